This is an optimization exercise on Yosys and OpenROAD, whose aim is small area, not a production implementation. At most, simulation tests tie the RTL to the original design; equivalence was not proved. Runs are listed by start time; runs that overlapped did not see each other's results, and the first one shown may already differ from the original design. The series may have gaps, and a smaller design here may also do less where the tests do not look. For run 3, only the layout was checked, not whether the RTL still works. Power figures rest on the tool's default switching activity, not on a simulated workload.

==> flow/design.v <==
module SPI_Slave
	#(parameter	DataWidth	= 8,
				BuferSize	= 32)
	(input logic					i_SCK, i_NRESET,
	input logic						i_NCE,
	input logic						i_MOSI,
	output logic					o_MISO,
	input logic[(DataWidth - 1):0]	i_WriteData,
	output logic[(DataWidth - 1):0]	o_ReadData);
	logic[4:0]		S, C;
	logic[2:0]		K;
	logic[7:0]		W;
	logic[7:0]		s_DataBufer[0:31];
	logic			s_MISO;
	logic[7:0]		s_ReadData_Reg;
	logic[4:0]		RdAddr;
	logic[31:0]		RdSel, WrEn;
	logic[7:0]		RdByte, RdMerged, WrByte;
	logic			CS_live;
	assign RdAddr = i_NCE ? C : (S - 5'd1);
	always_comb
	begin
		RdByte = 8'b0;
		for (int i = 0; i < 32; i++)
		begin
			RdSel[i] = (RdAddr == i);
			WrEn[i] = i_NCE ? RdSel[i] : ((K == 3'd0) && (RdAddr == ((i - 1) & 31)));
			RdByte = RdByte | (s_DataBufer[i] & {8{RdSel[i]}});
		end
	end
	assign CS_live = (C == S);
	always_comb
		for (int j = 0; j < 8; j++)
			RdMerged[j] = (CS_live && (j > K)) ? W[j] : RdByte[j];
	assign WrByte = i_NCE ? i_WriteData : {W[7:1], i_MOSI};
	always_ff	@(posedge i_SCK, negedge i_NRESET)
	begin
		if (~i_NRESET)
		begin
			for (int i = 0; i < 32; i++)	s_DataBufer[i] <= 8'b0;
			S <= 5'd0;
			C <= 5'd0;
			K <= 3'd7;
		end
		else
		begin
			for (int i = 0; i < 32; i++)
				if (WrEn[i])	s_DataBufer[i] <= WrByte;
			if (i_NCE)
				C <= C + 5'd1;
			else
			begin
				K <= K - 3'd1;
				if (K == 3'd0)	S <= S + 5'd1;
			end
		end
	end
	always_ff	@(posedge i_SCK)
	begin
		if (i_NCE)
		begin
			if (CS_live)	W <= i_WriteData;
		end
		else
			W[K] <= i_MOSI;
	end
	always_ff	@(posedge i_SCK)
	begin
		if (i_NRESET)
		begin
			if (~i_NCE)
				s_MISO <= RdByte[K];
			else
				s_ReadData_Reg <= RdMerged;
		end
	end
	assign o_MISO = s_MISO;
	assign o_ReadData = s_ReadData_Reg;
endmodule
==> flow/run.sh <==
#!/bin/bash
# synth_recipe.tcl (not shown) runs the flow's synth.tcl, then flattens the netlist and writes it again
# the make line also repeats each setting of config.mk as NAME=value (left out here)
make -C /OpenROAD-flow-scripts/flow DESIGN_CONFIG=/design/flow/config.mk WORK_HOME=/design/flow/orfs CLKGATE_MAP_FILE= SYNTH_SCRIPT=/design/flow/synth_recipe.tcl finish
==> flow/config.mk <==
export PLATFORM = sky130hd
export DESIGN_NAME = SPI_Slave
export DESIGN_NICKNAME = SPI_Slave
export VERILOG_FILES = /design/flow/design.v
export SDC_FILE = /design/flow/constraint.sdc
export NUM_CORES = 4
export LEC_CHECK = 0
export CAP_MARGIN = 20
export CORE_MARGIN = 2
export CORE_UTILIZATION = 40
export SLEW_MARGIN = 20
==> flow/constraint.sdc <==
create_clock -name core_clock -period 6.0 [get_ports {i_SCK}]
set_input_delay 1.2000 -clock core_clock [delete_from_list [all_inputs] [get_ports {i_SCK}]]
set_output_delay 1.2000 -clock core_clock [all_outputs]
set_load 0.01 [all_outputs]
==> results of run 1 <==
cells by family after synthesis:
group / Yosys count
multiplexers: 85
XOR/XNOR: 16
flip-flops: 286
AND/OR/NAND/NOR: 412
buffers and inverters: 110
AO/OA/AOI/OAI: 451
adder cells (fa/ha/maj): 10
per-stage QoR:
step,area (sq um),std cells
2_1_floorplan,13770,1370
3_5_place_dp,14580,1794
5_1_grt,15640,1851
4_1_cts,15620,1848
6_report,15640,1851
3_3_place_gp,14570,1794
registers in the layout (all words and copies together) (netlist names):
| register | flops |
|---|---|
| s_MISO | 1 |
| K | 3 |
| W | 8 |
| s_DataBufer | 256 |
| S | 5 |
| s_ReadData_Reg | 8 |
| C | 5 |
path summary, 6_finish.rpt:
kind                              startpoint            endpoint  slack, ns  cells past startpoint
setup reg to reg                        S[0]              s_MISO       1.37                     12
hold reg to reg            s_DataBufer[7][1]   s_DataBufer[7][1]       0.48                      2
setup / recovery                        S[0]              s_MISO       1.37                     12
min in group asynchronous           i_NRESET  s_DataBufer[27][7]       0.69                      1
hold / removal             s_DataBufer[7][1]   s_DataBufer[7][1]       0.48                      2
max in group asynchronous           i_NRESET  s_DataBufer[13][3]       3.83                      2
cell type report:
| cell class | count | share of cell area [%] |
|---|---|---|
| tap | 448 | 3.583 |
| clock buffer | 47 | 6.175 |
| timing repair buffer | 78 | 4.143 |
| inverter | 11 | 0.2640 |
| clock inverter | 7 | 0.4959 |
| multi-input combinational | 974 | 39.02 |
| sequential | 286 | 46.32 |
critical path, delay by kind of cell, from the launching register on:
family / cells / cell delay, ns
compound gates: 7 / 2.41
fa+ha+maj: 1 / 0.31
simple gates: 1 / 0.09
xor+xnor: 1 / 0.48
flops: 1 / 0.67
buf+inv: 2 / 0.39
power breakdown:
group	total [mW]	leakage [nW]	internal, mW	switching, mW
logic	3.71	2.57	1.29	2.42
clock network	1.96	0.519	1.14	0.816
registers	3.64	3.54	2.86	0.773
cells in the final DEF, fill, tap and decap left out, types with 4 or more instances in the layout:
master | netlist | layout
o22ai_1 | 5 | 5
nor3_1 | 12 | 11
clkbuf_16 | 0 | 31
o31a_1 | 5 | 5
nor4_1 | 6 | 6
clkinv_2 | 0 | 4
dfrtp_1 | 266 | 266
and3_1 | 6 | 6
buf_4 | 4 | 55
nor2b_1 | 8 | 7
nand3_1 | 27 | 27
clkbuf_8 | 0 | 13
o21ai_1 | 10 | 9
ha_1 | 10 | 10
a21o_1 | 6 | 6
a22o_1 | 15 | 15
nand4_1 | 17 | 17
and2_1 | 11 | 9
a32oi_1 | 30 | 30
inv_1 | 11 | 11
edfxtp_1 | 17 | 17
mux2_2 | 70 | 70
xor2_1 | 4 | 4
a222oi_1 | 8 | 8
a221oi_1 | 8 | 8
clkdlybuf4s50_1 | 0 | 18
a22oi_1 | 40 | 40
mux2i_1 | 14 | 14
a32o_1 | 9 | 9
xnor2_1 | 11 | 11
o21ai_0 | 69 | 69
a31oi_1 | 8 | 8
a2111oi_2 | 4 | 4
a21oi_1 | 189 | 186
a41oi_1 | 4 | 4
nand2_1 | 118 | 118
nor2_1 | 174 | 174
per-layer routing:
| metal | part of all wire [%] | track usage (%) | vias up |
|---|---|---|---|
| met5 | 0 | 0 | - |
| met4 | 5.6 | 14.64 | 0 |
| met3 | 8.2 | 5.239 | 143 |
| met2 | 43 | 45.97 | 592 |
| met1 | 43 | 43.92 | 5851 |
| li1 | - | - | 5061 |
==> results.cfg, run 1 <==
[status]
status = complete, no violations

[global_routing]
grt_pass1_vias = 11350
gr-usage-all-layers_pct = 30.87
grt_max_degree = 161
grt_pass1_wl_um = 80170
antenna_found_initial = 0
gr-total-overflow = 0

[routing]
routed-via-count = 11650
routed_via_density = 6.292
wl_per_cell_um = 29.80
drt_first_iter_violations = 1410
drc = 0
routed_wirelength_um = 55160
drt-pass1-iter-count = 6
ant_nets = 0

[yosys]
ys_ff_latch = 286
yosys.area.top_type = dfrtp_1
synthSimpleGateAreaFrac_pct = 13.92
ys_seq_area_share_pct = 52.61
synth_nets = 1392
synth_xor_area_share_pct = 1.072
synthTopCellsByArea = dfrtp_1, a21oi_1, mux2_2, nor2_1, edfxtp_1
yosysWarnings = 2
synth_top_area_share_pct = 48.33
netlist_area_sq_um = 13770
synth.avg_cell_area_sq_um = 10.05
synth_fa_ha_area_share_pct = 0.9085
syn_inst = 1370
synthFlopType = dfrtp_1
synth_common_cells = dfrtp_1, a21oi_1, nor2_1
async_flop_share_pct = 94.06
synthDistinctLibCells = 85
synth_compound_area_share_pct = 21.13
synthMuxAreaShare_pct = 6.841
synthMostInstantiatedCell = dfrtp_1
synth_edf_count = 17
synth_top_family_by_area = compound AO/OA/AOI/OAI gates

[place]
dp_slack_ns = 0.9569
io_buffers = 20
place_hpwl_um = 37820
place.gp.congestion = 0.9796

[clock_tree]
htreeDepth = 1
cts_buffers = 31
worstSkewPairLatency_ns = 0.61
cts_hold_buf = 0
cts_tree = built
cts_setup_buffers = 0
cts.sinks = 286
root_buffer = clkbuf_16
cts.path.max_buffers = 3
cts.clk_slew.worst_paths_ns = 0.07
cts_resized = 0

[setup_path]
cp_common_cell = o21ai_0
critPathCaptureType = flop
worstSetupPathType = reg -> reg
crit_fanout = 12
cpMaxStageDelayCell = a2111oi_1
worstPathArrival_ns = 4.98
cp_slowest_stage_delay_ns = 1.00
critPathRequiredTime_ns = 6.35
crit_path_start_kind = flop
crit_chain = inv_1, ha_1, xor2_2, o21ai_1, buf_4, a222oi_1, a21boi_1, o21ai_0, a2111oi_1, a311oi_1, o21ai_0, nand4_1

[floorplanning]
ios = 21
fp.dieH_um = 189.6
initial_core_util_pct = 40.87
rows = 67
core_area_sq_um = 33700
die-area_sq_um = 35930
die_x_um = 189.6

[timing]
rsz0062_at_grt = false
maxSlewViolCount = 0
final.setup.worst_slack_ns = 1.369
setup_viol = 0
setup_tns_ns = 0
holdWs_ns = 0.4790
fin_crit_ns = 4.631
hold_viol_final = 0
finClkSkew_ns = 0.01648
clock.fmax_mhz = 215.9
max-slew-margin-rel_pct = 19.81
worstMarginPinSlew_ns = 1.195
min_period_over_period_pct = 77.19

[cells_and_area]
diodes = 0
fin_util_pct = 46.42
fillers = 3255
drive_above_1_share_pct = 15.75
syn2layout_area_growth_pct = 13.58
multi_input_comb_area_sq_um = 6103
nets = 1404
seq_area_sq_um = 7246

[job]
drv_cap = 0

[power_and_ir_drop]
power.density_nw_per_um2 = 594.8
peakVddDrop_v = 0.0002709
finalPower_mw = 9.305
p_leak_nw = 6.624

[min_path]
hp-class = reg -> reg
==> inputs of run 2 (changes only) <==
==> flow/config.mk (replaced) <==
export PLATFORM = sky130hd
export DESIGN_NAME = SPI_Slave
export DESIGN_NICKNAME = SPI_Slave
export VERILOG_FILES = /design/flow/design.v
export SDC_FILE = /design/flow/constraint.sdc
export NUM_CORES = 4
export LEC_CHECK = 0
export CAP_MARGIN = 10
export CORE_MARGIN = 2
export CORE_UTILIZATION = 55
export CTS_BUF_LIST = sky130_fd_sc_hd__clkbuf_4 sky130_fd_sc_hd__clkbuf_8
export CTS_CLUSTER_SIZE = 20
export SLEW_MARGIN = 10
==> run 2 against run 1 <==
Compared with the run above: still clean; sequential share of layout area rose by 0.37 points; setup slack got worse by 0.41 ns; worst hold slack better by 0.013 ns; clock power hardly changed; largest cell class unchanged; highest routed layer unchanged.
==> results.cfg, run 2 <==
[timing]
hold_viol_final = 0
setup_viol = 0
holdWs_ns = 0.4917
maxSlewViolCount = 0
fin_crit_ns = 5.039
finClkSkew_ns = 0.01049
rsz0062_at_grt = false
setup_tns_ns = 0
clock.fmax_mhz = 198.5
worstMarginPinSlew_ns = 1.398
max-slew-margin-rel_pct = 6.789
min_period_over_period_pct = 83.98

[yosys]
synth_compound_area_share_pct = 21.13
synth.avg_cell_area_sq_um = 10.05
synthTopCellsByArea = dfrtp_1, a21oi_1, mux2_2, nor2_1, edfxtp_1
synthSimpleGateAreaFrac_pct = 13.92
synth_top_family_by_area = compound AO/OA/AOI/OAI gates
synth_top_area_share_pct = 48.33
synthDistinctLibCells = 85
ys_seq_area_share_pct = 52.61
netlist_area_sq_um = 13770
synthMuxAreaShare_pct = 6.841
synth_xor_area_share_pct = 1.072
ys_ff_latch = 286
synth_fa_ha_area_share_pct = 0.9085
yosys.area.top_type = dfrtp_1
synth_nets = 1392
synth_common_cells = dfrtp_1, a21oi_1, nor2_1
synthFlopType = dfrtp_1
synth_edf_count = 17
syn_inst = 1370
synthMostInstantiatedCell = dfrtp_1
yosysWarnings = 2
async_flop_share_pct = 94.06

[routing]
drc = 0
drt_first_iter_violations = 2043
drt-pass1-iter-count = 8
routed_wirelength_um = 52700
routed-via-count = 12010
ant_nets = 0
wl_per_cell_um = 30.01
routed_via_density = 6.841

[power_and_ir_drop]
p_switching_mw = 4.031
p_leak_nw = 6.661
finalPower_mw = 9.326
switching_share_pct = 43.23
p_seq_share_pct = 39.4
pwr-share-clk_pct = 21.2
power.density_nw_per_um2 = 601.0
comb_power_share_pct = 39.5
internal-power_mw = 5.294
peakVddDrop_v = 0.0002852

[global_routing]
busiest_layer = met1
grt_pass1_wl_um = 78030
gr-total-overflow = 0
gr-usage-all-layers_pct = 40.90
antenna_found_initial = 1
grt_use_met1_pct = 58.29
grt_max_degree = 166
grt_pass1_vias = 11440
use_met2_pct = 58.05
met3_usage_pct = 11.24

[clock_tree]
htreeDepth = 2
cts_buffers = 47
cts_hold_buf = 0
cts_setup_buffers = 0
cts.sinks = 286
cts_resized = 0
cts.clk_slew.worst_paths_ns = 0.06
cts_tree = built
cts.path.max_buffers = 3
root_buffer = clkbuf_8
worstSkewPairLatency_ns = 0.58

[cells_and_area]
fillers = 2017
seq_area_sq_um = 7246
layout_common_cells = dfrtp_1, a21oi_1, nor2_1
regMostFlops = s_DataBufer
drive_above_1_share_pct = 17.39
multi_input_comb_area_sq_um = 6095
nets = 1418
stdcell_area_sq_um = 15520
final_cells = 1756
diodes = 0
reg_top3 = s_DataBufer: 256 flops, W: 8 flops, s_ReadData_Reg: 8 flops
largest_register_ffs = 256
syn2layout_area_growth_pct = 12.67
mostFrequentLayoutCell = dfrtp_1

[floorplanning]
die_x_um = 162.2
initial_core_util_pct = 56.30
ios = 21
core_area_sq_um = 24460
rows = 57
die-area_sq_um = 26320
fp.dieH_um = 162.2

[setup_path]
cp-startpoint = S[0]
crit_path_start_kind = flop
critPathCaptureType = flop
worstPathArrival_ns = 5.35
worstSetupPathType = reg -> reg
reg2reg_from = S[0]
crit_fanout = 12
critPathRequiredTime_ns = 6.31

[min_path]
min-delay-start = s_DataBufer[5][5]
hp-class = reg -> reg

[place]
io_buffers = 20
placed_cells = 1670
placed_area_sq_um = 14410
place_hpwl_um = 35870
place.gp.congestion = 0.9977

[status]
status = complete, no violations

[job]
drv_cap = 0
-- run 2: cell counts after synthesis --
Identical to the previous run, type by type.
-- run 2: metrics by stage --
step	util [%]	worst slack [ns]
2_1_floorplan	-	2.300
3_3_place_gp	58.92	0.8825
3_5_place_dp	58.92	0.7652
4_1_cts	63.40	1.166
5_1_grt	63.43	0.8655
6_report	63.43	0.9612
-- run 2: final cells by class --
type / count / share of cell area (%)
multi-input combinational: 974 / 39.28
inverter: 11 / 0.2661
sequential: 286 / 46.69
clock inverter: 16 / 1.234
timing repair buffer: 76 / 4.080
clock buffer: 69 / 5.838
tap: 324 / 2.612
-- run 2: path summary, 6_finish.rpt --
kind,end,slack (ns),cells past startpoint
max in group asynchronous,s_DataBufer[9][3],3.96,2
min reg2reg,s_DataBufer[5][5],0.49,2
min in group asynchronous,S[0],0.64,1
min,s_DataBufer[5][5],0.49,2
max reg2reg,s_MISO,0.96,12
max,s_MISO,0.96,12
-- run 2: kinds of logic after synthesis --
logic type,count (synthesis)
AND/OR/NAND/NOR,412
adder cells (fa/ha/maj),10
XOR/XNOR,16
buffers and inverters,110
flip-flops,286
AO/OA/AOI/OAI,451
multiplexers,85
-- run 2: per-layer routing --
metal | routed length, um | vias to the layer above | share of wire [%]
met5 | 0 | - | 0
met4 | 3064 | 0 | 5.8
met2 | 22090 | 832 | 42
met3 | 6266 | 193 | 12
li1 | - | 5087 | -
met1 | 21280 | 5901 | 40
-- run 2: worst max-delay path: stages (launching register included) --
cell and delay [ns]:
dfrtp_1 0.70, inv_1 0.20, ha_1 0.32, xor2_2 0.56, o21ai_1 0.55, buf_4 0.37, a22oi_1 0.18, o21ai_0 0.32
a32oi_1 0.31, nand4_1 0.18, or4_1 0.60, a2111oi_2 0.33, nand4_1 0.15
-- run 2: power groups by stage --
stage	logic [mW]	registers (mW)	clock network [mW]
after floorplan	2.37	3.25	0
after global placement	3.46	3.64	0
after detailed placement	3.53	3.64	0
after CTS	3.55	3.62	1.98
after global routing	3.91	3.72	2.07
final	3.68	3.67	1.97
==> inputs of run 3 (changes only) <==
==> flow/design.v (replaced) <==
module SPI_Nand2 (input logic a, b, output logic y);
	assign y = ~(a & b);
endmodule
module SPI_Nand3 (input logic a, b, c, output logic y);
	assign y = ~(a & b & c);
endmodule
module SPI_Nand4 (input logic a, b, c, d, output logic y);
	assign y = ~(a & b & c & d);
endmodule
module SPI_Nor2 (input logic a, b, output logic y);
	assign y = ~(a | b);
endmodule
module SPI_And3 (input logic a, b, c, output logic y);
	assign y = a & b & c;
endmodule
module SPI_Oai21 (input logic a1, a2, b1, output logic y);
	assign y = ~((a1 | a2) & b1);
endmodule
module SPI_Aoi222 (input logic a1, a2, b1, b2, c1, c2, output logic y);
	assign y = ~((a1 & a2) | (b1 & b2) | (c1 & c2));
endmodule
module SPI_BitUpdate
	(input logic	en_n, dn, q,
	output logic	nq);
	logic	t;
	SPI_Nand2 u_hold (.a(q), .b(en_n), .y(t));
	SPI_Oai21 u_load (.a1(en_n), .a2(dn), .b1(t), .y(nq));
endmodule
module SPI_ColumnRead
	(input logic[31:0]	sel,
	input logic[31:0]	d,
	output logic		o);
	logic[11:0]	g;
	logic[2:0]	h;
	genvar i;
	generate
		for (i = 0; i < 10; i++)
		begin : g_aoi
			SPI_Aoi222 u_aoi (.a1(sel[3 * i]), .a2(d[3 * i]), .b1(sel[3 * i + 1]), .b2(d[3 * i + 1]),
				.c1(sel[3 * i + 2]), .c2(d[3 * i + 2]), .y(g[i]));
		end
	endgenerate
	SPI_Nand2 u_n30 (.a(sel[30]), .b(d[30]), .y(g[10]));
	SPI_Nand2 u_n31 (.a(sel[31]), .b(d[31]), .y(g[11]));
	SPI_Nand4 u_h0 (.a(g[0]), .b(g[1]), .c(g[2]), .d(g[3]), .y(h[0]));
	SPI_Nand4 u_h1 (.a(g[4]), .b(g[5]), .c(g[6]), .d(g[7]), .y(h[1]));
	SPI_Nand4 u_h2 (.a(g[8]), .b(g[9]), .c(g[10]), .d(g[11]), .y(h[2]));
	assign o = |h;
endmodule
module SPI_DecoderHigh
	(input logic[4:0]	a, a_n,
	output logic[31:0]	y);
	logic[3:0]	lo_n;
	logic[7:0]	hi_n;
	genvar i;
	generate
		for (i = 0; i < 4; i++)
		begin : g_lo
			SPI_Nand2 u_lo (.a(i[0] ? a[0] : a_n[0]), .b(i[1] ? a[1] : a_n[1]), .y(lo_n[i]));
		end
		for (i = 0; i < 8; i++)
		begin : g_hi
			SPI_Nand3 u_hi (.a(i[0] ? a[2] : a_n[2]), .b(i[1] ? a[3] : a_n[3]), .c(i[2] ? a[4] : a_n[4]), .y(hi_n[i]));
		end
		for (i = 0; i < 32; i++)
		begin : g_y
			SPI_Nor2 u_y (.a(lo_n[i % 4]), .b(hi_n[i / 4]), .y(y[i]));
		end
	endgenerate
endmodule
module SPI_DecoderLow
	(input logic[4:0]	a, a_n,
	input logic			en,
	output logic[31:0]	y_n);
	logic[3:0]	lo;
	logic[7:0]	hi;
	genvar i;
	generate
		for (i = 0; i < 4; i++)
		begin : g_lo
			SPI_And3 u_lo (.a(i[0] ? a[0] : a_n[0]), .b(i[1] ? a[1] : a_n[1]), .c(en), .y(lo[i]));
		end
		for (i = 0; i < 8; i++)
		begin : g_hi
			SPI_And3 u_hi (.a(i[0] ? a[2] : a_n[2]), .b(i[1] ? a[3] : a_n[3]), .c(i[2] ? a[4] : a_n[4]), .y(hi[i]));
		end
		for (i = 0; i < 32; i++)
		begin : g_y
			SPI_Nand2 u_y (.a(lo[i % 4]), .b(hi[i / 4]), .y(y_n[i]));
		end
	endgenerate
endmodule
module SPI_Slave
	#(parameter	DataWidth	= 8,
				BuferSize	= 32)
	(input logic					i_SCK, i_NRESET,
	input logic						i_NCE,
	input logic						i_MOSI,
	output logic					o_MISO,
	input logic[(DataWidth - 1):0]	i_WriteData,
	output logic[(DataWidth - 1):0]	o_ReadData);
	logic[4:0]		P, C;
	logic[2:0]		K;
	logic[7:0]		W;
	logic[7:0]		s_DataBufer[0:31];
	logic[7:0]		s_Next[0:31];
	logic			s_MISO;
	logic[7:0]		s_ReadData_Reg;
	logic[4:0]		S, RdAddr, WrAddr;
	logic			WrGo;
	logic[31:0]		RdSel, WrEn_n;
	logic[7:0]		RdByte, RdMerged, WrByteN;
	logic[31:0]		Column[0:7];
	logic			CS_live;
	assign S = P + 5'd1;
	assign RdAddr = i_NCE ? C : P;
	assign WrAddr = i_NCE ? C : S;
	assign WrGo = i_NCE | (K == 3'd0);
	SPI_DecoderHigh u_rd_dec (.a(RdAddr), .a_n(~RdAddr), .y(RdSel));
	SPI_DecoderLow u_wr_dec (.a(WrAddr), .a_n(~WrAddr), .en(WrGo), .y_n(WrEn_n));
	assign WrByteN = ~(i_NCE ? i_WriteData : {W[7:1], i_MOSI});
	genvar gi, gj;
	generate
		for (gj = 0; gj < 8; gj++)
		begin : g_col
			for (gi = 0; gi < 32; gi++)
			begin : g_bit
				assign Column[gj][gi] = s_DataBufer[gi][gj];
				SPI_BitUpdate u_upd (.en_n(WrEn_n[gi]), .dn(WrByteN[gj]), .q(s_DataBufer[gi][gj]), .nq(s_Next[gi][gj]));
			end
			SPI_ColumnRead u_rd (.sel(RdSel), .d(Column[gj]), .o(RdByte[gj]));
		end
	endgenerate
	assign CS_live = (C == S);
	always_comb
		for (int j = 0; j < 8; j++)
			RdMerged[j] = (CS_live && (j > K)) ? W[j] : RdByte[j];
	always_ff	@(posedge i_SCK, negedge i_NRESET)
	begin
		if (~i_NRESET)
		begin
			for (int i = 0; i < 32; i++)	s_DataBufer[i] <= 8'b0;
			P <= 5'd31;
			C <= 5'd0;
			K <= 3'd7;
		end
		else
		begin
			for (int i = 0; i < 32; i++)	s_DataBufer[i] <= s_Next[i];
			if (i_NCE)
				C <= C + 5'd1;
			else
			begin
				K <= K - 3'd1;
				if (K == 3'd0)	P <= S;
			end
		end
	end
	always_ff	@(posedge i_SCK)
	begin
		if (i_NCE)
		begin
			if (CS_live)	W <= i_WriteData;
		end
		else
			W[K] <= i_MOSI;
	end
	always_ff	@(posedge i_SCK)
	begin
		if (i_NRESET)
		begin
			if (~i_NCE)
				s_MISO <= RdByte[K];
			else
				s_ReadData_Reg <= RdMerged;
		end
	end
	assign o_MISO = s_MISO;
	assign o_ReadData = s_ReadData_Reg;
endmodule
==> flow/config.mk (replaced) <==
export PLATFORM = sky130hd
export DESIGN_NAME = SPI_Slave
export DESIGN_NICKNAME = SPI_Slave
export VERILOG_FILES = /design/flow/design.v
export SDC_FILE = /design/flow/constraint.sdc
export NUM_CORES = 4
export LEC_CHECK = 0
export CAP_MARGIN = 20
export CORE_MARGIN = 2
export CORE_UTILIZATION = 55
export CTS_BUF_LIST = sky130_fd_sc_hd__clkbuf_16
export CTS_CLUSTER_DIAMETER = 100
export CTS_CLUSTER_SIZE = 30
export SLEW_MARGIN = 20
export SYNTH_HIERARCHICAL = 1
==> run 3 against run 2 <==
Compared with the run above: register-to-register slack improved by 1.3 ns; sequential cell count unchanged; routed wire length down 32%; setup slack gained 1.0 ns; die area shrank 12%; sequential power shrank 6.0%; fmax up 25%; non-clock buffer count fell by 44; clock power shrank 48%; global-route usage fell by 10 points; highest routed layer unchanged.
==> results.cfg, run 3 <==
[place]
io_buffers = 20
place_hpwl_um = 23810
place.gp.congestion = 1.009
placed_area_sq_um = 12740

[floorplanning]
die-area_sq_um = 23070
fp.dieH_um = 151.9
core_area_sq_um = 21620
rows = 54
initial_core_util_pct = 55.63
ios = 21
die_x_um = 151.9

[clock_tree]
cts.path.max_buffers = 3
worstSkewPairLatency_ns = 0.51
cts_tree = built
cts.sinks = 286
cts_buffers = 13
htreeDepth = 1
cts_setup_buffers = 0
cts_hold_buf = 0
cts.clk_slew.worst_paths_ns = 0.12
cts_resized = 0
root_buffer = clkbuf_16

[yosys]
yosysWarnings = 12
async_flop_share_pct = 94.06
synth_top_area_share_pct = 54.30
synthTopCellsByArea = dfrtp_1, o21ai_1, nand2_1, a222oi_1, edfxtp_1
ys_ff_latch = 286
synthMostInstantiatedCell = nand2_1
ys_seq_area_share_pct = 60.29
netlist_area_sq_um = 12030
synth_edf_count = 17
synthFlopType = dfrtp_1
syn_inst = 1176
synth_nets = 1196
synth.avg_cell_area_sq_um = 10.23
yosys.area.top_type = dfrtp_1
synthDistinctLibCells = 37
synth_common_cells = nand2_1, dfrtp_1, o21ai_1

[setup_path]
critPathRequiredTime_ns = 6.27
worstSetupPathType = in -> reg
crit_fanout = 18
crit_path_start_kind = input pin
worstPathArrival_ns = 4.30
critPathCaptureType = flop

[routing]
drc = 0
routed_wirelength_um = 35650
routed_via_density = 6.382
routed-via-count = 9567
wl_per_cell_um = 23.79
ant_nets = 0
drt-pass1-iter-count = 9
drt_first_iter_violations = 1363

[cells_and_area]
multi_input_comb_area_sq_um = 4745
fillers = 1854
nets = 1233
diodes = 0
layout_common_cells = nand2_1, dfrtp_1, o21ai_1
stdcell_area_sq_um = 13110
seq_area_sq_um = 7252
reg_top3 = s_DataBufer: 256 flops, W: 8 flops, s_ReadData_Reg: 8 flops
largest_register_ffs = 256
drive_above_1_share_pct = 4.922
syn2layout_area_growth_pct = 8.988
regMostFlops = s_DataBufer
mostFrequentLayoutCell = nand2_1

[timing]
holdWs_ns = 0.5015
setup_tns_ns = 0
rsz0062_at_grt = false
maxSlewViolCount = 0
clock.fmax_mhz = 247.7
worstMarginPinSlew_ns = 0.8930
setup_viol = 0
hold_viol_final = 0
max-slew-margin-rel_pct = 40.47
fin_crit_ns = 4.036
min_period_over_period_pct = 67.27
finClkSkew_ns = 0.03160

[min_path]
hp-class = reg -> reg

[global_routing]
gr-usage-all-layers_pct = 30.91
grt_pass1_vias = 9223
antenna_found_initial = 0
grt_pass1_wl_um = 55850
gr-total-overflow = 0
grt_max_degree = 159

[power_and_ir_drop]
power.density_nw_per_um2 = 502.8
finalPower_mw = 6.591
p_leak_nw = 5.771
peakVddDrop_v = 0.0002957

[status]
status = complete, no violations

[job]
drv_cap = 0
## run 3: cell count changes in the layout (fill, tap and decap cells not counted), sizes merged, moves of 40 or more
cell,before,now
a21oi,189,6
o21ai,80,271
mux2,70,12
a222oi,8,80
nor2,176,40
nand2,118,329
a22oi,40,0
buf,57,14
clkbuf,70,13
## run 3: final cells by class
class	instances	share of cell area [%]
clock inverters	8	0.3627
repair buffers	32	2.310
inverters	23	0.6586
multi-input cells	857	36.19
clock buffers	13	2.482
flip-flops and latches	286	55.32
well taps	280	2.673
## run 3: worst paths after layout
check	end	slack, ns	from	depth (start not counted)
min reg2reg	s_DataBufer[6][3]	0.50	s_DataBufer[6][3]	2
min in group asynchronous	s_DataBufer[28][0]	0.74	i_NRESET	1
max in group asynchronous	s_DataBufer[18][5]	3.97	i_NRESET	2
max reg2reg	s_MISO	2.25	P[0]	11
max	s_MISO	1.96	i_NCE	12
min	s_DataBufer[6][3]	0.50	s_DataBufer[6][3]	2
## run 3: kinds of logic after synthesis
logic type / after synthesis / synth area share [%]
mux: 26 / 2.497
simple gates: 440 / 15.09
buf+inv: 33 / 1.092
fa+ha+maj: 8 / 0.8322
compound gates: 364 / 18.81
xor+xnor: 19 / 1.384
flops: 286 / 60.29
## run 3: per-stage QoR
step / util [%] / worst slack (ns) / instances
2_1_floorplan: - / 2.011 / 1176
3_3_place_gp: 58.91 / 1.614 / 1478
3_5_place_dp: 58.91 / 1.584 / 1478
4_1_cts: 60.63 / 2.111 / 1499
5_1_grt: 60.63 / 1.922 / 1499
6_report: 60.63 / 1.964 / 1499
## run 3: per-module statistics from Yosys, one instance, submodules excluded, excerpt
module | cells inside | cell area, sq um
SPI_And3 | 1 | 6.256
SPI_Aoi222 | 1 | 10.01
SPI_ColumnRead | 1 | 6.256
SPI_Nand2 | 1 | 3.754
SPI_Nand3 | 1 | 5.005
SPI_Nand4 | 1 | 6.256
SPI_Nor2 | 1 | 3.754
SPI_Oai21 | 1 | 5.005
SPI_Slave | 448 | 8354
## run 3: critical path: stages
cell and delay, ns:
buf_2 0.26, nand2_1 0.11, o21ai_0 0.15, inv_1 0.10
nand2_1 0.32, nor2_1 0.25, a222oi_1 0.58, nand4_1 0.23
or3_1 0.46, mux4_2 0.49, nand2_1 0.09, nand2_1 0.06
## run 3: power breakdown
group          internal (mW)  total (mW)  switching [mW]
logic                  0.819        2.11            1.30
registers               2.81        3.45           0.648
clock network          0.411        1.02           0.610
## run 3: layer usage
metal / vias up / share of wire (%) / track usage, %
met3: 90 / 8.5 / 5.305
met4: 0 / 4.1 / 10.41
met5: - / 0 / 0
li1: 4391 / - / -
met1: 4655 / 44 / 45.95
met2: 431 / 44 / 46.70
==> inputs of run 4 (changes only) <==
--- a/flow/design.v
+++ b/flow/design.v
@@ -1,5 +1,11 @@
 module SPI_Nand2 (input logic a, b, output logic y);
 	assign y = ~(a & b);
+endmodule
+module SPI_And2 (input logic a, b, output logic y);
+	assign y = a & b;
+endmodule
+module SPI_OrNot (input logic a, b, output logic y);
+	assign y = a | ~b;
 endmodule
 module SPI_Nand3 (input logic a, b, c, output logic y);
 	assign y = ~(a & b & c);
@@ -49,22 +55,23 @@
 endmodule
 module SPI_DecoderHigh
 	(input logic[4:0]	a, a_n,
+	input logic[31:0]	v,
 	output logic[31:0]	y);
-	logic[3:0]	lo_n;
-	logic[7:0]	hi_n;
+	logic[3:0]	lo;
+	logic[7:0]	hi;
 	genvar i;
 	generate
 		for (i = 0; i < 4; i++)
 		begin : g_lo
-			SPI_Nand2 u_lo (.a(i[0] ? a[0] : a_n[0]), .b(i[1] ? a[1] : a_n[1]), .y(lo_n[i]));
+			SPI_And2 u_lo (.a(i[0] ? a[0] : a_n[0]), .b(i[1] ? a[1] : a_n[1]), .y(lo[i]));
 		end
 		for (i = 0; i < 8; i++)
 		begin : g_hi
-			SPI_Nand3 u_hi (.a(i[0] ? a[2] : a_n[2]), .b(i[1] ? a[3] : a_n[3]), .c(i[2] ? a[4] : a_n[4]), .y(hi_n[i]));
+			SPI_And3 u_hi (.a(i[0] ? a[2] : a_n[2]), .b(i[1] ? a[3] : a_n[3]), .c(i[2] ? a[4] : a_n[4]), .y(hi[i]));
 		end
 		for (i = 0; i < 32; i++)
 		begin : g_y
-			SPI_Nor2 u_y (.a(lo_n[i % 4]), .b(hi_n[i / 4]), .y(y[i]));
+			SPI_And3 u_y (.a(lo[i % 4]), .b(hi[i / 4]), .c(v[i]), .y(y[i]));
 		end
 	endgenerate
 endmodule
@@ -104,6 +111,7 @@
 	logic[7:0]		W;
 	logic[7:0]		s_DataBufer[0:31];
 	logic[7:0]		s_Next[0:31];
+	logic[31:0]		s_Valid, s_ValidNext;
 	logic			s_MISO;
 	logic[7:0]		s_ReadData_Reg;
 	logic[4:0]		S, RdAddr, WrAddr;
@@ -116,11 +124,15 @@
 	assign RdAddr = i_NCE ? C : P;
 	assign WrAddr = i_NCE ? C : S;
 	assign WrGo = i_NCE | (K == 3'd0);
-	SPI_DecoderHigh u_rd_dec (.a(RdAddr), .a_n(~RdAddr), .y(RdSel));
+	SPI_DecoderHigh u_rd_dec (.a(RdAddr), .a_n(~RdAddr), .v(s_Valid), .y(RdSel));
 	SPI_DecoderLow u_wr_dec (.a(WrAddr), .a_n(~WrAddr), .en(WrGo), .y_n(WrEn_n));
 	assign WrByteN = ~(i_NCE ? i_WriteData : {W[7:1], i_MOSI});
 	genvar gi, gj;
 	generate
+		for (gi = 0; gi < 32; gi++)
+		begin : g_valid
+			SPI_OrNot u_valid (.a(s_Valid[gi]), .b(WrEn_n[gi]), .y(s_ValidNext[gi]));
+		end
 		for (gj = 0; gj < 8; gj++)
 		begin : g_col
 			for (gi = 0; gi < 32; gi++)
@@ -139,14 +151,14 @@
 	begin
 		if (~i_NRESET)
 		begin
-			for (int i = 0; i < 32; i++)	s_DataBufer[i] <= 8'b0;
+			s_Valid <= 32'b0;
 			P <= 5'd31;
 			C <= 5'd0;
 			K <= 3'd7;
 		end
 		else
 		begin
-			for (int i = 0; i < 32; i++)	s_DataBufer[i] <= s_Next[i];
+			s_Valid <= s_ValidNext;
 			if (i_NCE)
 				C <= C + 5'd1;
 			else
@@ -156,6 +168,8 @@
 			end
 		end
 	end
+	always_ff	@(posedge i_SCK)
+		for (int i = 0; i < 32; i++)	s_DataBufer[i] <= s_Next[i];
 	always_ff	@(posedge i_SCK)
 	begin
 		if (i_NCE)
==> run 4 against run 3 <==
Compared with the run above: worst hold slack got worse by 0.037 ns; synthesized area decreased by 1.5%; largest cell class unchanged; critical endpoint unchanged; still clean; total power increased by 5.5%; sequential power increased by 11%; routed wire length decreased by 3.5%.
==> results.cfg, run 4 <==
[yosys]
netlist_area_sq_um = 11850
yosysWarnings = 12
syn_inst = 1240
synthTopCellsByArea = dfxtp_1, o21ai_1, nand2_1, dfrtp_1, a222oi_1
synth.avg_cell_area_sq_um = 9.555
ys_seq_area_share_pct = 57.15
synth_nets = 1260
synthFlopType = dfxtp_1
synthDistinctLibCells = 38
synth_top_area_share_pct = 43.26
ys_ff_latch = 318
synthMostInstantiatedCell = nand2_1
yosys.area.top_type = dfxtp_1
async_flop_share_pct = 14.15
synth_common_cells = nand2_1, dfxtp_1, o21ai_1
synth_edf_count = 17

[clock_tree]
cts.sinks = 318
cts_resized = 0
cts_buffers = 14
cts_tree = built
cts.path.max_buffers = 3
htreeDepth = 1
root_buffer = clkbuf_16
cts_setup_buffers = 0
cts.clk_slew.worst_paths_ns = 0.12
cts_hold_buf = 0
worstSkewPairLatency_ns = 0.51

[power_and_ir_drop]
p_switching_mw = 2.517
pwr-share-clk_pct = 16.1
p_seq_share_pct = 54.9
p_leak_nw = 5.258
peakVddDrop_v = 0.0003592
power.density_nw_per_um2 = 537.4
comb_power_share_pct = 29.0
internal-power_mw = 4.434
switching_share_pct = 36.21

[timing]
max-slew-margin-rel_pct = 50.52
min_period_over_period_pct = 73.20
setup_viol = 0
final.setup.worst_slack_ns = 1.608
fin_crit_ns = 4.392
hold_viol_final = 0
maxSlewViolCount = 0
worstMarginPinSlew_ns = 0.7422
rsz0062_at_grt = false
setup_tns_ns = 0
clock.fmax_mhz = 227.7
finClkSkew_ns = 0.01857

[floorplanning]
core_area_sq_um = 21090
die-area_sq_um = 22730
ios = 21
initial_core_util_pct = 56.18
rows = 53
fp.dieH_um = 150.8
die_x_um = 150.8

[setup_path]
worstSetupPathType = in -> reg
crit_fanout = 25
crit_chain = buf_2, nand2_1, o21ai_0, inv_1, and2_1, and3_1, a222oi_1, nand4_1, or3_1, mux4_2, nand2_1, nand2_1
crit_path_start_kind = input pin
critPathCaptureType = flop
critPathRequiredTime_ns = 6.27
cpMaxStageDelayCell = a222oi_1
cp_slowest_stage_delay_ns = 0.74
cp_common_cell = nand2_1
worstPathArrival_ns = 4.66

[place]
dp_slack_ns = 1.184
io_buffers = 20
place_hpwl_um = 23290
place.gp.congestion = 1.023

[routing]
routed_via_density = 6.178
wl_per_cell_um = 22.04
drc = 0
routed_wirelength_um = 34400
routed-via-count = 9644
drt_first_iter_violations = 1153
ant_nets = 0
drt-pass1-iter-count = 6

[cells_and_area]
reg_top3 = s_DataBufer: 256 flops, s_Valid: 32 flops
fin_util_pct = 61.33
drive_above_1_share_pct = 4.673
largest_register_ffs = 256
nets = 1296
layout_common_cells = nand2_1, o21ai_1, dfxtp_1
syn2layout_area_growth_pct = 9.167
regMostFlops = s_DataBufer
mostFrequentLayoutCell = nand2_1

[min_path]
hp-class = reg -> reg

[global_routing]
grt_pass1_vias = 8766
grt_max_degree = 48
gr-total-overflow = 0
grt_pass1_wl_um = 52290
antenna_found_initial = 2
gr-usage-all-layers_pct = 30.25

[job]
drv_cap = 0

[status]
status = complete, no violations
## run 4: final timing paths
kind                                         start                  to  slack, ns  cells past startpoint
worst max-delay path                         i_NCE              s_MISO       1.61                     12
worst min-delay path            s_DataBufer[13][3]  s_DataBufer[13][3]       0.46                      2
worst max register to register                P[4]              s_MISO       2.03                     11
worst min register to register  s_DataBufer[13][3]  s_DataBufer[13][3]       0.46                      2
max in group asynchronous                 i_NRESET         s_Valid[30]       4.74                      2
min in group asynchronous                 i_NRESET         s_Valid[12]       0.80                      2
## run 4: routing by layer
| metal | wire [um] | track usage [%] | vias to the layer above |
|---|---|---|---|
| met4 | 1131 | 10.37 | 0 |
| met2 | 15010 | 45.95 | 379 |
| met1 | 15460 | 43.42 | 4572 |
| met5 | 0 | 0 | - |
| met3 | 2802 | 5.934 | 65 |
| li1 | - | - | 4628 |
## run 4: per-stage QoR
step / cell area [sq um] / power, mW / hold WS, ns / instances
finish: 12930 / 6.951 / 0.4648 / 1561
global placement: 12510 / 5.759 / 0.4433 / 1535
global route: 12930 / 7.367 / 0.4783 / 1559
floorplan: 11850 / 4.994 / 0.4267 / 1240
detailed placement: 12510 / 5.800 / 0.4452 / 1535
CTS: 12930 / 6.916 / 0.4665 / 1559
## run 4: area by class of cell
| type | count | area, sq um |
|---|---|---|
| antenna | 2 | 5.005 |
| clock buffer | 15 | 375.4 |
| clock inverter | 9 | 41.29 |
| fill | 1898 | 8154 |
| inverter | 23 | 86.33 |
| multi-input combinational | 889 | 5045 |
| sequential | 318 | 6771 |
| tap | 275 | 344.1 |
| timing repair buffer | 30 | 265.3 |
## run 4: worst max-delay path: cells and delay by family
kind,cells,cell delay [ns]
mux,1,0.46
compound gates,2,0.89
simple gates,7,1.66
buf+inv,2,0.43
## run 4: logic make-up after synthesis
kind of cell    Yosys count  share of synthesized area (%)
fa+ha+maj                 8                         0.8449
buf+inv                  33                          1.109
compound gates          364                          19.09
flops                   318                          57.15
xor+xnor                 19                          1.405
simple gates            472                          17.86
mux                      26                          2.535
## run 4: power groups by stage
stage	Combinational [mW]	Sequential, mW	Clock [mW]
global placement	1.90	3.86	0
detailed placement	1.97	3.83	0
floorplan	1.45	3.55	0
CTS	1.97	3.80	1.15
global route	2.25	3.91	1.21
finish	2.01	3.82	1.12
## run 4: modules after synthesis, one instance, submodules excluded, a selection
module | cells | cell area, sq um
SPI_And2 | 1 | 6.256
SPI_And3 | 1 | 6.256
SPI_Nand2 | 1 | 3.754
SPI_Aoi222 | 1 | 10.01
SPI_ColumnRead | 1 | 6.256
SPI_Nand4 | 1 | 6.256
SPI_OrNot | 1 | 6.256
SPI_Oai21 | 1 | 5.005
SPI_Slave | 480 | 7874
==> inputs of run 5 (changes only) <==
==> flow/design.v (replaced) <==
module SPI_Nand2 (input logic a, b, output logic y);
	assign y = ~(a & b);
endmodule
module SPI_And2 (input logic a, b, output logic y);
	assign y = a & b;
endmodule
module SPI_Nand3 (input logic a, b, c, output logic y);
	assign y = ~(a & b & c);
endmodule
module SPI_Nand4 (input logic a, b, c, d, output logic y);
	assign y = ~(a & b & c & d);
endmodule
module SPI_Nor2 (input logic a, b, output logic y);
	assign y = ~(a | b);
endmodule
module SPI_And3 (input logic a, b, c, output logic y);
	assign y = a & b & c;
endmodule
module SPI_Oai21 (input logic a1, a2, b1, output logic y);
	assign y = ~((a1 | a2) & b1);
endmodule
module SPI_Aoi222 (input logic a1, a2, b1, b2, c1, c2, output logic y);
	assign y = ~((a1 & a2) | (b1 & b2) | (c1 & c2));
endmodule
module SPI_BitUpdate
	(input logic	en_n, h, dn, q,
	output logic	nq);
	logic	t;
	SPI_Nand2 u_hold (.a(q), .b(h), .y(t));
	SPI_Oai21 u_load (.a1(en_n), .a2(dn), .b1(t), .y(nq));
endmodule
module SPI_ColumnRead
	(input logic[31:0]	sel,
	input logic[31:0]	d,
	output logic		o);
	logic[11:0]	g;
	logic[2:0]	h;
	genvar i;
	generate
		for (i = 0; i < 10; i++)
		begin : g_aoi
			SPI_Aoi222 u_aoi (.a1(sel[3 * i]), .a2(d[3 * i]), .b1(sel[3 * i + 1]), .b2(d[3 * i + 1]),
				.c1(sel[3 * i + 2]), .c2(d[3 * i + 2]), .y(g[i]));
		end
	endgenerate
	SPI_Nand2 u_n30 (.a(sel[30]), .b(d[30]), .y(g[10]));
	SPI_Nand2 u_n31 (.a(sel[31]), .b(d[31]), .y(g[11]));
	SPI_Nand4 u_h0 (.a(g[0]), .b(g[1]), .c(g[2]), .d(g[3]), .y(h[0]));
	SPI_Nand4 u_h1 (.a(g[4]), .b(g[5]), .c(g[6]), .d(g[7]), .y(h[1]));
	SPI_Nand4 u_h2 (.a(g[8]), .b(g[9]), .c(g[10]), .d(g[11]), .y(h[2]));
	assign o = |h;
endmodule
module SPI_Decoder
	(input logic[4:0]	a, a_n,
	input logic			v,
	output logic[31:0]	sel,
	output logic[31:0]	en_n);
	logic[3:0]	lo, lo_n;
	logic[7:0]	hi, hi_n;
	genvar i;
	generate
		for (i = 0; i < 4; i++)
		begin : g_lo
			SPI_Nand3 u_lo_n (.a(i[0] ? a[0] : a_n[0]), .b(i[1] ? a[1] : a_n[1]), .c(v), .y(lo_n[i]));
			SPI_And2 u_lo (.a(i[0] ? a[0] : a_n[0]), .b(i[1] ? a[1] : a_n[1]), .y(lo[i]));
		end
		for (i = 0; i < 8; i++)
		begin : g_hi
			SPI_Nand3 u_hi_n (.a(i[0] ? a[2] : a_n[2]), .b(i[1] ? a[3] : a_n[3]), .c(i[2] ? a[4] : a_n[4]), .y(hi_n[i]));
			SPI_And3 u_hi (.a(i[0] ? a[2] : a_n[2]), .b(i[1] ? a[3] : a_n[3]), .c(i[2] ? a[4] : a_n[4]), .y(hi[i]));
		end
		for (i = 0; i < 32; i++)
		begin : g_y
			SPI_Nor2 u_sel (.a(lo_n[i % 4]), .b(hi_n[i / 4]), .y(sel[i]));
			SPI_Nand2 u_en (.a(lo[i % 4]), .b(hi[i / 4]), .y(en_n[i]));
		end
	endgenerate
endmodule
module SPI_Slave
	#(parameter	DataWidth	= 8,
				BuferSize	= 32)
	(input logic					i_SCK, i_NRESET,
	input logic						i_NCE,
	input logic						i_MOSI,
	output logic					o_MISO,
	input logic[(DataWidth - 1):0]	i_WriteData,
	output logic[(DataWidth - 1):0]	o_ReadData);
	logic[4:0]		S, C;
	logic[2:0]		K;
	logic[7:0]		s_DataBufer[0:31];
	logic[7:0]		s_Next[0:31];
	logic			s_Valid;
	logic[31:0]		Hold;
	logic[7:0]		s_Prev;
	logic			s_MISO;
	logic[7:0]		s_ReadData_Reg;
	logic[4:0]		Addr, C_next;
	logic[31:0]		Sel, En_n;
	logic[7:0]		RdByte, WrByte, WrByteN;
	logic[31:0]		Column[0:7];
	assign Addr = i_NCE ? C : S;
	SPI_Decoder u_dec (.a(Addr), .a_n(~Addr), .v(s_Valid), .sel(Sel), .en_n(En_n));
	always_comb
		for (int j = 0; j < 8; j++)
			WrByte[j] = i_NCE ? i_WriteData[j] : ((K == j) ? i_MOSI : RdByte[j]);
	assign WrByteN = ~WrByte;
	genvar gi, gj;
	generate
		for (gi = 0; gi < 32; gi++)
		begin : g_hold
			SPI_And2 u_hold (.a(En_n[gi]), .b(s_Valid), .y(Hold[gi]));
		end
		for (gj = 0; gj < 8; gj++)
		begin : g_col
			for (gi = 0; gi < 32; gi++)
			begin : g_bit
				assign Column[gj][gi] = s_DataBufer[gi][gj];
				SPI_BitUpdate u_upd (.en_n(En_n[gi]), .h(Hold[gi]), .dn(WrByteN[gj]), .q(s_DataBufer[gi][gj]), .nq(s_Next[gi][gj]));
			end
			SPI_ColumnRead u_rd (.sel(Sel), .d(Column[gj]), .o(RdByte[gj]));
		end
	endgenerate
	function automatic logic[4:0] Next(input logic[4:0] x);
		Next = {x[3:0], x[4] ^ x[2] ^ (x[3:0] == 4'd0)};
	endfunction
	assign C_next = Next(C);
	always_ff	@(posedge i_SCK, negedge i_NRESET)
	begin
		if (~i_NRESET)
		begin
			s_Valid <= 1'b0;
			s_Prev <= 8'b0;
			S <= 5'd0;
			C <= 5'd0;
			K <= 3'd7;
		end
		else
		begin
			s_Valid <= 1'b1;
			if (i_NCE)
			begin
				if (C_next == S)	s_Prev <= i_WriteData;
				C <= C_next;
			end
			else
			begin
				K <= K - 3'd1;
				if (K == 3'd0)
				begin
					s_Prev <= WrByte;
					S <= Next(S);
				end
			end
		end
	end
	always_ff	@(posedge i_SCK)
		for (int i = 0; i < 32; i++)	s_DataBufer[i] <= s_Next[i];
	always_ff	@(posedge i_SCK)
	begin
		if (i_NRESET)
		begin
			if (~i_NCE)
				s_MISO <= s_Prev[K];
			else
				s_ReadData_Reg <= RdByte;
		end
	end
	assign o_MISO = s_MISO;
	assign o_ReadData = s_ReadData_Reg;
endmodule
==> run 5 against run 4 <==
Compared with the run above: highest routed layer unchanged; non-clock buffer count is 1 higher; first-iteration DRC count grew 4.6%; still clean; via count decreased by 4.7%; largest cell class unchanged; sequential power is 41% lower; synthesized area is 10% lower; total power decreased by 40%; critical path depth rose by 1.
==> results.cfg, run 5 <==
[place]
place_hpwl_um = 21340
io_buffers = 20
place.gp.congestion = 0.8940
dp_slack_ns = 0.5865

[cells_and_area]
drive_above_1_share_pct = 3.764
diodes = 0
nets = 1236
largest_register_ffs = 256
reg_top3 = s_DataBufer: 256 flops, s_Prev: 8 flops, s_ReadData_Reg: 8 flops
syn2layout_area_growth_pct = 9.798
fin_util_pct = 62.10
fillers = 1725
layout_common_cells = nand2_1, o21ai_1, dfxtp_1
regMostFlops = s_DataBufer
seq_area_sq_um = 5951
mostFrequentLayoutCell = nand2_1
multi_input_comb_area_sq_um = 4679

[timing]
maxSlewViolCount = 0
hold_viol_final = 0
holdWs_ns = 0.4631
rsz0062_at_grt = false
finClkSkew_ns = 0.02868
setup_tns_ns = 0
clock.fmax_mhz = 199.3
worstMarginPinSlew_ns = 0.8270
max-slew-margin-rel_pct = 44.74
setup_viol = 0
final.setup.worst_slack_ns = 0.9820
min_period_over_period_pct = 83.63
fin_crit_ns = 5.018

[setup_path]
worstSetupPathType = in -> reg
rrSetupSlack_ns = 1.68
crit_fanout = 26
rr_endpoint = s_DataBufer[28][7]
worstPathArrival_ns = 5.40
critPathCaptureType = flop
cp-startpoint = i_NCE
critPathRequiredTime_ns = 6.38
reg2reg_from = C[0]
crit_path_start_kind = input pin
cp-endpoint = s_DataBufer[28][7]
worstRegToRegCells = 13

[yosys]
synth_xor_area_share_pct = 0.6579
synth_edf_count = 9
netlist_area_sq_um = 10650
synthDistinctLibCells = 34
synth_common_cells = nand2_1, dfxtp_1, o21ai_1
synth_compound_area_share_pct = 21.31
synth.avg_cell_area_sq_um = 9.033
synthMuxAreaShare_pct = 1.750
synthSimpleGateAreaFrac_pct = 18.75
synth_top_family_by_area = compound AO/OA/AOI/OAI gates
synth_fa_ha_area_share_pct = 0.5874
synthTopCellsByArea = dfxtp_1, o21ai_1, nand2_1, a222oi_1, dfrtp_1
synth_top_area_share_pct = 48.12
syn_inst = 1179
synth_nets = 1196
synthMostInstantiatedCell = nand2_1
yosys.area.top_type = dfxtp_1
async_flop_share_pct = 7.666
ys_ff_latch = 287
ys_seq_area_share_pct = 55.86
yosysWarnings = 12
synthFlopType = dfxtp_1

[global_routing]
gr-usage-all-layers_pct = 31.29
grt_pass1_wl_um = 49100
gr-total-overflow = 0
grt_max_degree = 37
grt_pass1_vias = 8311
antenna_found_initial = 0

[clock_tree]
cts.sinks = 287
htreeDepth = 1
cts_buffers = 13
cts_hold_buf = 0
root_buffer = clkbuf_16
cts_resized = 0
cts_tree = built
cts_setup_buffers = 0
worstSkewPairLatency_ns = 0.51
cts.path.max_buffers = 3
cts.clk_slew.worst_paths_ns = 0.11

[power_and_ir_drop]
p_leak_nw = 4.037
power.density_nw_per_um2 = 355.4
peakVddDrop_v = 0.0002368

[floorplanning]
die-area_sq_um = 20490
fp.dieH_um = 143.2
ios = 21
rows = 50
die_x_um = 143.2
core_area_sq_um = 18830
initial_core_util_pct = 56.56

[routing]
routed-via-count = 9189
routed_via_density = 6.200
routed_wirelength_um = 32190
drc = 0
ant_nets = 0
drt-pass1-iter-count = 10
wl_per_cell_um = 21.72
drt_first_iter_violations = 1206

[status]
status = complete, no violations

[job]
drv_cap = 0

[min_path]
hp-class = reg -> reg
[run 5: cell types whose count changed after synthesis, moves of 10 or more]
cell | before | now
and2_1 | 5 | 37
and3_1 | 53 | 8
dfrtp_1 | 37 | 19
mux2_2 | 11 | 1
nand2b_1 | 34 | 5
nand3_1 | 4 | 16
nor2_1 | 8 | 40
[run 5: stage by stage]
stage / instance area (sq um) / instances / total power [mW]
final: 11690 / 1482 / 4.156
after detailed placement: 11330 / 1464 / 3.172
after CTS: 11690 / 1482 / 4.160
after floorplan: 10650 / 1179 / 2.824
after global placement: 11330 / 1464 / 3.160
after global routing: 11690 / 1482 / 4.328
[run 5: layer usage]
metal,GRT usage (%),routed length (um),part of all wire [%]
met3,5.466,2805,8.7
met4,9.119,885,2.7
met2,45.00,13540,42
met1,47.86,14960,46
met5,0,0,0
[run 5: logic make-up after synthesis]
| logic type | Yosys count |
|---|---|
| AND/OR/NAND/NOR | 467 |
| AO/OA/AOI/OAI | 366 |
| flip-flops | 287 |
| buffers and inverters | 29 |
| multiplexers | 16 |
| XOR/XNOR | 8 |
| adder cells (fa/ha/maj) | 5 |
| other | 1 |
[run 5: worst min path at each step]
| stage | from | cells past startpoint | slack [ns] | to |
|---|---|---|---|---|
| finish | s_DataBufer[25][3] | 2 | 0.46 | s_DataBufer[25][3] |
| global route | s_DataBufer[16][7] | 2 | 0.48 | s_DataBufer[16][7] |
| CTS | s_DataBufer[26][7] | 2 | 0.46 | s_DataBufer[26][7] |
| detailed placement | s_DataBufer[28][4] | 2 | 0.45 | s_DataBufer[28][4] |
| global placement | s_DataBufer[9][1] | 2 | 0.44 | s_DataBufer[9][1] |
| floorplan | s_DataBufer[0][0] | 2 | 0.43 | s_DataBufer[0][0] |
[run 5: worst max-delay path: stages]
cell and delay (ns):
buf_2 0.44, nand2_1 0.16, o21a_1 0.19, nand3_1 0.48
nor2_1 0.30, a222oi_1 0.66, nand4_1 0.18, or3_1 0.49
nand2_1 0.10, a21oi_1 0.10, a21oi_4 0.57, buf_4 0.38
o21ai_1 0.11
[run 5: final cells by class]
cell class,instances,area share [%]
clock buffers,13,2.782
clock inverters,5,0.3103
inverters,23,0.7383
multi-input cells,863,40.02
flip-flops and latches,287,50.89
well taps,260,2.782
repair buffers,31,2.482
[run 5: power by group]
group	switching [mW]	leakage, nW	internal (mW)
clock network	0.599	0.188	0.406
logic	0.617	1.43	0.264
registers	0.154	2.42	2.12
[run 5: per-module statistics from Yosys (local to each module, per instance), excerpt]
module,cells inside,copies in the design
SPI_And2,1,36
SPI_And3,1,8
SPI_ColumnRead,1,8
SPI_Nand2,1,304
SPI_Nand3,1,12
SPI_Nand4,1,24
SPI_Nor2,1,32
SPI_Oai21,1,256
SPI_Slave,419,1
==> inputs of run 6 (changes only) <==
==> flow/flow/run.sh (new file) <==
#!/bin/bash
# The standard layout (standard.sh), with two changes: the ports are buffered
# by the smallest buffer, and clock tree synthesis inserts no dummy loads.
# ORFS's logs stay under orfs/logs; the make output goes to standard.log.
set -euo pipefail
export BUFFER_PORTS_ARGS="-buffer_cell sky130_fd_sc_hd__buf_1"
export CTS_ARGS="-sink_clustering_enable -repair_clock_nets -sink_clustering_size 30 -sink_clustering_max_diameter 100 -buf_list sky130_fd_sc_hd__clkbuf_16 -dont_use_dummy_load"
bash standard.sh > standard.log 2>&1
==> flow/standard.sh (new file) <==
#!/bin/bash
# synth_recipe.tcl (not shown) runs the flow's synth.tcl, then flattens the netlist and writes it again
# the make line also repeats each setting of config.mk as NAME=value (left out here)
make -C /OpenROAD-flow-scripts/flow DESIGN_CONFIG=/design/flow/config.mk WORK_HOME=/design/flow/orfs CLKGATE_MAP_FILE= SYNTH_SCRIPT=/design/flow/synth_recipe.tcl "${@:-finish}"
removed: flow/run.sh
==> run 6 against run 5 <==
Compared with the run above: setup slack better by 0.19 ns; sequential cell count is the same; register-to-register slack better by 0.07 ns; clock power fell by 4%; critical path type unchanged; sequential power hardly changed; utilization is 0.63 points lower; global-route usage is 0.69 points lower; synthesized cell count unchanged; final area down 1.0%; die area is the same; total power down 1.4%.
==> results.cfg, run 6 <==
[status]
status = complete, no violations

[yosys]
synth_top_area_share_pct = 48.12
synthTopCellsByArea = dfxtp_1, o21ai_1, nand2_1, a222oi_1, dfrtp_1
synthFlopType = dfxtp_1
yosys.area.top_type = dfxtp_1
synthDistinctLibCells = 34
synth.avg_cell_area_sq_um = 9.033
async_flop_share_pct = 7.666
ys_seq_area_share_pct = 55.86
syn_inst = 1179
yosysWarnings = 12
synth_nets = 1196
netlist_area_sq_um = 10650
synthMostInstantiatedCell = nand2_1
synth_edf_count = 9
ys_ff_latch = 287
synth_common_cells = nand2_1, dfxtp_1, o21ai_1

[setup_path]
critPathRequiredTime_ns = 6.30
cpMaxStageDelayCell = a21oi_4
crit_fanout = 33
worstPathArrival_ns = 5.13
critPathCaptureType = flop
crit_path_start_kind = input pin
cp_common_cell = nand2_1
crit_chain = clkbuf_2, nand2_1, o21a_1, nand3_1, nor2_1, a222oi_1, nand4_1, or3_1, nand2_1, a21oi_1, a21oi_4, mux2i_1
cp_top_family = simple AND/OR/NAND/NOR gates
cp_slowest_stage_delay_ns = 0.81
path_buf_inv = 1
worstSetupPathType = in -> reg

[timing]
fin_crit_ns = 4.830
worstMarginPinSlew_ns = 1.046
min_period_over_period_pct = 80.50
setup_tns_ns = 0
holdWs_ns = 0.4631
rsz0062_at_grt = false
clock.fmax_mhz = 207.0
final.setup.worst_slack_ns = 1.170
hold_viol_final = 0
max-slew-margin-rel_pct = 30.11
maxSlewViolCount = 0
finClkSkew_ns = 0.04927
setup_viol = 0

[power_and_ir_drop]
peakVddDrop_v = 0.0002506
comb_power_share_pct = 21.2
switching_share_pct = 32.37
p_switching_mw = 1.326
internal-power_mw = 2.771
p_leak_nw = 3.976
pwr-share-clk_pct = 23.5
p_seq_share_pct = 55.3
power.density_nw_per_um2 = 354.0

[routing]
routed-via-count = 9092
drc = 0
wl_per_cell_um = 21.17
routed_wirelength_um = 31270
drt-pass1-iter-count = 9
ant_nets = 0
drt_first_iter_violations = 1381
routed_via_density = 6.156

[clock_tree]
cts.path.max_buffers = 3
cts_hold_buf = 0
cts_buffers = 13
cts.sinks = 287
htreeDepth = 1
root_buffer = clkbuf_16
cts_resized = 0
cts_setup_buffers = 0
worstSkewPairLatency_ns = 0.51
cts_tree = built
cts.clk_slew.worst_paths_ns = 0.11

[cells_and_area]
final_cells = 1477
multi_input_comb_area_sq_um = 4679
reg_top3 = s_DataBufer: 256 flops, s_Prev: 8 flops, s_ReadData_Reg: 8 flops
fillers = 1716
drive_above_1_share_pct = 3.533
largest_register_ffs = 256
syn2layout_area_growth_pct = 8.682
layout_common_cells = nand2_1, o21ai_1, dfxtp_1
diodes = 0
nets = 1236
mostFrequentLayoutCell = nand2_1
seq_area_sq_um = 5949
regMostFlops = s_DataBufer

[job]
drv_cap = 0

[place]
placed_cells = 1464
dp_slack_ns = 0.9215
io_buffers = 20
place_hpwl_um = 21380
place.gp.congestion = 0.9291

[floorplanning]
die_x_um = 143.2
rows = 50
core_area_sq_um = 18830
fp.dieH_um = 143.2
initial_core_util_pct = 56.56
ios = 21
die-area_sq_um = 20490

[global_routing]
grt_pass1_vias = 8162
gr-usage-all-layers_pct = 30.60
grt_max_degree = 34
antenna_found_initial = 0
gr-total-overflow = 0
grt_pass1_wl_um = 48310

[min_path]
hp-class = reg -> reg
## run 6: cell counts after synthesis
Identical to the previous run, type by type.
## run 6: per-module statistics from Yosys, one instance, submodules excluded, a selection
module	area [sq um]	flops+latches	times used
SPI_And2	6.256	0	36
SPI_And3	6.256	0	8
SPI_Aoi222	10.01	0	80
SPI_ColumnRead	6.256	0	8
SPI_Nand2	3.754	0	304
SPI_Nand3	5.005	0	12
SPI_Nand4	6.256	0	24
SPI_Nor2	3.754	0	32
SPI_Oai21	5.005	0	256
SPI_Slave	6771	287	1
## run 6: stage by stage
step	total power, mW	util, %	cell area (sq um)
after floorplan	2.824	-	10650
after global placement	3.140	59.74	11250
after detailed placement	3.154	59.74	11250
after CTS	4.101	61.47	11570
after global routing	4.278	61.47	11570
final	4.097	61.47	11570
## run 6: worst reg2reg max path: stages (launching register included)
cell	delay, ns
dfrtp_1	0.46
nand2_1	0.11
o21a_1	0.30
inv_1	0.18
nand3_1	0.23
nor2_1	0.21
a222oi_1	0.64
nand4_1	0.22
or3_1	0.51
nand2_1	0.10
a21oi_1	0.09
a21oi_4	0.81
mux2i_1	0.17
## run 6: kinds of logic after synthesis
family                   count (synthesis)  synth area share (%)
AO/OA/AOI/OAI                          366                 21.31
XOR/XNOR                                 8                0.6579
adder cells (fa/ha/maj)                  5                0.5874
buffers and inverters                   29                 1.046
flip-flops                             287                 55.86
multiplexers                            16                 1.750
other                                    1               0.03521
AND/OR/NAND/NOR                        467                 18.75
## run 6: cell type report
cell class / count / area share (%)
sequential: 287 / 51.40
multi-input combinational: 863 / 40.43
clock buffer: 13 / 2.810
tap: 260 / 2.810
timing repair buffer: 31 / 1.805
inverter: 23 / 0.7459
## run 6: metal layers
layer  share of wire [%]  wire length (um)  GRT usage [%]  vias up
met2                  42             13030          43.52      389
li1                    -                 -              -     4353
met5                   0                 0              0        -
met4                 2.3               706          7.295        0
met3                 9.2              2877          5.801       50
met1                  47             14660          47.64     4300
## run 6: final timing paths
kind | from | endpoint | slack, ns | cells past startpoint
setup / recovery | i_NCE | s_Prev[7] | 1.17 | 12
hold / removal | s_DataBufer[28][6] | s_DataBufer[28][6] | 0.46 | 2
setup reg to reg | C[2] | s_Prev[7] | 1.75 | 12
hold reg to reg | s_DataBufer[28][6] | s_DataBufer[28][6] | 0.46 | 2
max in group asynchronous | i_NRESET | K[0] | 5.02 | 2
min in group asynchronous | i_NRESET | C[2] | 0.66 | 2
## run 6: power by group through the flow
| stage | Sequential [mW] | Clock (mW) | Combinational (mW) |
|---|---|---|---|
| after global routing | 2.29 | 1.04 | 0.942 |
| final | 2.27 | 0.965 | 0.867 |
| after global placement | 2.31 | 0 | 0.835 |
| after floorplan | 2.26 | 0 | 0.568 |
| after detailed placement | 2.31 | 0 | 0.848 |
| after CTS | 2.27 | 0.985 | 0.851 |
==> inputs of run 7 (changes only) <==
==> flow/config.mk (replaced) <==
export PLATFORM = sky130hd
export DESIGN_NAME = SPI_Slave
export DESIGN_NICKNAME = SPI_Slave
export VERILOG_FILES = /design/flow/design.v
export SDC_FILE = /design/flow/constraint.sdc
export NUM_CORES = 4
export LEC_CHECK = 0
export CAP_MARGIN = 0
export CORE_MARGIN = 2
export CORE_UTILIZATION = 60
export SLEW_MARGIN = 0
export SYNTH_HIERARCHICAL = 1
==> run 7 against run 6 <==
Compared with the run above: largest cell class unchanged; still clean; sequential cell count unchanged; sequential power is essentially flat; synthesized area unchanged; critical path depth unchanged; global-route usage rose by 2.5 points.
==> results.cfg, run 7 <==
[floorplanning]
ios = 21
initial_core_util_pct = 61.57
rows = 48
die_x_um = 137.2
die-area_sq_um = 18830
fp.dieH_um = 137.2
core_area_sq_um = 17300

[yosys]
synthMostInstantiatedCell = nand2_1
synth_common_cells = nand2_1, dfxtp_1, o21ai_1
yosys.area.top_type = dfxtp_1
ys_seq_area_share_pct = 55.86
synthDistinctLibCells = 34
synth.avg_cell_area_sq_um = 9.033
synth_nets = 1196
synth_top_area_share_pct = 48.12
syn_inst = 1179
synthFlopType = dfxtp_1
ys_ff_latch = 287
synthTopCellsByArea = dfxtp_1, o21ai_1, nand2_1, a222oi_1, dfrtp_1
async_flop_share_pct = 7.666
synth_edf_count = 9
yosysWarnings = 12
netlist_area_sq_um = 10650

[cells_and_area]
layout_common_cells = nand2_1, o21ai_1, dfxtp_1
reg_top3 = s_DataBufer: 256 flops, s_Prev: 8 flops, s_ReadData_Reg: 8 flops
mostFrequentLayoutCell = nand2_1
syn2layout_area_growth_pct = 7.801
nets = 1234
drive_above_1_share_pct = 3.374
largest_register_ffs = 256
regMostFlops = s_DataBufer

[power_and_ir_drop]
peakVddDrop_v = 0.0002964
p_leak_nw = 3.951
power.density_nw_per_um2 = 356.2

[global_routing]
grt_pass1_wl_um = 47670
gr-usage-all-layers_pct = 33.15
antenna_found_initial = 2
grt_pass1_vias = 8081
grt_max_degree = 37
gr-total-overflow = 0

[setup_path]
worstSetupPathType = in -> reg
crit_fanout = 33
critPathRequiredTime_ns = 6.32
critPathCaptureType = flop
worstPathArrival_ns = 5.39
crit_path_start_kind = input pin

[timing]
setup_tns_ns = 0
final.setup.worst_slack_ns = 0.9254
min_period_over_period_pct = 84.58
worstMarginPinSlew_ns = 1.085
fin_crit_ns = 5.075
finClkSkew_ns = 0.04414
max-slew-margin-rel_pct = 27.52
rsz0062_at_grt = false
hold_viol_final = 0
clock.fmax_mhz = 197.1
maxSlewViolCount = 0
setup_viol = 0

[clock_tree]
cts_setup_buffers = 0
cts_buffers = 13
cts.sinks = 287
cts_resized = 0
cts_hold_buf = 0
cts.path.max_buffers = 3
root_buffer = clkbuf_16
cts_tree = built
worstSkewPairLatency_ns = 0.50
cts.clk_slew.worst_paths_ns = 0.11
htreeDepth = 1

[place]
place.gp.congestion = 0.9277
io_buffers = 20
dp_slack_ns = 0.5268
place_hpwl_um = 20640

[status]
status = complete, no violations

[routing]
drt_first_iter_violations = 1345
wl_per_cell_um = 21.76
routed-via-count = 9356
ant_nets = 0
drt-pass1-iter-count = 9
drc = 0
routed_via_density = 6.493
routed_wirelength_um = 31360

[min_path]
hp-class = reg -> reg

[job]
drv_cap = 0
run 7: cell counts after synthesis:
No cell type changed its count.
run 7: worst max-delay path, cell delays in order:
cell      delay [ns]
clkbuf_2        0.32
mux2i_1         0.70
inv_1           0.26
nand3_1         0.25
nor2_1          0.20
a222oi_1        0.52
nand4_1         0.24
or3_1           0.44
mux2i_1         0.16
nor2_1          0.08
a21oi_4         0.83
o21ai_1         0.17
run 7: per-stage QoR:
| step | cells | util [%] | hold WS, ns | total power, mW | cell area [sq um] |
|---|---|---|---|---|---|
| floorplan | 1179 | - | 0.4333 | 2.824 | 10650 |
| finish | 1441 | 66.38 | 0.4643 | 4.089 | 11480 |
| global route | 1440 | 66.36 | 0.4810 | 4.261 | 11480 |
| global placement | 1427 | 64.48 | 0.4434 | 3.125 | 11150 |
| CTS | 1440 | 66.36 | 0.4660 | 4.091 | 11480 |
| detailed placement | 1427 | 64.48 | 0.4496 | 3.148 | 11150 |
run 7: cells by family (layout without fill, tap and decap cells):
family | Yosys count | count (layout) | share of synthesized area, %
flip-flops | 287 | 287 | 55.86
other | 1 | 2 | 0.03521
buffers and inverters | 29 | 65 | 1.046
XOR/XNOR | 8 | 8 | 0.6579
multiplexers | 16 | 16 | 1.750
AO/OA/AOI/OAI | 366 | 366 | 21.31
AND/OR/NAND/NOR | 467 | 467 | 18.75
adder cells (fa/ha/maj) | 5 | 5 | 0.5874
run 7: layer usage:
metal	global-route usage (%)	share of wire (%)	routed length [um]
met4	9.507	2.9	914
met5	0	0.041	13
met3	6.623	12	3628
met2	45.52	41	12860
met1	52.27	44	13940
run 7: final cells by class:
type,instances,area [sq um]
antenna,1,2.502
clock buffer,13,325.3
timing repair buffer,29,156.4
inverter,23,86.33
sequential,287,5949
fill,1500,5816
tap,225,281.5
multi-input combinational,863,4679
run 7: where the power goes:
part | switching, mW | internal (mW)
Clock | 0.566 | 0.394
Sequential | 0.148 | 2.12
Combinational | 0.615 | 0.250
run 7: worst paths after layout:
path | cells after the start | slack [ns] | endpoint | start
max | 12 | 0.93 | s_DataBufer[8][0] | i_NCE
min | 2 | 0.46 | s_DataBufer[28][6] | s_DataBufer[28][6]
max reg2reg | 11 | 1.59 | s_DataBufer[8][0] | C[4]
min reg2reg | 2 | 0.46 | s_DataBufer[28][6] | s_DataBufer[28][6]
max in group asynchronous | 2 | 5.02 | K[0] | i_NRESET
min in group asynchronous | 2 | 0.66 | C[3] | i_NRESET
run 7: modules after synthesis, one instance, submodules excluded, excerpt:
module          cells  times used  flip-flops and latches
SPI_Nand3           1          12                       0
SPI_Nand4           1          24                       0
SPI_Aoi222          1          80                       0
SPI_Slave         419           1                     287
SPI_And2            1          36                       0
SPI_ColumnRead      1           8                       0
SPI_Nor2            1          32                       0
SPI_Oai21           1         256                       0
SPI_And3            1           8                       0
SPI_Nand2           1         304                       0
==> inputs of run 8 (changes only) <==
--- a/flow/config.mk
+++ b/flow/config.mk
@@ -7,6 +7,6 @@
 export LEC_CHECK = 0
 export CAP_MARGIN = 0
 export CORE_MARGIN = 2
-export CORE_UTILIZATION = 60
+export CORE_UTILIZATION = 68
 export SLEW_MARGIN = 0
 export SYNTH_HIERARCHICAL = 1
==> run 8 against run 7 <==
Compared with the run above: synthesized cell count did not move; final cell count fell by 0.97%; final area fell by 0.22%; routed wire length fell by 3.3%; clock skew fell by 0.0061 ns.
==> results.cfg, run 8 <==
[yosys]
yosysWarnings = 12
async_flop_share_pct = 7.666
synth_common_cells = nand2_1, dfxtp_1, o21ai_1
syn_inst = 1179
ys_seq_area_share_pct = 55.86
synth_top_area_share_pct = 48.12
synthTopCellsByArea = dfxtp_1, o21ai_1, nand2_1, a222oi_1, dfrtp_1
synthMostInstantiatedCell = nand2_1
yosys.area.top_type = dfxtp_1
synthDistinctLibCells = 34
synthFlopType = dfxtp_1
ys_ff_latch = 287
synth_nets = 1196
synth_edf_count = 9
synth.avg_cell_area_sq_um = 9.033
netlist_area_sq_um = 10650

[setup_path]
critPathCaptureType = flop
worstSetupPathType = in -> reg
critPathRequiredTime_ns = 6.33
worstPathArrival_ns = 5.43
rr_endpoint = s_DataBufer[4][3]
reg2reg_from = C[4]
cp-endpoint = s_DataBufer[4][3]
crit_path_start_kind = input pin
rrSetupSlack_ns = 1.45
worstRegToRegCells = 11
crit_fanout = 33
cp-startpoint = i_NCE

[global_routing]
gr-total-overflow = 0
grt_pass1_wl_um = 47000
grt_max_degree = 37
grt_pass1_vias = 8669
gr-usage-all-layers_pct = 35.99
antenna_found_initial = 0

[cells_and_area]
nets = 1235
layout_common_cells = nand2_1, o21ai_1, dfxtp_1
fillers = 1149
diodes = 0
mostFrequentLayoutCell = nand2_1
drive_above_1_share_pct = 3.454
reg_top3 = s_DataBufer: 256 flops, s_Prev: 8 flops, s_ReadData_Reg: 8 flops
syn2layout_area_growth_pct = 7.566
largest_register_ffs = 256
regMostFlops = s_DataBufer

[power_and_ir_drop]
p_leak_nw = 3.950
power.density_nw_per_um2 = 357.2
comb_power_share_pct = 21.0
peakVddDrop_v = 0.0003278
p_seq_share_pct = 55.5
p_switching_mw = 1.333
pwr-share-clk_pct = 23.4
switching_share_pct = 32.57
internal-power_mw = 2.759

[floorplanning]
rows = 45
fp.dieH_um = 129.2
initial_core_util_pct = 69.80
die-area_sq_um = 16680
die_x_um = 129.2
ios = 21
core_area_sq_um = 15260

[status]
status = complete, no violations

[min_path]
hp-class = reg -> reg

[timing]
min_period_over_period_pct = 85.00
fin_crit_ns = 5.100
finClkSkew_ns = 0.03803
maxSlewViolCount = 0
final.setup.worst_slack_ns = 0.9000
rsz0062_at_grt = false
setup_tns_ns = 0
setup_viol = 0
clock.fmax_mhz = 196.1
hold_viol_final = 0
worstMarginPinSlew_ns = 1.160
max-slew-margin-rel_pct = 22.53

[routing]
routed-via-count = 9471
drc = 0
routed_wirelength_um = 30320
ant_nets = 0
drt-pass1-iter-count = 6
drt_first_iter_violations = 1428
wl_per_cell_um = 21.25
routed_via_density = 6.637

[place]
place.gp.congestion = 0.9808
dp_slack_ns = 0.6206
io_buffers = 20
place_hpwl_um = 20400

[clock_tree]
cts_hold_buf = 0
root_buffer = clkbuf_16
cts_tree = built
cts_resized = 0
htreeDepth = 1
cts.clk_slew.worst_paths_ns = 0.11
worstSkewPairLatency_ns = 0.50
cts.path.max_buffers = 3
cts_buffers = 13
cts.sinks = 287
cts_setup_buffers = 0

[job]
drv_cap = 0
-- run 8: cell counts after synthesis --
Identical to the previous run, type by type.
-- run 8: worst min-delay path by stage --
stage	endpoint	startpoint	slack [ns]	depth (start not counted)
5_1_grt	s_DataBufer[25][6]	s_DataBufer[25][6]	0.48	2
2_1_floorplan	s_DataBufer[0][0]	s_DataBufer[0][0]	0.43	2
3_3_place_gp	s_DataBufer[1][7]	s_DataBufer[1][7]	0.44	2
4_1_cts	s_DataBufer[25][1]	s_DataBufer[25][1]	0.46	2
6_report	s_DataBufer[25][1]	s_DataBufer[25][1]	0.46	2
3_5_place_dp	s_DataBufer[1][5]	s_DataBufer[1][5]	0.45	2
-- run 8: critical path: stages --
cell and delay [ns]:
clkbuf_2 0.23, mux2i_1 0.73, inv_1 0.33, nand3_1 0.23, nor2_1 0.16, a222oi_1 0.49, nand4_1 0.22, or3_1 0.51
mux2i_1 0.17, nor2_1 0.08, a21oi_4 0.88, o21ai_1 0.18
-- run 8: per-module statistics from Yosys, one instance, submodules excluded, a selection --
module	flip-flops and latches	copies in the design	cells	cell area [sq um]
SPI_Nand3	0	12	1	5.005
SPI_Nand4	0	24	1	6.256
SPI_Nor2	0	32	1	3.754
SPI_Nand2	0	304	1	3.754
SPI_Aoi222	0	80	1	10.01
SPI_Oai21	0	256	1	5.005
-- run 8: through the flow --
step / std cells / instance area, sq um / utilization [%] / power (mW) / hold slack, ns
after floorplan: 1179 / 10650 / - / 2.824 / 0.4333
after global placement: 1414 / 11130 / 72.95 / 3.109 / 0.4438
after detailed placement: 1414 / 11130 / 72.95 / 3.134 / 0.4497
after CTS: 1427 / 11460 / 75.08 / 4.060 / 0.4626
after global routing: 1427 / 11460 / 75.08 / 4.238 / 0.4777
final: 1427 / 11460 / 75.08 / 4.092 / 0.4595
-- run 8: cells by family (layout without fill, tap and decap cells) --
family	Yosys count	after routing	share of synthesized area, %
XOR/XNOR	8	8	0.6579
AND/OR/NAND/NOR	467	467	18.75
multiplexers	16	16	1.750
flip-flops	287	287	55.86
buffers and inverters	29	66	1.046
AO/OA/AOI/OAI	366	366	21.31
other	1	1	0.03521
adder cells (fa/ha/maj)	5	5	0.5874
-- run 8: routing by layer --
metal | global-route usage, % | vias up | routed length [um]
met4 | 10.74 | 0 | 989
met1 | 51.22 | 4495 | 12800
met5 | 0 | - | 0
met3 | 6.482 | 80 | 3344
met2 | 56.59 | 537 | 13190
li1 | - | 4359 | -
-- run 8: area by class of cell --
class                           instances  area (sq um)  share of cell area [%]
Multi-Input combinational cell        863          4679                   40.85
Inverter                               23         86.33                  0.7536
Sequential cell                       287          5949                   51.93
Tap cell                              211         264.0                   2.304
Timing Repair Buffer                   30         151.4                   1.322
Clock buffer                           13         325.3                   2.840
-- run 8: power by group through the flow --
stage	clock network, mW	registers [mW]	logic, mW
6_report	0.959	2.27	0.860
5_1_grt	1.02	2.30	0.920
4_1_cts	0.961	2.27	0.831
3_5_place_dp	0	2.31	0.825
3_3_place_gp	0	2.30	0.805
2_1_floorplan	0	2.26	0.568
==> inputs of run 9 (changes only) <==
==> flow/flow/run.sh (replaced) <==
#!/bin/bash
# The standard layout (standard.sh), with two changes: the ports are buffered
# by the smallest buffer, and clock tree synthesis inserts no dummy loads.
# ORFS's logs stay under orfs/logs; the make output goes to standard.log.
set -euo pipefail
export BUFFER_PORTS_ARGS="-buffer_cell sky130_fd_sc_hd__buf_1"
export CTS_ARGS="-sink_clustering_enable -repair_clock_nets -sink_clustering_size 32 -sink_clustering_max_diameter 120 -buf_list sky130_fd_sc_hd__clkbuf_16 -dont_use_dummy_load"
bash standard.sh > standard.log 2>&1
--- a/flow/config.mk
+++ b/flow/config.mk
@@ -7,6 +7,6 @@
 export LEC_CHECK = 0
 export CAP_MARGIN = 0
 export CORE_MARGIN = 2
-export CORE_UTILIZATION = 68
+export CORE_UTILIZATION = 60
 export SLEW_MARGIN = 0
 export SYNTH_HIERARCHICAL = 1
==> run 9 against run 8 <==
Compared with the run above: still clean; via count is 1.5% lower; largest power group unchanged; setup slack worse by 0.088 ns; critical path depth stayed put; final cell count is 0.91% higher; critical path type unchanged.
==> results.cfg, run 9 <==
[status]
status = complete, no violations

[routing]
wl_per_cell_um = 21.82
drt_first_iter_violations = 1401
drc = 0
ant_nets = 0
drt-pass1-iter-count = 9
routed_via_density = 6.478
routed-via-count = 9328
routed_wirelength_um = 31420

[clock_tree]
worstSkewPairLatency_ns = 0.51
htreeDepth = 1
cts_resized = 0
cts.sinks = 287
cts_setup_buffers = 0
root_buffer = clkbuf_16
cts.path.max_buffers = 3
cts_hold_buf = 0
cts_buffers = 12
cts_tree = built
cts.clk_slew.worst_paths_ns = 0.12

[yosys]
synthMostInstantiatedCell = nand2_1
synth_fa_ha_area_share_pct = 0.5874
async_flop_share_pct = 7.666
yosysWarnings = 12
synth_xor_area_share_pct = 0.6579
synthTopCellsByArea = dfxtp_1, o21ai_1, nand2_1, a222oi_1, dfrtp_1
yosys.area.top_type = dfxtp_1
synthSimpleGateAreaFrac_pct = 18.75
ys_ff_latch = 287
syn_inst = 1179
synth_compound_area_share_pct = 21.31
ys_seq_area_share_pct = 55.86
synth_common_cells = nand2_1, dfxtp_1, o21ai_1
synth_nets = 1196
synthMuxAreaShare_pct = 1.750
synth_edf_count = 9
synthDistinctLibCells = 34
netlist_area_sq_um = 10650
synth_top_family_by_area = compound AO/OA/AOI/OAI gates
synth.avg_cell_area_sq_um = 9.033
synth_top_area_share_pct = 48.12
synthFlopType = dfxtp_1

[min_path]
min-delay-start = s_DataBufer[4][4]
hp-class = reg -> reg

[floorplanning]
rows = 48
core_area_sq_um = 17300
initial_core_util_pct = 61.57
fp.dieH_um = 137.2
die_x_um = 137.2
die-area_sq_um = 18830
ios = 21

[cells_and_area]
largest_register_ffs = 256
seq_area_sq_um = 5949
multi_input_comb_area_sq_um = 4679
reg_top3 = s_DataBufer: 256 flops, s_Prev: 8 flops, s_ReadData_Reg: 8 flops
stdcell_area_sq_um = 11460
nets = 1233
fillers = 1498
syn2layout_area_growth_pct = 7.566
layout_common_cells = nand2_1, o21ai_1, dfxtp_1
mostFrequentLayoutCell = nand2_1
drive_above_1_share_pct = 3.295
regMostFlops = s_DataBufer

[place]
place_hpwl_um = 20640
placed_area_sq_um = 11150
place.gp.congestion = 0.9277
io_buffers = 20

[global_routing]
grt_max_degree = 37
antenna_found_initial = 2
gr-total-overflow = 0
grt_pass1_wl_um = 47450
gr-usage-all-layers_pct = 33.03
grt_pass1_vias = 8010

[timing]
maxSlewViolCount = 0
hold_viol_final = 0
fin_crit_ns = 5.188
setup_tns_ns = 0
setup_viol = 0
max-slew-margin-rel_pct = 24.48
clock.fmax_mhz = 192.7
rsz0062_at_grt = false
finClkSkew_ns = 0.03691
min_period_over_period_pct = 86.47
worstMarginPinSlew_ns = 1.130

[setup_path]
crit_path_start_kind = input pin
worstPathArrival_ns = 5.53
reg2reg_from = C[4]
worstSetupPathType = in -> reg
critPathCaptureType = flop
cp-startpoint = i_NCE
crit_fanout = 33
critPathRequiredTime_ns = 6.34

[power_and_ir_drop]
peakVddDrop_v = 0.0002996
power.density_nw_per_um2 = 355.0
p_leak_nw = 3.939

[job]
drv_cap = 0
-- run 9: cell count changes in the layout (fill, tap and decap cells not counted) --
cell       change
clkbuf_16      -1
diode_2        +1
buf_4          -2
buf_12         +1
-- run 9: modules after synthesis, one instance, submodules excluded, excerpt --
module,cell area [sq um],times used
SPI_Slave,6771,1
SPI_Aoi222,10.01,80
SPI_And2,6.256,36
SPI_And3,6.256,8
SPI_ColumnRead,6.256,8
SPI_Nand4,6.256,24
SPI_Nand3,5.005,12
SPI_Oai21,5.005,256
SPI_Nand2,3.754,304
SPI_Nor2,3.754,32
-- run 9: cells by family (layout without fill, tap and decap cells) --
kind of cell               Yosys count  after routing
muxes                               16             16
xor gates and xnor gates             8              8
and+or+nand+nor                    467            467
AOI/OAI and AO/OA                  366            366
adders and majority gates            5              5
DFF                                287            287
buffers and inverters               29             64
other                                1              2
-- run 9: final timing paths --
kind                                            to  slack, ns  cells past startpoint
worst max-delay path            s_DataBufer[26][0]       0.81                     12
worst min-delay path             s_DataBufer[4][4]       0.47                      2
worst max register to register  s_DataBufer[26][0]       1.47                     11
worst min register to register   s_DataBufer[4][4]       0.47                      2
max in group asynchronous                     K[0]       5.03                      2
min in group asynchronous                     C[0]       0.66                      2
-- run 9: worst max-delay path, stage by stage --
cell,delay [ns]
clkbuf_2,0.32
mux2i_1,0.73
inv_1,0.28
nand3_1,0.25
nor2_1,0.20
a222oi_1,0.52
nand4_1,0.24
or3_1,0.44
mux2i_1,0.16
nor2_1,0.08
a21oi_4,0.86
o21ai_1,0.20
-- run 9: final cells by class --
type	count	area share [%]
diodes	1	0.02184
clock buffers	12	2.621
inverters	23	0.7536
multi-input cells	863	40.85
flip-flops and latches	287	51.93
well taps	225	2.457
repair buffers	29	1.365
-- run 9: routing by layer --
| layer | up-vias | routed length, um | track usage [%] |
|---|---|---|---|
| met5 | - | 16 | 0 |
| met4 | 2 | 959 | 8.648 |
| met3 | 65 | 3568 | 6.659 |
| met2 | 499 | 12780 | 45.44 |
| met1 | 4411 | 14090 | 52.29 |
| li1 | 4351 | - | - |
-- run 9: power breakdown --
part	total [mW]	internal, mW	switching (mW)
clock network	0.937	0.366	0.571
logic	0.865	0.250	0.615
registers	2.26	2.12	0.149
-- run 9: per-stage QoR --
stage	cells	utilization, %	worst slack, ns	hold WS, ns	total power [mW]
global placement	1427	64.48	0.6126	0.4434	3.125
CTS	1439	66.22	1.001	0.4667	4.056
detailed placement	1427	64.48	0.5268	0.4496	3.148
floorplan	1179	-	1.005	0.4333	2.824
finish	1440	66.23	0.8119	0.4654	4.067
global route	1439	66.22	0.5921	0.4818	4.226

## static timing again, ports no longer ideal
No port has a modelled driver above. Below, the same layouts with a new extraction and two added sets of constraints.
Step 1, drivers: a clkbuf_16 drives i_SCK and a buf_2 each remaining input, both assumed.
Step 2, shift: input delay + t, output delay - t, t = (earliest + latest rising clock arrival at the registers) / 2. This alone moves slack from input paths to output paths.
Three values: no drivers, after step 1, after step 2; two values: the first two.
run | shift t [ns] | setup slack, ns | worst setup path after step 2 | slew at the worst register clock pin (ns)
run 1 | 0.651 | 1.369 / 1.369 / 0.753 | input to register | 0.07 / 0.07
run 2 | 0.627 | 0.961 / 0.961 / 0.573 | input to register | 0.07 / 0.07
run 3 | 0.544 | 1.964 / 1.990 / 1.446 | input to register | 0.12 / 0.12
run 4 | 0.542 | 1.608 / 1.628 / 1.085 | input to register | 0.12 / 0.12
run 5 | 0.544 | 0.982 / 1.006 / 0.462 | input to register | 0.12 / 0.12
run 6 | 0.530 | 1.170 / 1.193 / 0.662 | input to register | 0.12 / 0.12
run 7 | 0.527 | 0.925 / 0.928 / 0.401 | input to register | 0.11 / 0.11
run 8 | 0.520 | 0.900 / 0.918 / 0.398 | input to register | 0.11 / 0.11
run 9 | 0.534 | 0.812 / 0.812 / 0.278 | input to register | 0.12 / 0.12
After both steps every run listed still meets setup and hold. For run 1, which loses most, drivers alone change the setup slack by 0.000 ns; drivers and shift together by -0.616 ns.
